Source: an optimization exercise on an open RTL-to-GDS flow (aim: a short achievable clock period and few clock cycles). Production flows keep margins and buffers that such runs may drop.
Where RTL was checked, it was by simulation tests only, not by an equivalence proof against the original.
Order is by start time. A run may have started before the one above it ended, and the first run may already hold edits.
The series may have gaps, and a smaller design here may also do less where the tests do not look.
The RTL of run 2 was laid out without a check of its function.
Power is estimated from default activity; no workload was simulated.

==> flow/design.v <==
`timescale 1ns / 1ps
module ctrl(
    input [5:0] OpCode,
    input [5:0] Funct,
	 output [1:0] NPC_Sel,
	 output NPCOp,
    output [1:0] ExtOp,
	 output ALUSrc,
    output [2:0] ALUOp,
	 output MemWrite,
	 output [1:0] RegDst,
	 output [1:0] DataSrc,
    output RegWrite
    );
	assign nop = (OpCode == 6'b000000 && Funct == 6'b000000) ? 1 : 0;
	assign jr = (OpCode == 6'b000000 && Funct == 6'b001000) ? 1 : 0;
	assign jalr = (OpCode == 6'b000000 && Funct == 6'b001001) ? 1 : 0;
	assign addu = (OpCode == 6'b000000 && Funct == 6'b100001) ? 1 : 0;
	assign subu = (OpCode == 6'b000000 && Funct == 6'b100011) ? 1 : 0;
	assign slt = (OpCode == 6'b000000 && Funct == 6'b101010) ? 1 : 0;
	assign beq = (OpCode == 6'b000100) ? 1 : 0;
	assign addiu = (OpCode == 6'b001001) ? 1 : 0;
	assign ori = (OpCode == 6'b001101) ? 1 : 0;
	assign lui = (OpCode == 6'b001111) ? 1 : 0;
	assign lw = (OpCode == 6'b100011) ? 1 : 0;
	assign sw = (OpCode == 6'b101011) ? 1 : 0;
	assign j = (OpCode == 6'b000010) ? 1 : 0;
	assign jal = (OpCode == 6'b000011) ? 1 : 0;
	assign NPC_Sel = (nop + addu + subu + slt + addiu + ori + lui + lw + sw) ? 2'b00 :
	                 (j + jal) ? 2'b01 :
						  (beq) ? 2'b10 :
						  (jr + jalr) ? 2'b11 :
						  2'b00;
	assign NPCOp = (j + jal) ? 1'b1 :
	               (beq) ? 1'b0 :
						1'b0;
	assign ExtOp = (ori) ? 2'b00 :
	               (addiu + lw + sw) ? 2'b01 :
						(lui) ? 2'b10 :
						2'b00;
	assign ALUSrc = (jr + jalr + addu + subu + slt + beq) ? 1'b0 :
	                (addiu + ori + lui + lw + sw) ? 1'b1 :
						 1'b0;
	assign ALUOp = (addu + addiu + lw + sw) ? 3'b001 :
	               (subu + beq) ? 3'b010 :
						(jr + jalr + ori) ? 3'b100 :
						(slt) ? 3'b110 :
						(lui) ? 3'b111 :
						3'b000;
	assign MemWrite = (nop + jr + jalr + addu + subu + slt + beq + addiu + ori + lui + lw + j + jal) ? 1'b0 :
	                  (sw) ? 1'b1 :
							1'b0;
	assign RegDst = (addu + subu + slt) ? 2'b00 :
	                (addiu + ori + lui + lw) ? 2'b01 :
						 (jalr + jal) ? 2'b10 :
						 2'b00;
	assign DataSrc = (addu + subu + slt + addiu + ori + lui) ? 2'b00 :
	                 (lw) ? 2'b01 :
						  (jalr + jal) ? 2'b10 :
						  2'b00;
	assign RegWrite = (nop + jr + beq + sw + j) ? 1'b0 :
	                  (jalr + addu + subu + slt + addiu + ori + lui + lw + jal) ? 1'b1 :
							1'b0;
endmodule
`timescale 1ns / 1ps
module ATDecoder(
    input [31:0] Instr,
    output [4:0] A1,
    output [4:0] A2,
    output [4:0] A3,
    output [3:0] ic
    );
	wire [5:0] OpCode, Funct;
	assign OpCode = Instr[31:26];
	assign Funct = Instr[5:0];
	assign nop = (OpCode == 6'b000000 && Funct == 6'b000000) ? 1 : 0;
	assign jr = (OpCode == 6'b000000 && Funct == 6'b001000) ? 1 : 0;
	assign jalr = (OpCode == 6'b000000 && Funct == 6'b001001) ? 1 : 0;
	assign addu = (OpCode == 6'b000000 && Funct == 6'b100001) ? 1 : 0;
	assign subu = (OpCode == 6'b000000 && Funct == 6'b100011) ? 1 : 0;
	assign slt = (OpCode == 6'b000000 && Funct == 6'b101010) ? 1 : 0;
	assign beq = (OpCode == 6'b000100) ? 1 : 0;
	assign addiu = (OpCode == 6'b001001) ? 1 : 0;
	assign ori = (OpCode == 6'b001101) ? 1 : 0;
	assign lui = (OpCode == 6'b001111) ? 1 : 0;
	assign lw = (OpCode == 6'b100011) ? 1 : 0;
	assign sw = (OpCode == 6'b101011) ? 1 : 0;
	assign j = (OpCode == 6'b000010) ? 1 : 0;
	assign jal = (OpCode == 6'b000011) ? 1 : 0;
	assign ic = (addu + subu + slt) ? 4'b0001 : 
	            (addiu + ori + lui) ? 4'b0010 :
					(lw) ? 4'b0011 :
					(sw) ? 4'b0100 :
					(beq) ? 4'b0101 :
					(j) ? 4'b0110 :
					(jr) ? 4'b0111 :
					(jal) ? 4'b1000 :
					(jalr) ? 4'b1001 :
					4'b0000;
	assign A1 = (ic == 4'b0001 || ic == 4'b0010 || ic == 4'b0011 || 
						ic == 4'b0100 || ic == 4'b0101 || ic ==4'b0111 || ic == 4'b1001) ? Instr[25:21] :
					5'b0;
	assign A2 = (ic == 4'b0001 || ic == 4'b0101 || ic == 4'b0100) ? Instr[20:16] :
					5'b0;
	assign A3 = (ic == 4'b0001 || ic == 4'b1001) ? 
						((Instr[15:11] == 5'b0) ? 5'b0 : Instr[15:11]) :
					(ic == 4'b0010 || ic == 4'b0011) ? 
						((Instr[20:16] == 5'b0) ? 5'b0 : Instr[20:16]) :
					(ic == 4'b1000) ? 5'b11111 :
					5'b0;
endmodule
`timescale 1ns / 1ps
module hazard(
    input [31:0] Instr,
    input Clk,
    input Reset,
    output StallF,
    output StallD,
    output FlushE,
    output [2:0] Forward_RS_D_Sel,
    output [2:0] Forward_RT_D_Sel,
    output [2:0] Forward_RS_E_Sel,
    output [2:0] Forward_RT_E_Sel,
    output [2:0] Forward_RT_M_Sel
    );
	wire [4:0] A1D, A2D, A3D;
	wire [3:0] icD;
	reg [4:0] A1E, A2E, A3E, A1M, A2M, A3M, A1W, A2W, A3W;
	reg [3:0] icE, icM, icW;
	wire stall;
	wire stall_E, stall_M, stall_E_cal_r, stall_E_cal_i, stall_E_load, stall_M_load;
	assign StallF = stall;
	assign StallD = stall;
	assign FlushE = stall;
	assign stall = stall_E || stall_M;
		assign stall_E = (A3E != 5'b0 && (
							  (icE == 4'b0001 && stall_E_cal_r) || 
							  (icE == 4'b0010 && stall_E_cal_i) || 
							  (icE == 4'b0011 && stall_E_load)));
			assign stall_E_cal_r = ((icD == 4'b0101 && 
												((A1D != 5'b0 && A1D == A3E) || (A2D != 5'b0 && A2D == A3E))) || 
										  (icD == 4'b0111 && 
												A1D != 5'b0 && A1D == A3E) || 
										  (icD == 4'b1001 && 
												A1D != 5'b0 && A1D == A3E));
			assign stall_E_cal_i = ((icD == 4'b0101 && 
												((A1D != 5'b0 && A1D == A3E) || (A2D != 5'b0 && A2D == A3E))) || 
										  (icD == 4'b0111 && 
												A1D != 5'b0 && A1D == A3E) || 
										  (icD == 4'b1001 && 
												A1D != 5'b0 && A1D == A3E));
			assign stall_E_load = ((icD == 4'b0101 && 
												((A1D != 5'b0 && A1D == A3E) || (A2D != 5'b0 && A2D == A3E))) ||
										 (icD == 4'b0001 && 
												(A1D == A3E || A2D == A3E)) ||
										 (icD == 4'b0010 && 
												A1D != 5'b0 && A1D == A3E) ||
										 (icD == 4'b0011 && 
												A1D != 5'b0 && A1D == A3E) ||
										 (icD == 4'b0100 && 
												A1D != 5'b0 && A1D == A3E) ||
										 (icD == 4'b0111 && 
												A1D != 5'b0 && A1D == A3E) || 
										 (icD == 4'b1001 && 
												A1D != 5'b0 && A1D == A3E));
		assign stall_M = (A3M != 5'b0 && 
							  icM == 4'b0011 && stall_M_load);
			assign stall_M_load = ((icD == 4'b0101 && 
												(A1D != 5'b0 && A1D == A3M || A2D != 5'b0 && A2D == A3M)) || 
										 (icD == 4'b0111 && 
												A1D != 5'b0 && A1D == A3M) || 
										 (icD == 4'b1001 && 
												A1D != 5'b0 && A1D == A3M));
	assign Forward_RS_D_Sel = ((A1D != 5'b0 && A3E != 5'b0 && A1D == A3E && 
												(icE == 4'b1000 || icE == 4'b1001)) ? 3'b100 :
										(A1D != 5'b0 && A3M != 5'b0 && A1D == A3M && 
												(icM == 4'b0001 || icM == 4'b0010)) ? 3'b011 :
										(A1D != 5'b0 && A3M != 5'b0 && A1D == A3M && 
												(icM == 4'b1000 || icM == 4'b1001)) ? 3'b010 :
										(A1D != 5'b0 && A3W != 5'b0 && A1D == A3W && 
												(icW == 4'b0001 || icW == 4'b0010 || icW == 4'b0011 || icW == 4'b1000 || icW == 4'b1001)) ? 3'b001 :
										3'b000);
	assign Forward_RT_D_Sel = ((A2D != 5'b0 && A3E != 5'b0 && A2D == A3E && 
												(icE == 4'b1000 || icE == 4'b1001)) ? 3'b100 :
										(A2D != 5'b0 && A3M != 5'b0 && A2D == A3M && 
												(icM == 4'b0001 || icM == 4'b0010)) ? 3'b011 :
										(A2D != 5'b0 && A3M != 5'b0 && A2D == A3M && 
												(icM == 4'b1000 || icM == 4'b1001)) ? 3'b010 :
										(A2D != 5'b0 && A3W != 5'b0 && A2D == A3W && 
												(icW == 4'b0001 || icW == 4'b0010 || icW == 4'b0011 || icW == 4'b1000 || icW == 4'b1001)) ? 3'b001 :
										3'b000);
	assign Forward_RS_E_Sel = ((A1E != 5'b0 && A3M != 5'b0 && A1E == A3M && 
												(icM == 4'b0001 || icM == 4'b0010)) ? 3'b011 :
										(A1E != 5'b0 && A3M != 5'b0 && A1E == A3M && 
												(icM == 4'b1000 || icM == 4'b1001)) ? 3'b010 :
										(A1E != 5'b0 && A3W != 5'b0 && A1E == A3W && 
												(icW == 4'b0001 || icW == 4'b0010 || icW == 4'b0011 || icW == 4'b1000 || icW == 4'b1001)) ? 3'b001 :
										3'b000);
	assign Forward_RT_E_Sel = ((A2E != 5'b0 && A3M != 5'b0 && A2E == A3M && 
												(icM == 4'b0001 || icM == 4'b0010)) ? 3'b011 :
										(A2E != 5'b0 && A3M != 5'b0 && A2E == A3M && 
												(icM == 4'b1000 || icM == 4'b1001)) ? 3'b010 :
										(A2E != 5'b0 && A3W != 5'b0 && A2E == A3W && 
												(icW == 4'b0001 || icW == 4'b0010 || icW == 4'b0011 || icW == 4'b1000 || icW == 4'b1001)) ? 3'b001 :
										3'b000);
	assign Forward_RT_M_Sel = ((A2M != 5'b0 && A3W != 5'b0 && A2M == A3W && 
												(icW == 4'b0001 || icW == 4'b0010 || icW == 4'b0011 || icW == 4'b1000 || icW == 4'b1001)) ? 3'b001 :
										3'b000);
	always @(posedge Clk) begin
		if (Reset) begin
			A1E <= 5'b0; A2E <= 5'b0; A3E <= 5'b0; 
			A1M <= 5'b0; A2M <= 5'b0; A3M <= 5'b0; 
			A1W <= 5'b0; A2W <= 5'b0; A3W <= 5'b0; 
			icE <= 4'b0; icM <= 4'b0; icW <= 4'b0;
		end else if (stall) begin
			A1E <= 5'b0; A2E <= 5'b0; A3E <= 5'b0; 
			A1M <= A1E; A2M <= A2E; A3M <= A3E; 
			A1W <= A1M; A2W <= A2M; A3W <= A3M; 
			icE <= icD; icM <= icE; icW <= icM;
		end else begin
			A1E <= A1D; A2E <= A2D; A3E <= A3D; 
			A1M <= A1E; A2M <= A2E; A3M <= A3E; 
			A1W <= A1M; A2W <= A2M; A3W <= A3M; 
			icE <= icD; icM <= icE; icW <= icM;
		end
	end
	ATDecoder at (
    .Instr(Instr), 
    .A1(A1D), 
    .A2(A2D), 
    .A3(A3D), 
    .ic(icD)
    );
endmodule
`timescale 1ns / 1ps
module mf(
    input [31:0] PC4E,
    input [31:0] AO,
    input [31:0] PC4M,
    input [31:0] Wd,
    input [31:0] Rd,
    input [2:0] Forward_Sel,
    output [31:0] MF_OUT
    );
	assign MF_OUT = (Forward_Sel == 3'b100) ? (PC4E+4) : 
	                (Forward_Sel == 3'b011) ? AO : 
						 (Forward_Sel == 3'b010) ? (PC4M+4) : 
						 (Forward_Sel == 3'b001) ? Wd : 
						 (Forward_Sel == 3'b000) ? Rd : 
						 32'b0; 
endmodule
`timescale 1ns / 1ps
module MUX_RF_A3(
    input [4:0] A3,
    input [4:0] A2,
    input [1:0] RegDst,
    output reg [4:0] RegDstOut
    );
	always @(*) begin
		case(RegDst)
			2'b00: begin
				RegDstOut = A3;
			end
			2'b01: begin
				RegDstOut = A2;
			end
			2'b10: begin
				RegDstOut = 31;
			end
			default: begin
				RegDstOut = A3;
			end
		endcase
	end
endmodule
module MUX_ALU_B(
    input [31:0] Rd2,
	 input [31:0] Ext,
	 input ALUSrc,
	 output [31:0] ALUSrcOut
	 );
	assign ALUSrcOut = (ALUSrc == 1) ? Ext : Rd2;
endmodule
module MUX_RF_WD(
    input [31:0] C,
	 input [31:0] Dout,
	 input [31:0] PC,
	 input [1:0] DataSrc,
	 output reg [31:0] DataSrcOut
	 );
	always @(*) begin
		case (DataSrc)
			2'b00: begin
				DataSrcOut = C;
			end
			2'b01: begin
				DataSrcOut = Dout;
			end
			2'b10: begin
				DataSrcOut = PC;
			end
			default: begin
				DataSrcOut = C;
			end
		endcase
	end
endmodule
module MUX_PC(
	 input [31:0] add4,
	 input [31:0] NPC,
	 input [31:0] mf,
	 input [1:0] NPC_Sel,
	 input Branch,
	 output reg [31:0] MUX_PC_OUT
	 );
	always @(*) begin
		case (NPC_Sel)
			2'b00: begin
				MUX_PC_OUT = add4;
			end
			2'b01: begin
				MUX_PC_OUT = NPC;
			end
			2'b10: begin
				MUX_PC_OUT = (Branch == 1) ? NPC : add4;
			end
			2'b11: begin
				MUX_PC_OUT = mf;
			end
		endcase
	end
endmodule
`timescale 1ns / 1ps
module pc(
    input [31:0] NPC,
    input Clk,
    input Reset,
    input En,
    output reg [31:0] PC
    );
	always @(posedge Clk) begin
		if (Reset) begin
			PC <= 32'h0000_3000;
		end else begin
			if (En) begin
				PC <= NPC;
			end
		end
	end
endmodule
`timescale 1ns / 1ps
module F(
    input [31:0] NPC,
    input [1:0] NPC_Sel,
	 input Branch,
	 input [31:0] MF_RS_D_OUT,
    input Clk,
    input Reset,
    input StallF,
    input StallD,
    output reg [31:0] IRD,
    output reg [31:0] PC4D,
    output [31:0] i_addr,
    input [31:0] i_data
    );
	wire [31:0] PCF_OUT, Instr, PC4, MUX_PC_OUT;
	assign PC4 = PCF_OUT + 4;
	always @(posedge Clk) begin
		if (Reset) begin
			IRD <= 32'b0;
			PC4D <= 32'b0;
		end else if (~StallD) begin
			IRD <= Instr;
			PC4D <= PC4;
		end
	end
	pc PCF (
    .NPC(MUX_PC_OUT), 
    .Clk(Clk), 
    .Reset(Reset), 
    .En(~StallF), 
    .PC(PCF_OUT)
    );
	assign i_addr = PCF_OUT;
	assign Instr = i_data;
	MUX_PC mux_pc_F (
    .add4(PC4), 
    .NPC(NPC), 
    .mf(MF_RS_D_OUT), 
    .NPC_Sel(NPC_Sel), 
    .Branch(Branch), 
    .MUX_PC_OUT(MUX_PC_OUT)
    );
endmodule
`timescale 1ns / 1ps
module cmp(
    input [31:0] Rd1,
    input [31:0] Rd2,
    input [5:0] OpCode,
    output Branch
    );
	assign Branch = ((OpCode == 6'b000100 && Rd1 == Rd2) 
	                ) ? 1 : 0;
endmodule
`timescale 1ns / 1ps
module ext(
    input [1:0] ExtOp,
    input [15:0] Imm,
    output reg [31:0] Ext
    );
	always @(*) begin
		case (ExtOp)
			2'b00: begin
				Ext = {16'b0, Imm};
			end
			2'b01: begin
				Ext = {{16{Imm[15]}}, Imm};
			end
			2'b10: begin
				Ext = {Imm, 16'b0};
			end
			2'b11: begin
				Ext = 32'b0;
			end
		endcase
	end
endmodule
`timescale 1ns / 1ps
module grf(
    input [4:0] A1,
    input [4:0] A2,
    input [4:0] A3,
    input [31:0] Wd,
    input We,
    input Clk,
    input Reset,
    output [31:0] Rd1,
    output [31:0] Rd2
    );
	reg [31:0] generalRegister[31:0];
	integer i;
	assign Rd1 = generalRegister[A1];
	assign Rd2 = generalRegister[A2];
	always @(posedge Clk) begin
		if (Reset) begin
			for(i=0; i<32; i=i+1) begin
				generalRegister[i] <= 0;
			end
		end else begin
			if (We == 1 && A3 != 0) begin
				generalRegister[A3] <= Wd;
			end
		end
	end
endmodule
`timescale 1ns / 1ps
module npc(
    input [31:0] PC4,
    input [25:0] I26,
    input NPCOp,
    output [31:0] NPC
    );
	assign NPC = (NPCOp == 1'b1) ? {PC4[31:28], I26[25:0], 2'b00} :
											 PC4 + {{14{I26[15]}}, I26[15:0], 2'b00};
endmodule
`timescale 1ns / 1ps
module D(
    input [31:0] IRD,
    input [31:0] PC4D,
    input Clk,
    input Reset,
    input FlushE,
    input [2:0] Forward_RS_D_Sel,
    input [2:0] Forward_RT_D_Sel,
    input [31:0] PC4fromE,
    input [31:0] AO,
    input [31:0] PC4fromM,
    input [31:0] MUX_RF_WD_OUT,
    output Branch,
    output [1:0] NPC_Sel,
    output [31:0] NPC,
	 output [31:0] MF_RS_D_OUT,
    output reg [31:0] IRE,
    output reg [31:0] PC4E,
    output reg [31:0] RSE,
    output reg [31:0] RTE,
    output reg [31:0] EXTE,
    input [4:0] MUX_RF_A3_OUT,
    input We
    );
	wire [31:0] Rd1, Rd2, Ext, MF_RT_D_OUT;
	wire [1:0] ExtOp;
	wire NPCOp;
	always @(posedge Clk) begin
		if (Reset == 1'b1 || FlushE == 1) begin
			IRE <= 32'b0;
			PC4E <= 32'b0;
			RSE <= 32'b0;
			RTE <= 32'b0;
			EXTE <= 32'b0;
		end else begin
			IRE <= IRD;
			PC4E <= PC4D;
			RSE <= MF_RS_D_OUT;
			RTE <= MF_RT_D_OUT;
			EXTE <= Ext;
		end
	end
	ctrl controllerD (
    .OpCode(IRD[31:26]), 
    .Funct(IRD[5:0]), 
    .NPC_Sel(NPC_Sel), 
	 .NPCOp(NPCOp),
    .ExtOp(ExtOp)
    );
	grf GRFD (
    .A1(IRD[25:21]), 
    .A2(IRD[20:16]), 
    .A3(MUX_RF_A3_OUT), 
    .Wd(MUX_RF_WD_OUT), 
    .We(We), 
    .Clk(Clk), 
    .Reset(Reset), 
    .Rd1(Rd1), 
    .Rd2(Rd2)
    );
	cmp CMPD (
    .Rd1(MF_RS_D_OUT), 
    .Rd2(MF_RT_D_OUT), 
    .OpCode(IRD[31:26]), 
    .Branch(Branch)
    );
	npc NPCD (
    .PC4(PC4D), 
    .I26(IRD[25:0]), 
    .NPCOp(NPCOp), 
    .NPC(NPC)
    );
	ext EXTD (
    .ExtOp(ExtOp), 
    .Imm(IRD[15:0]), 
    .Ext(Ext)
    );
	mf MF_RS_D (
    .PC4E(PC4fromE), 
    .AO(AO), 
    .PC4M(PC4fromM), 
    .Wd(MUX_RF_WD_OUT), 
    .Rd(Rd1), 
    .Forward_Sel(Forward_RS_D_Sel), 
    .MF_OUT(MF_RS_D_OUT)
    );
	mf MF_RT_D (
    .PC4E(PC4fromE), 
    .AO(AO), 
    .PC4M(PC4fromM), 
    .Wd(MUX_RF_WD_OUT), 
    .Rd(Rd2), 
    .Forward_Sel(Forward_RT_D_Sel), 
    .MF_OUT(MF_RT_D_OUT)
    );
endmodule
`timescale 1ns / 1ps
module alu(
    input [31:0] A,
    input [31:0] B,
    input [2:0] ALUOp,
    output reg [31:0] C,
    output N,
    output Z,
    output reg V,
    output reg Carry
    );
	assign N = C[31];
	assign Z = ~(|C);
	reg CS;
	always @(*) begin
		C = 32'b0;
		CS = 1'b0;
		V = 1'b0;
		Carry = 1'b0;
		case (ALUOp)
			3'b000: begin
				C = 32'b0;
			end
			3'b001: begin
				{CS, C[30:0]} = A[30:0] + B[30:0];
				{Carry, C[31]} = A[31] + B[31] + CS;
				V = CS ^ Carry;
			end
			3'b010: begin
				{CS, C[30:0]} = A[30:0] - B[30:0];
				{Carry, C[31]} = A[31] - B[31] - CS;
				V = CS ^ Carry;
			end
			3'b011: begin
				C = A & B;
			end
			3'b100: begin
				C = A | B;
			end
			3'b101: begin
				C = A ^ B;
			end
			3'b110: begin
				C = (A<B) ? 32'b1 : 32'b0;
			end
			3'b111: begin
				C = B;
			end
		endcase
	end
endmodule
`timescale 1ns / 1ps
module E(
    input [31:0] IRE,
    input [31:0] PC4E,
    input [31:0] RSE,
    input [31:0] RTE,
    input [31:0] EXTE,
    input Clk,
    input Reset,
    output reg [31:0] IRM,
    output reg [31:0] PC4M,
    output reg [31:0] AOM,
    output reg [31:0] RTM,
    input [2:0] Forward_RS_E_Sel,
    input [2:0] Forward_RT_E_Sel,
    input [31:0] AO,
    input [31:0] PC4fromM,
    input [31:0] MUX_RF_WD_OUT
    );
	wire [31:0] ALUSrcOut, C, MF_RS_E_OUT, MF_RT_E_OUT;
	wire [2:0] ALUOp;
	wire ALUSrc, N, Z, V, Carry;
	always @(posedge Clk) begin
		if (Reset) begin
			IRM <= 32'b0;
			PC4M <= 32'b0;
			AOM <= 32'b0;
			RTM <= 32'b0;
		end else begin
			IRM <= IRE;
			PC4M <= PC4E;
			AOM <= C;
			RTM <= MF_RT_E_OUT;
		end
	end
	ctrl controllerE (
    .OpCode(IRE[31:26]), 
    .Funct(IRE[5:0]), 
    .ALUSrc(ALUSrc), 
    .ALUOp(ALUOp)
    );
	alu ALUE (
    .A(MF_RS_E_OUT), 
    .B(ALUSrcOut), 
    .ALUOp(ALUOp), 
    .C(C), 
    .N(N), 
    .Z(Z), 
    .V(V), 
    .Carry(Carry)
    );
	MUX_ALU_B mux_alu_b_E (
    .Rd2(MF_RT_E_OUT), 
    .Ext(EXTE), 
    .ALUSrc(ALUSrc), 
    .ALUSrcOut(ALUSrcOut)
    );
	mf MF_RS_E (
    .PC4E(32'b0), 
    .AO(AO), 
    .PC4M(PC4fromM), 
    .Wd(MUX_RF_WD_OUT), 
    .Rd(RSE), 
    .Forward_Sel(Forward_RS_E_Sel), 
    .MF_OUT(MF_RS_E_OUT)
    );
	mf MF_RT_E (
    .PC4E(32'b0), 
    .AO(AO), 
    .PC4M(PC4fromM), 
    .Wd(MUX_RF_WD_OUT), 
    .Rd(RTE), 
    .Forward_Sel(Forward_RT_E_Sel), 
    .MF_OUT(MF_RT_E_OUT)
    );
endmodule
`timescale 1ns / 1ps
module M(
    input [31:0] IRM,
    input [31:0] PC4M,
    input [31:0] AOM,
    input [31:0] RTM,
    input Clk,
    input Reset,
    output reg [31:0] IRW,
    output reg [31:0] PC4W,
    output reg [31:0] AOW,
    output reg [31:0] DRW,
    input [2:0] Forward_RT_M_Sel,
    input [31:0] MUX_RF_WD_OUT,
    output [31:0] d_addr,
    output [31:0] d_wdata,
    output d_we,
    input [31:0] d_rdata
    );
	wire [31:0] MF_RT_M_OUT, Dout;
	wire MemWrite;
	always @(posedge Clk) begin
		if (Reset) begin
			IRW <= 32'b0;
			PC4W <= 32'b0;
			AOW <= 32'b0;
			DRW <= 32'b0;
		end else begin
			IRW <= IRM;
			PC4W <= PC4M;
			AOW <= AOM;
			DRW <= Dout;
		end
	end
	ctrl controllerM (
    .OpCode(IRM[31:26]), 
    .Funct(IRM[5:0]), 
    .MemWrite(MemWrite)
    );
	assign d_addr = AOM;
	assign d_wdata = MF_RT_M_OUT;
	assign d_we = MemWrite;
	assign Dout = d_rdata;
	mf MF_RT_M (
    .PC4E(32'b0), 
    .AO(32'b0), 
    .PC4M(32'b0), 
    .Wd(MUX_RF_WD_OUT), 
    .Rd(RTM), 
    .Forward_Sel(Forward_RT_M_Sel), 
    .MF_OUT(MF_RT_M_OUT)
    );
endmodule
`timescale 1ns / 1ps
module W(
    input [31:0] IRW,
    input [31:0] PC4W,
    input [31:0] AOW,
    input [31:0] DRW,
    output [4:0] MUX_RF_A3_OUT,
    output [31:0] MUX_RF_WD_OUT,
	 output RegWrite
    );
	wire [1:0] RegDst, DataSrc;
	ctrl contorllerW (
    .OpCode(IRW[31:26]), 
    .Funct(IRW[5:0]), 
    .RegDst(RegDst), 
    .DataSrc(DataSrc), 
    .RegWrite(RegWrite)
    );
	MUX_RF_A3 mux_rf_a3_W (
    .A3(IRW[15:11]), 
    .A2(IRW[20:16]), 
    .RegDst(RegDst), 
    .RegDstOut(MUX_RF_A3_OUT)
    );
	MUX_RF_WD mux_rf_wd_W (
    .C(AOW), 
    .Dout(DRW), 
    .PC(PC4W+4), 
    .DataSrc(DataSrc), 
    .DataSrcOut(MUX_RF_WD_OUT)
    );
endmodule
`timescale 1ns / 1ps
module datapath(
    input StallF,
    input StallD,
    input FlushE,
    input [2:0] Forward_RS_D_Sel,
    input [2:0] Forward_RT_D_Sel,
    input [2:0] Forward_RS_E_Sel,
    input [2:0] Forward_RT_E_Sel,
    input [2:0] Forward_RT_M_Sel,
    input Clk,
    input Reset,
    output [31:0] IRD,
    output [31:0] i_addr,
    input [31:0] i_data,
    output [31:0] d_addr,
    output [31:0] d_wdata,
    output d_we,
    input [31:0] d_rdata,
    output rf_we,
    output [4:0] rf_waddr,
    output [31:0] rf_wdata
    );
	wire [31:0] PC4D;
	wire [31:0] IRE, PC4E, RSE, RTE, EXTE;
	wire [31:0] IRM, PC4M, AOM, RTM;
	wire [31:0] IRW, PC4W, AOW, DRW;
	wire [31:0] NPC, MF_RS_D_OUT, MUX_RF_WD_OUT;
	wire [4:0] MUX_RF_A3_OUT;
	wire [1:0] NPC_Sel;
	wire Branch, RegWrite;
	assign rf_we = RegWrite && MUX_RF_A3_OUT != 5'b0;
	assign rf_waddr = MUX_RF_A3_OUT;
	assign rf_wdata = MUX_RF_WD_OUT;
	F f (
    .NPC(NPC), 
    .NPC_Sel(NPC_Sel), 
    .Branch(Branch), 
	 .MF_RS_D_OUT(MF_RS_D_OUT),
    .Clk(Clk), 
    .Reset(Reset), 
    .StallF(StallF), 
    .StallD(StallD), 
    .IRD(IRD), 
    .PC4D(PC4D),
    .i_addr(i_addr),
    .i_data(i_data)
    );
	D d (
    .IRD(IRD), 
    .PC4D(PC4D), 
    .Clk(Clk), 
    .Reset(Reset), 
    .FlushE(FlushE), 
    .Forward_RS_D_Sel(Forward_RS_D_Sel), 
    .Forward_RT_D_Sel(Forward_RT_D_Sel), 
    .PC4fromE(PC4E), 
    .AO(AOM), 
    .PC4fromM(PC4M), 
    .MUX_RF_WD_OUT(MUX_RF_WD_OUT), 
    .Branch(Branch), 
    .NPC_Sel(NPC_Sel), 
    .NPC(NPC), 
	 .MF_RS_D_OUT(MF_RS_D_OUT),
    .IRE(IRE), 
    .PC4E(PC4E), 
    .RSE(RSE), 
    .RTE(RTE), 
    .EXTE(EXTE), 
    .MUX_RF_A3_OUT(MUX_RF_A3_OUT), 
    .We(RegWrite)
    );
	E e (
    .IRE(IRE), 
    .PC4E(PC4E), 
    .RSE(RSE), 
    .RTE(RTE), 
    .EXTE(EXTE), 
    .Clk(Clk), 
    .Reset(Reset), 
    .IRM(IRM), 
    .PC4M(PC4M), 
    .AOM(AOM), 
    .RTM(RTM), 
    .Forward_RS_E_Sel(Forward_RS_E_Sel), 
    .Forward_RT_E_Sel(Forward_RT_E_Sel), 
    .AO(AOM), 
    .PC4fromM(PC4M), 
    .MUX_RF_WD_OUT(MUX_RF_WD_OUT)
    );
	M m (
    .IRM(IRM), 
    .PC4M(PC4M), 
    .AOM(AOM), 
    .RTM(RTM), 
    .Clk(Clk), 
    .Reset(Reset), 
    .IRW(IRW), 
    .PC4W(PC4W), 
    .AOW(AOW), 
    .DRW(DRW), 
    .Forward_RT_M_Sel(Forward_RT_M_Sel), 
    .MUX_RF_WD_OUT(MUX_RF_WD_OUT),
    .d_addr(d_addr),
    .d_wdata(d_wdata),
    .d_we(d_we),
    .d_rdata(d_rdata)
    );
	W w (
    .IRW(IRW), 
    .PC4W(PC4W), 
    .AOW(AOW), 
    .DRW(DRW), 
    .MUX_RF_A3_OUT(MUX_RF_A3_OUT), 
    .MUX_RF_WD_OUT(MUX_RF_WD_OUT), 
    .RegWrite(RegWrite)
    );
endmodule
`timescale 1ns / 1ps
module mips(
    input clk,
    input reset,
    output [31:0] i_addr,
    input [31:0] i_data,
    output [31:0] d_addr,
    output [31:0] d_wdata,
    output d_we,
    input [31:0] d_rdata,
    output rf_we,
    output [4:0] rf_waddr,
    output [31:0] rf_wdata
    );
	wire StallF, StallD, FlushE;
	wire [2:0] Forward_RS_D_Sel, Forward_RT_D_Sel, Forward_RS_E_Sel, Forward_RT_E_Sel, Forward_RT_M_Sel;
	wire [31:0] Instr;
	datapath pipeline_dp (
    .StallF(StallF), 
    .StallD(StallD), 
    .FlushE(FlushE), 
    .Forward_RS_D_Sel(Forward_RS_D_Sel), 
    .Forward_RT_D_Sel(Forward_RT_D_Sel), 
    .Forward_RS_E_Sel(Forward_RS_E_Sel), 
    .Forward_RT_E_Sel(Forward_RT_E_Sel), 
    .Forward_RT_M_Sel(Forward_RT_M_Sel), 
    .Clk(clk), 
    .Reset(reset), 
    .IRD(Instr),
    .i_addr(i_addr),
    .i_data(i_data),
    .d_addr(d_addr),
    .d_wdata(d_wdata),
    .d_we(d_we),
    .d_rdata(d_rdata),
    .rf_we(rf_we),
    .rf_waddr(rf_waddr),
    .rf_wdata(rf_wdata)
    );
	hazard pipeline_hzd (
    .Instr(Instr), 
    .Clk(clk), 
    .Reset(reset), 
    .StallF(StallF), 
    .StallD(StallD), 
    .FlushE(FlushE), 
    .Forward_RS_D_Sel(Forward_RS_D_Sel), 
    .Forward_RT_D_Sel(Forward_RT_D_Sel), 
    .Forward_RS_E_Sel(Forward_RS_E_Sel), 
    .Forward_RT_E_Sel(Forward_RT_E_Sel), 
    .Forward_RT_M_Sel(Forward_RT_M_Sel)
    );
endmodule
==> flow/run.sh <==
#!/bin/bash
# synth_recipe.tcl (not shown) runs the flow's synth.tcl, then flattens the netlist and writes it again
# the make line also repeats each setting of config.mk as NAME=value (left out here)
make -C /OpenROAD-flow-scripts/flow DESIGN_CONFIG=/design/flow/config.mk WORK_HOME=/design/flow/orfs CLKGATE_MAP_FILE= SYNTH_SCRIPT=/design/flow/synth_recipe.tcl finish
==> flow/config.mk <==
export PLATFORM = sky130hd
export DESIGN_NAME = mips
export DESIGN_NICKNAME = mips
export VERILOG_FILES = /design/flow/design.v
export SDC_FILE = /design/flow/constraint.sdc
export NUM_CORES = 4
export LEC_CHECK = 0
export CAP_MARGIN = 20
export CORE_MARGIN = 2
export CORE_UTILIZATION = 40
export PLACE_DENSITY = 0.6
export SLEW_MARGIN = 20
==> flow/constraint.sdc <==
create_clock -name core_clock -period 8.0 [get_ports {clk}]
set_input_delay 1.6000 -clock core_clock [delete_from_list [all_inputs] [get_ports {clk}]]
set_output_delay 1.6000 -clock core_clock [all_outputs]
set_load 0.01 [all_outputs]
==> results of run 1 <==
==> state kept, by name, summed over array words and instances, names as in the netlist, 22 cells and up, named ones only <==
register,flops
pipeline_dp.d.GRFD.generalRegister,1024
pipeline_dp.d.IRE,22
pipeline_dp.f.PCF.PC,32
pipeline_dp.f.IRD,32
pipeline_dp.e.AOM,32
pipeline_dp.m.AOW,32
pipeline_dp.m.PC4W,32
pipeline_dp.e.RTM,32
pipeline_dp.m.IRW,22
pipeline_dp.e.PC4M,32
pipeline_dp.d.RSE,32
pipeline_dp.d.PC4E,32
pipeline_dp.m.DRW,32
pipeline_dp.f.PC4D,32
pipeline_dp.d.EXTE,32
pipeline_dp.d.RTE,32
pipeline_dp.e.IRM,22
==> layout make-up <==
| class | count | share of cell area |
|---|---|---|
| clock inverter | 101 | 0.01026 |
| sequential | 1558 | 0.4371 |
| clock buffer | 219 | 0.04952 |
| timing repair buffer | 439 | 0.04257 |
| tap | 2788 | 0.03677 |
| antenna | 3 | 0.00007912 |
| multi-input combinational | 4870 | 0.4160 |
| inverter | 194 | 0.007701 |
==> metal layers <==
| metal | routed length (µm) | share of wire | vias to the layer above | global-route usage |
|---|---|---|---|---|
| met4 | 24660 | 0.073 | 10 | 0.1954 |
| met5 | 57 | 0.00017 | - | 0 |
| met2 | 156200 | 0.46 | 4128 | 0.4992 |
| met3 | 33860 | 0.10 | 891 | 0.06392 |
| li1 | - | - | 26750 | - |
| met1 | 125400 | 0.37 | 32540 | 0.4013 |
==> kinds of logic after synthesis <==
logic type,Yosys count,synth area share
fa+ha+maj,133,0.02024
simple gates,2633,0.1413
mux,851,0.1992
compound gates,1024,0.08328
flops,1558,0.4972
other cells,1,0.00004499
xor+xnor,197,0.02070
buf+inv,822,0.03804
==> worst max-delay path by stage <==
stage,startpoint,to,slack (ps)
after floorplan,pipeline_hzd.A3W[3]$_SDFF_PP0_,pipeline_dp.e.AOM[30]$_SDFF_PP0_,1840
after global placement,pipeline_hzd.A3M[2]$_SDFF_PP0_,pipeline_dp.e.AOM[30]$_SDFF_PP0_,670
after detailed placement,pipeline_hzd.A3M[2]$_SDFF_PP0_,pipeline_dp.e.AOM[30]$_SDFF_PP0_,800
after CTS,pipeline_hzd.A3M[2]$_SDFF_PP0_,pipeline_dp.e.AOM[30]$_SDFF_PP0_,770
after global routing,pipeline_hzd.A3M[4]$_SDFF_PP0_,pipeline_dp.e.AOM[0]$_SDFF_PP0_,320
final,pipeline_hzd.A3M[2]$_SDFF_PP0_,pipeline_dp.e.AOM[30]$_SDFF_PP0_,640
==> synthesized netlist by cell type (all sizes together) (17+ instances only) <==
library cell  number
nor2            1535
edfxtp          1024
mux4             640
dfxtp            534
clkbuf           507
nand2            301
a21oi            275
nor2b            197
inv              193
o21ai            175
mux2i            150
ha               130
and3             129
nand3            122
buf              121
a211oi           105
xnor2            104
nor3             102
xor2              93
a221oi            61
mux2              61
o211ai            47
and2              46
nand4             42
nor4              42
a31oi             37
a21o              33
o21a              29
o31ai             29
o22ai             26
or3               23
o221ai            21
o21bai            18
a221o             17
nand2b            17
==> where the power goes <==
| group | internal [mW] | switching [mW] | leakage [nW] | total [mW] |
|---|---|---|---|---|
| sequential | 8.85 | 0.283 | 14.9 | 9.13 |
| clock | 4.46 | 3.58 | 2.75 | 8.04 |
| combinational | 1.07 | 1.60 | 15.3 | 2.67 |
| total | 14.4 | 5.46 | 33.0 | 19.8 |
==> stage by stage <==
| step | power [mW] | std cells | instance area, µm² | hold WS (ps) | setup slack [ps] |
|---|---|---|---|---|---|
| floorplan | 10.78 | 7250 | 83470 | 413.8 | 1842 |
| global placement | 11.87 | 9849 | 89190 | 420.5 | 667.9 |
| detailed placement | 11.89 | 9849 | 89190 | 423.1 | 797.9 |
| CTS | 19.83 | 10170 | 94860 | 415.9 | 768.2 |
| global route | 20.36 | 10170 | 94880 | 443.8 | 320.7 |
| finish | 19.85 | 10170 | 94880 | 422.3 | 642.2 |
==> worst register-to-register path, delay by kind of cell, from the launching register on <==
family          cells  cell delay [ps]
compound gates     16             3480
xor+xnor            1              180
fa+ha+maj           2              640
buf+inv             4              740
flops               1              590
mux                 1              220
simple gates        3             1400
==> run summary, run 1 <==
- Detailed placer's ending HPWL: 231.0 mm
- Port bufs: 200
- Worst Setup End Kind: flip-flop
- CTS tree: yes
- Worst-Margin Slew: 1251 ps
- Slew margin rel.: 0.1629
- RSZ-0062 raised after global routing: false
- Pwr dens: 209.2 nW/µm²
- Yosys warning count: 40
- Final count of hold timing violations: 0
- Gpl congestion: 1.020
- Clock Tree Root: clkbuf_16
- Initial antenna violation count: 15
- Die Wd: 460.5 µm
- Ports: 201
- Setup_tns: 0 ps
- Nets: 7435
- Delay-heaviest family, CP: compound AO/OA/AOI/OAI gates
- Area contributors post-synth: edfxtp_1 37%, mux4_2 17%, dfxtp_1 13%, nor2_1 6.9%, clkbuf_1 2.3%
- FF-to-FF End: pipeline_dp.e.AOM[30]$_SDFF_PP0_
- Starting density of the core: 0.4025
- Worst r2r src: pipeline_hzd.A3M[2]$_SDFF_PP0_
- Die Area: 212000 µm²
- WHS Endpoint: pipeline_dp.e.IRM[16]$_SDFF_PP0_
- Clock Sinks: 1558
- Share of cells above drive strength 1: 0.1830
- Total global-route track usage: 0.3168
- Worst hold start: pipeline_dp.d.IRE[16]$_SDFF_PP0_
- Clk Latency, worst-skew pair: 870 ps
- Routed vias/inst: 6.324
- Number of synthesized flops with an enable pin: 1024
- Min Tclk post-route: 7358 ps
- Area growth syn-to-layout: 13.83%
- Sequential-to-total area share from yosys stat: 0.4972
- GR Overflow Total: 0
- CTS hold repair buffers: 0
- # Post-CTS Setup Buffers: 0
- Post-route ant nets: 0
- Delay of the slowest critical-path stage: 860 ps
- Routed vias: 64330
- Ys async rst share: 0
- Worst path slowest cell: nor4_1
- Worst path bufs/invs: 4
- Clk_skew: 70.89 ps
- Setup-failing EPs final: 0
- Flop2flop setup slack: 640 ps
- Commonest non-fill, non-tap cell in the layout: nor2_1
- Fmax: 135.9 MHz
- Layout fillers: 18850
- Worst Setup Start Kind: flip-flop
- Cell Area, Synth: 83350 µm²
- Worst Path Max Fanout: 9
- Number of remaining DRC errors: 0
- Cell count along the critical path: 27
- Post-synth top flop: edfxtp_1
- Worst-case reg-to-reg path depth: 27
- H-tree depth: 4
- Part of the cycle the worst path needs: 0.9197
- Clk buf depth: 3
- Register Area: 41470 µm²
- Leading area contributor after synthesis: edfxtp_1
- Std cell rows: 167
- Max rail drop VDD: 206.8 µV
- Final core occ: 0.4582
- Highest-count cells in the layout ignoring fill and taps: 1531 x nor2_1, 1024 x edfxtp_1, 640 x mux4_2
- Worst Path Required: 8750 ps
- Mean area per synthesized cell: 11.55 µm²
- WS Path Type: reg -> reg
- Hold Path Class: reg -> reg
- Core Area: 207100 µm²
- Reg clk slew, reported paths: 60 ps
- Routed Wire Length: 340.2 mm
- DR WL/cell: 33.44 µm
- Largest net degree at the start of global routing: 164
- Total iterations of the first detailed-routing run: 7
- Hold path cells: 1
- Max-slew violation count: 0
- Status: finished clean
- First-pass GRT wire length: 477.8 mm
- Leakage: 32.98 nW
- Yosys reg bits: 1558
- TritonCTS buffer count: 173
- Cts repair resizes: 0
- Vias in the first global route: 62660
- Mapped Cells: 7219
- CP most frequent cell: a21oi_1
- Multi-input logic area: 39470 µm²
- Worst EP arrival: 8110 ps
- Maxcap violations: 0
- Initial DRC count: 8768
- Post-synth top area share: 0.3689
- Vert. Die Dim: 460.5 µm
- Yosys cell types: 97
Testbench counts, summed over its fixed seeds: cycles 48,407.
==> run 2: changes to the inputs <==
==> flow/design.v (replaced) <==
module mips(
    input clk,
    input reset,
    output [31:0] i_addr,
    input [31:0] i_data,
    output [31:0] d_addr,
    output [31:0] d_wdata,
    output d_we,
    input [31:0] d_rdata,
    output rf_we,
    output [4:0] rf_waddr,
    output [31:0] rf_wdata
    );
	reg [31:0] pc;
	reg [31:0] ir_d, pc4_d;
	reg [31:0] a_e, b_e, st_e, bt_e;
	reg byp_a_e, byp_b_e, byp_st_e, ld_st_e;
	reg add_e, sub_e, slt_e, or_e, beq_e, jr_e, ld_e, sw_e, we_e;
	reg [4:0] dst_e;
	reg [31:0] ao_m, st_m;
	reg ld_m, sw_m, we_m;
	reg [4:0] dst_m;
	reg rf_we_w;
	reg [4:0] rf_waddr_w;
	reg [31:0] rf_wdata_w;
	reg [31:0] rf [1:31];
	wire [31:0] pc4 = pc + 32'd4;
	assign i_addr = pc;
	wire [5:0] op = ir_d[31:26];
	wire [5:0] fn = ir_d[5:0];
	wire [4:0] rs = ir_d[25:21];
	wire [4:0] rt = ir_d[20:16];
	wire [4:0] rd = ir_d[15:11];
	wire [15:0] imm = ir_d[15:0];
	wire is_r = op == 6'h00;
	wire d_addu = is_r && fn == 6'h21;
	wire d_subu = is_r && fn == 6'h23;
	wire d_slt = is_r && fn == 6'h2a;
	wire d_jr = is_r && fn == 6'h08;
	wire d_beq = op == 6'h04;
	wire d_addiu = op == 6'h09;
	wire d_ori = op == 6'h0d;
	wire d_lui = op == 6'h0f;
	wire d_lw = op == 6'h23;
	wire d_sw = op == 6'h2b;
	wire d_j = op == 6'h02;
	wire d_jal = op == 6'h03;
	wire d_beq_st = d_beq && rs == rt;    
	wire d_beq_dy = d_beq && rs != rt;
	wire d_rrr = d_addu || d_subu || d_slt;
	wire use_a = d_rrr || d_jr || d_beq_dy || d_addiu || d_ori || d_lw || d_sw;
	wire use_b = d_rrr || d_beq_dy;
	wire [4:0] d_dst = d_rrr ? rd :
	                   (d_addiu || d_ori || d_lui || d_lw) ? rt :
	                   d_jal ? 5'd31 : 5'd0;
	wire dec_we = d_dst != 5'd0;
	wire stall = ld_e && ((use_a && rs == dst_e) || (use_b && rt == dst_e));
	wire [31:0] m_val = ld_m ? d_rdata : ao_m;
	wire [31:0] rf_a = (rs == 5'd0) ? 32'd0 : rf[rs];
	wire [31:0] rf_b = (rt == 5'd0) ? 32'd0 : rf[rt];
	wire [31:0] va = (we_m && dst_m == rs) ? m_val : rf_a;
	wire [31:0] vb = (we_m && dst_m == rt) ? m_val : rf_b;
	wire [31:0] sext = {{16{imm[15]}}, imm};
	wire [31:0] bt_d = pc4_d + {sext[29:0], 2'b00};
	wire [31:0] imm_v = d_ori ? {16'd0, imm} :
	                    d_lui ? {imm, 16'd0} :
	                    d_jal ? pc4_d + 32'd4 : sext;
	wire redir_d = d_j || d_jal || d_beq_st;
	wire [31:0] tgt_d = d_beq ? bt_d : {pc4_d[31:28], ir_d[25:0], 2'b00};
	wire [31:0] A = byp_a_e ? ao_m : a_e;
	wire [31:0] B = byp_b_e ? ao_m : b_e;
	wire [31:0] sum = A + B;
	wire [32:0] dif = {1'b0, A} - {1'b0, B};
	wire [31:0] res = ({32{add_e}} & sum) |
	                  ({32{sub_e}} & dif[31:0]) |
	                  {31'd0, slt_e & dif[32]} |
	                  ({32{or_e}} & (A | B));
	wire redir_e = (beq_e && A == B) || jr_e;
	wire [31:0] tgt_e = jr_e ? A : bt_e;
	wire [31:0] st_v = ld_st_e ? d_rdata : byp_st_e ? ao_m : st_e;
	integer i;
	always @(posedge clk) begin
		if (reset) begin
			pc <= 32'h0000_3000;
			ir_d <= 32'd0;
			pc4_d <= 32'd0;
		end else if (redir_e) begin
			pc <= tgt_e;
			ir_d <= 32'd0;
		end else if (!stall) begin
			pc <= redir_d ? tgt_d : pc4;
			ir_d <= i_data;
			pc4_d <= pc4;
		end
	end
	always @(posedge clk) begin
		if (reset || stall) begin
			byp_a_e <= 1'b0; byp_b_e <= 1'b0; byp_st_e <= 1'b0; ld_st_e <= 1'b0;
			add_e <= 1'b0; sub_e <= 1'b0; slt_e <= 1'b0; or_e <= 1'b0;
			beq_e <= 1'b0; jr_e <= 1'b0; ld_e <= 1'b0; sw_e <= 1'b0; we_e <= 1'b0;
			dst_e <= 5'd0;
		end else begin
			byp_a_e <= use_a && we_e && dst_e == rs;
			byp_b_e <= use_b && we_e && dst_e == rt;
			byp_st_e <= we_e && !ld_e && dst_e == rt;
			ld_st_e <= ld_e && dst_e == rt;
			add_e <= d_addu || d_addiu || d_lw || d_sw;
			sub_e <= d_subu;
			slt_e <= d_slt;
			or_e <= d_ori || d_lui || d_jal;
			beq_e <= d_beq_dy;
			jr_e <= d_jr;
			ld_e <= d_lw && dec_we;
			sw_e <= d_sw;
			we_e <= dec_we;
			dst_e <= d_dst;
		end
		if (reset) begin
			a_e <= 32'd0; b_e <= 32'd0; st_e <= 32'd0; bt_e <= 32'd0;
		end else begin
			a_e <= (d_lui || d_jal) ? 32'd0 : va;
			b_e <= use_b ? vb : imm_v;
			st_e <= vb;
			bt_e <= bt_d;
		end
	end
	always @(posedge clk) begin
		if (reset) begin
			ao_m <= 32'd0; st_m <= 32'd0;
			ld_m <= 1'b0; sw_m <= 1'b0; we_m <= 1'b0; dst_m <= 5'd0;
			rf_we_w <= 1'b0; rf_waddr_w <= 5'd0; rf_wdata_w <= 32'd0;
		end else begin
			ao_m <= res; st_m <= st_v;
			ld_m <= ld_e; sw_m <= sw_e; we_m <= we_e; dst_m <= dst_e;
			rf_we_w <= we_m; rf_waddr_w <= dst_m; rf_wdata_w <= m_val;
		end
	end
	always @(posedge clk) begin
		if (reset) begin
			for (i = 1; i < 32; i = i + 1) rf[i] <= 32'd0;
		end else if (we_m) begin
			rf[dst_m] <= m_val;
		end
	end
	assign d_addr = ao_m;
	assign d_wdata = st_m;
	assign d_we = sw_m;
	assign rf_we = rf_we_w;
	assign rf_waddr = rf_waddr_w;
	assign rf_wdata = rf_wdata_w;
endmodule
--- a/flow/config.mk
+++ b/flow/config.mk
@@ -9,4 +9,6 @@
 export CORE_MARGIN = 2
 export CORE_UTILIZATION = 40
 export PLACE_DENSITY = 0.6
+export SETUP_SLACK_MARGIN = 5
 export SLEW_MARGIN = 20
+export TNS_END_PERCENT = 100
==> run 2 against run 1 <==
Global-route usage is 1.9 points lower. Final area is 4.2% lower. Fmax is 100% higher. Flip-flop and latch count is 172 lower. Utilization is 4.5 points higher. Largest power group unchanged. Register-to-register slack better by 3700 ps.
==> run summary, run 2 <==
- Comb pwr share: 0.147
- Multi-input logic area: 36920 µm²
- Die Wd: 430.7 µm
- Worst-case reg-to-reg path depth: 14
- Routed length on met2: 132.0 mm
- Nets: 6353
- Clk Latency, worst-skew pair: 840 ps
- Vert. Die Dim: 430.7 µm
- Hold path cells: 2
- RSZ-0062 raised after global routing: true
- Die Area: 185500 µm²
- Worst Setup Start Kind: flip-flop
- Worst hold start: bt_e[31]$_SDFF_PP0_
- Std cell rows: 156
- Core Area: 180700 µm²
- Leakage: 31.72 nW
- Detailed placer's ending HPWL: 174.4 mm
- Sequential-to-total area share from yosys stat: 0.5217
- Worst r2r src: byp_b_e$_SDFF_PP0_
- Worst-Margin Slew: 1172 ps
- Share of cells above drive strength 1: 0.3339
- Fmax: 272.1 MHz
- Port bufs: 200
- Commonest non-fill, non-tap cell in the layout: nor2_1
- WS Path Type: reg -> reg
- Vias in the first global route: 53290
- Layout fillers: 15160
- Hold Path Class: reg -> reg
- H-tree depth: 4
- Clock Sinks: 1386
- Area contributors post-synth: edfxtp_1 42%, mux4_2 20%, dfxtp_1 10%, nor2_1 7.2%, mux2i_1 2.6%
- Met1 wire length: 99.71 mm
- Clock power share: 0.406
- Setup-failing EPs final: 0
- Most common cell in the netlist: nor2_1
- Yosys warning count: 1
- Max rail drop VDD: 233.0 µV
- Post-synth top area share: 0.4222
- Ys async rst share: 0
- Top reg by flops: rf
- Clk_skew: 56.16 ps
- Mapped Cells: 5857
- Starting density of the core: 0.4029
- Gpl congestion: 0.9620
- Routed Wire Length: 287.9 mm
- Status: finished clean
- Flop2flop setup slack: 4320 ps
- Switching Fraction: 0.2706
- Pwr dens: 200.2 nW/µm²
- Number of remaining DRC errors: 0
- Worst EP arrival: 4350 ps
- Leading area contributor after synthesis: edfxtp_1
- Slew margin rel.: 0.2178
- Total iterations of the first detailed-routing run: 6
- Synth top cells by count: 1390 x nor2_1, 1024 x edfxtp_1, 640 x mux4_2
- Number of synthesized flops with an enable pin: 1024
- Internal: 13.27 mW
- Register Area: 38310 µm²
- Largest net degree at the start of global routing: 83
- Clk buf depth: 3
- Worst Setup End Kind: flip-flop
- Maxcap violations: 0
- Setup_tns: 0 ps
- CTS tree: yes
- Max-slew violation count: 0
- Total global-route track usage: 0.2980
- Highest-count cells in the layout ignoring fill and taps: 1347 x nor2_1, 1024 x edfxtp_1, 640 x mux4_2
- P_sw: 4.923 mW
- Yosys cell types: 85
- Met3 WL post-DR: 33.45 mm
- WHS Endpoint: pc[31]$_SDFFE_PP0P_
- Power Total: 18.19 mW
- Routed vias: 55500
- Worst Path Required: 8670 ps
- Worst Path Max Fanout: 8
- Min Tclk post-route: 3676 ps
- DR WL/cell: 33.24 µm
- FF-to-FF End: pc[9]$_SDFFE_PP0P_
- GR Overflow Total: 0
- Post-route ant nets: 0
- Reg power frac: 0.447
- Highest routed layer: met5
- Post-synth top flop: edfxtp_1
- Ports: 201
- Initial DRC count: 8089
- Yosys reg bits: 1386
- First-pass GRT wire length: 394.7 mm
- Area growth syn-to-layout: 24.80%
- Mean area per synthesized cell: 12.43 µm²
- TritonCTS buffer count: 155
- Routed vias/inst: 6.408
- Initial antenna violation count: 7
- Cell Area, Synth: 72830 µm²
- Reg clk slew, reported paths: 60 ps
- Part of the cycle the worst path needs: 0.4595
- Final count of hold timing violations: 0
- CTS hold repair buffers: 0
- Clock Tree Root: clkbuf_16
- Number of flip-flops in the largest register: 1024
[run 2: layer usage]
| layer | GRT usage | up-vias |
|---|---|---|
| li1 | - | 22530 |
| met1 | 0.3742 | 28160 |
| met2 | 0.4636 | 3940 |
| met3 | 0.07435 | 865 |
| met4 | 0.1846 | 4 |
| met5 | 0 | - |
[run 2: worst max path at each step]
stage	endpoint	cells past startpoint	slack [ps]	from
5_1_grt	pc[9]$_SDFFE_PP0P_	14	4310	byp_b_e$_SDFF_PP0_
3_5_place_dp	rf[18][3]$_SDFFCE_PN0P_	6	2350	reset
3_3_place_gp	rf[18][11]$_SDFFCE_PN0P_	6	2390	reset
2_1_floorplan	ao_m[26]$_SDFF_PP0_	14	4700	byp_b_e$_SDFF_PP0_
4_1_cts	ao_m[30]$_SDFF_PP0_	16	4410	byp_b_e$_SDFF_PP0_
6_report	pc[9]$_SDFFE_PP0P_	14	4320	byp_b_e$_SDFF_PP0_
[run 2: kinds of logic after synthesis]
logic type,share of synthesized area
xor+xnor,0.01708
mux,0.2259
flops,0.5217
simple gates,0.1126
compound gates,0.06345
buf+inv,0.03670
fa+ha+maj,0.02247
[run 2: critical path, stage by stage (launching register included)]
cell and delay, ps:
dfxtp_4 360, buf_12 140, buf_12 150, mux2i_4 290, ha_4 250, or3_4 370, or4_4 480, nor2_4 120
nand4_1 120, buf_6 160, buf_12 150, a311oi_4 460, a21oi_4 130, a221oi_2 250, nor2_1 60
[run 2: repair_timing]
item / CTS / global route
gates resized for setup: 1213 / 234
pin swaps: 132 / 84
setup buffers: 231 / 58
setup endpoints to repair: 2403 / 683
gates cloned: 62 / 29
[run 2: layout make-up]
class / instances / area share
Timing Repair Buffer: 624 / 0.07564
Tap cell: 2370 / 0.03263
Inverter: 147 / 0.006347
Multi-Input combinational cell: 3843 / 0.4062
Timing Repair inverter: 1 / 0.00009637
Antenna cell: 4 / 0.0001101
Clock inverter: 79 / 0.009857
Clock buffer: 207 / 0.04762
Sequential cell: 1386 / 0.4215
[run 2: metrics by stage]
step                cells  utilization  setup WS [ps]  hold WS (ps)  cell area [µm²]
floorplan            5857            -           4700         413.8            73560
global placement     7987       0.4290           2388         443.2            77530
detailed placement   7989       0.4292           2348         446.5            77570
CTS                  8568       0.4918           4409         462.1            88890
global route         8657       0.5028           4311         487.2            90870
finish               8661       0.5028           4324         464.2            90880
[run 2: power groups by stage]
| stage | Sequential (mW) | Combinational, mW | Clock [mW] |
|---|---|---|---|
| after floorplan | 8.19 | 1.40 | 0 |
| after global placement | 8.30 | 2.08 | 0 |
| after detailed placement | 8.31 | 2.09 | 0 |
| after CTS | 8.12 | 2.47 | 7.42 |
| after global routing | 8.15 | 2.75 | 7.70 |
| final | 8.13 | 2.67 | 7.39 |
==> run 3: changes to the inputs <==
--- a/flow/design.v
+++ b/flow/design.v
@@ -12,10 +12,11 @@
     output [31:0] rf_wdata
     );
 	reg [31:0] pc;
-	reg [31:0] ir_d, pc4_d;
+	reg [31:0] ir_d, pc4_d, tgt_d;
+	reg redir_st_d;
 	reg [31:0] a_e, b_e, st_e, bt_e;
-	reg byp_a_e, byp_b_e, byp_st_e, ld_st_e;
-	reg add_e, sub_e, slt_e, or_e, beq_e, jr_e, ld_e, sw_e, we_e;
+	reg ld_st_e, byp_st_e;
+	reg add_e, sub_e, slt_e, or_e, inv_e, beq_e, jr_e, ld_e, sw_e, we_e;
 	reg [4:0] dst_e;
 	reg [31:0] ao_m, st_m;
 	reg ld_m, sw_m, we_m;
@@ -24,8 +25,16 @@
 	reg [4:0] rf_waddr_w;
 	reg [31:0] rf_wdata_w;
 	reg [31:0] rf [1:31];
-	wire [31:0] pc4 = pc + 32'd4;
+	wire [29:0] pc4_hi;
+	ks_add #(30) inc_f (.a(pc[31:2]), .b(30'd0), .cin(1'b1), .s(pc4_hi), .cout());
+	wire [31:0] pc4 = {pc4_hi, pc[1:0]};
 	assign i_addr = pc;
+	wire [5:0] f_op = i_data[31:26];
+	wire f_beq = f_op == 6'h04;
+	wire f_redir = f_op == 6'h02 || f_op == 6'h03 || (f_beq && i_data[25:21] == i_data[20:16]);
+	wire [29:0] f_bt;
+	ks_add #(30) bt_f (.a(pc[31:2]), .b({{14{i_data[15]}}, i_data[15:0]}), .cin(1'b1), .s(f_bt), .cout());
+	wire [31:0] f_tgt = f_beq ? {f_bt, pc[1:0]} : {pc4[31:28], i_data[25:0], 2'b00};
 	wire [5:0] op = ir_d[31:26];
 	wire [5:0] fn = ir_d[5:0];
 	wire [4:0] rs = ir_d[25:21];
@@ -45,8 +54,7 @@
 	wire d_sw = op == 6'h2b;
 	wire d_j = op == 6'h02;
 	wire d_jal = op == 6'h03;
-	wire d_beq_st = d_beq && rs == rt;    
-	wire d_beq_dy = d_beq && rs != rt;
+	wire d_beq_dy = d_beq && rs != rt;    
 	wire d_rrr = d_addu || d_subu || d_slt;
 	wire use_a = d_rrr || d_jr || d_beq_dy || d_addiu || d_ori || d_lw || d_sw;
 	wire use_b = d_rrr || d_beq_dy;
@@ -61,20 +69,33 @@
 	wire [31:0] va = (we_m && dst_m == rs) ? m_val : rf_a;
 	wire [31:0] vb = (we_m && dst_m == rt) ? m_val : rf_b;
 	wire [31:0] sext = {{16{imm[15]}}, imm};
-	wire [31:0] bt_d = pc4_d + {sext[29:0], 2'b00};
 	wire [31:0] imm_v = d_ori ? {16'd0, imm} :
 	                    d_lui ? {imm, 16'd0} :
 	                    d_jal ? pc4_d + 32'd4 : sext;
-	wire redir_d = d_j || d_jal || d_beq_st;
-	wire [31:0] tgt_d = d_beq ? bt_d : {pc4_d[31:28], ir_d[25:0], 2'b00};
-	wire [31:0] A = byp_a_e ? ao_m : a_e;
-	wire [31:0] B = byp_b_e ? ao_m : b_e;
-	wire [31:0] sum = A + B;
-	wire [32:0] dif = {1'b0, A} - {1'b0, B};
-	wire [31:0] res = ({32{add_e}} & sum) |
-	                  ({32{sub_e}} & dif[31:0]) |
-	                  {31'd0, slt_e & dif[32]} |
-	                  ({32{or_e}} & (A | B));
+	wire jr_late = d_jr && we_e && dst_e == rs;
+	wire byp_a = use_a && we_e && dst_e == rs;
+	wire byp_b = use_b && we_e && dst_e == rt;
+	wire jr_d = d_jr && !jr_late;
+	wire [31:0] A = a_e;
+	wire [31:0] B = b_e;
+	wire [31:0] sum;
+	wire cout;
+	ks_add #(32) alu_e (.a(A), .b(B ^ {32{inv_e}}), .cin(inv_e), .s(sum), .cout(cout));
+	wire lt = !cout;
+	wire [31:0] orv = A | B;
+	wire [31:0] res = ({32{add_e || sub_e}} & sum) |
+	                  {31'd0, slt_e & lt} |
+	                  ({32{or_e}} & orv);
+	wire [31:0] a_src = (d_lui || d_jal) ? 32'd0 : va;
+	wire [31:0] b_src = use_b ? vb : imm_v;
+	wire [31:0] a_nx = ({32{byp_a && (add_e || sub_e)}} & sum) |
+	                   {31'd0, byp_a && slt_e && lt} |
+	                   ({32{byp_a && or_e}} & orv) |
+	                   ({32{!byp_a}} & a_src);
+	wire [31:0] b_nx = ({32{byp_b && (add_e || sub_e)}} & sum) |
+	                   {31'd0, byp_b && slt_e && lt} |
+	                   ({32{byp_b && or_e}} & orv) |
+	                   ({32{!byp_b}} & b_src);
 	wire redir_e = (beq_e && A == B) || jr_e;
 	wire [31:0] tgt_e = jr_e ? A : bt_e;
 	wire [31:0] st_v = ld_st_e ? d_rdata : byp_st_e ? ao_m : st_e;
@@ -84,32 +105,36 @@
 			pc <= 32'h0000_3000;
 			ir_d <= 32'd0;
 			pc4_d <= 32'd0;
+			tgt_d <= 32'd0;
+			redir_st_d <= 1'b0;
 		end else if (redir_e) begin
 			pc <= tgt_e;
 			ir_d <= 32'd0;
+			redir_st_d <= 1'b0;
 		end else if (!stall) begin
-			pc <= redir_d ? tgt_d : pc4;
+			pc <= redir_st_d ? tgt_d : jr_d ? va : pc4;
 			ir_d <= i_data;
 			pc4_d <= pc4;
+			tgt_d <= f_tgt;
+			redir_st_d <= f_redir;
 		end
 	end
 	always @(posedge clk) begin
 		if (reset || stall) begin
-			byp_a_e <= 1'b0; byp_b_e <= 1'b0; byp_st_e <= 1'b0; ld_st_e <= 1'b0;
-			add_e <= 1'b0; sub_e <= 1'b0; slt_e <= 1'b0; or_e <= 1'b0;
+			ld_st_e <= 1'b0; byp_st_e <= 1'b0;
+			add_e <= 1'b0; sub_e <= 1'b0; slt_e <= 1'b0; or_e <= 1'b0; inv_e <= 1'b0;
 			beq_e <= 1'b0; jr_e <= 1'b0; ld_e <= 1'b0; sw_e <= 1'b0; we_e <= 1'b0;
 			dst_e <= 5'd0;
 		end else begin
-			byp_a_e <= use_a && we_e && dst_e == rs;
-			byp_b_e <= use_b && we_e && dst_e == rt;
+			ld_st_e <= ld_e && dst_e == rt;
 			byp_st_e <= we_e && !ld_e && dst_e == rt;
-			ld_st_e <= ld_e && dst_e == rt;
 			add_e <= d_addu || d_addiu || d_lw || d_sw;
 			sub_e <= d_subu;
 			slt_e <= d_slt;
 			or_e <= d_ori || d_lui || d_jal;
+			inv_e <= d_subu || d_slt;
 			beq_e <= d_beq_dy;
-			jr_e <= d_jr;
+			jr_e <= jr_late;
 			ld_e <= d_lw && dec_we;
 			sw_e <= d_sw;
 			we_e <= dec_we;
@@ -118,10 +143,10 @@
 		if (reset) begin
 			a_e <= 32'd0; b_e <= 32'd0; st_e <= 32'd0; bt_e <= 32'd0;
 		end else begin
-			a_e <= (d_lui || d_jal) ? 32'd0 : va;
-			b_e <= use_b ? vb : imm_v;
+			a_e <= a_nx;
+			b_e <= b_nx;
 			st_e <= vb;
-			bt_e <= bt_d;
+			bt_e <= tgt_d;
 		end
 	end
 	always @(posedge clk) begin
@@ -149,3 +174,33 @@
 	assign rf_waddr = rf_waddr_w;
 	assign rf_wdata = rf_wdata_w;
 endmodule
+module ks_add #(parameter W = 32) (
+    input [W-1:0] a,
+    input [W-1:0] b,
+    input cin,
+    output [W-1:0] s,
+    output cout
+    );
+	localparam L = (W > 16) ? 5 : (W > 8) ? 4 : (W > 4) ? 3 : (W > 2) ? 2 : 1;
+	wire [W-1:0] g [0:L];
+	wire [W-1:0] p [0:L];
+	wire [W-1:0] x = a ^ b;
+	assign g[0] = (a & b) | {{(W-1){1'b0}}, x[0] & cin};
+	assign p[0] = {x[W-1:1], 1'b0};
+	genvar k, i;
+	generate
+		for (k = 0; k < L; k = k + 1) begin : lvl
+			for (i = 0; i < W; i = i + 1) begin : bt
+				if (i >= (1 << k)) begin : cmb
+					assign g[k+1][i] = g[k][i] | (p[k][i] & g[k][i-(1<<k)]);
+					assign p[k+1][i] = p[k][i] & p[k][i-(1<<k)];
+				end else begin : pass
+					assign g[k+1][i] = g[k][i];
+					assign p[k+1][i] = p[k][i];
+				end
+			end
+		end
+	endgenerate
+	assign s = x ^ {g[L][W-2:0], cin};
+	assign cout = g[L][W-1];
+endmodule
--- a/flow/config.mk
+++ b/flow/config.mk
@@ -7,8 +7,8 @@
 export LEC_CHECK = 0
 export CAP_MARGIN = 20
 export CORE_MARGIN = 2
-export CORE_UTILIZATION = 40
-export PLACE_DENSITY = 0.6
+export CORE_UTILIZATION = 65
+export PLACE_DENSITY = 0.75
 export SETUP_SLACK_MARGIN = 5
 export SLEW_MARGIN = 20
 export TNS_END_PERCENT = 100
==> run 3 against run 2 <==
Via count increased by 8.1%. Combinational power is 6% lower. Register-to-register slack improved by 300 ps.
==> run summary, run 3 <==
- Mux cell area share after synthesis: 0.2131
- Mapped Cells: 5883
- Setup-failing EPs final: 0
- Clk Latency, worst-skew pair: 820 ps
- Routed vias/inst: 7.675
- Leading area contributor after synthesis: edfxtp_1
- Number of remaining DRC errors: 0
- Worst-case reg-to-reg path depth: 9
- WHS Endpoint: sw_m$_SDFF_PP0_
- Total global-route track usage: 0.4884
- Hold_ws: 443.5 ps
- Final count of hold timing violations: 0
- Leakage: 31.04 nW
- Initial antenna violation count: 8
- Starting density of the core: 0.6579
- Sequential-to-total area share from yosys stat: 0.5292
- Area growth syn-to-layout: 22.44%
- Post-route ant nets: 0
- Min Tclk post-route: 3377 ps
- Status: finished clean
- Nets: 6366
- Yosys cell types: 89
- Max-slew violation count: 0
- WS Path Type: reg -> reg
- Post-Synth Simple-Gate Area: 0.1140
- Post-synth top flop: edfxtp_1
- Synth Area in XOR/XNOR: 0.01931
- Highest-count cells in the layout ignoring fill and taps: 1283 x nor2_1, 1024 x edfxtp_1, 613 x mux4_2
- Maxcap violations: 0
- First-pass GRT wire length: 399.7 mm
- Largest net degree at the start of global routing: 89
- Worst hold start: sw_e$_SDFF_PP0_
- Clk buf depth: 3
- Worst Setup End Kind: flip-flop
- Ys async rst share: 0
- CTS tree: yes
- Area contributors post-synth: edfxtp_1 42%, mux4_2 19%, dfxtp_1 11%, nor2_1 6.8%, mux2i_1 2.4%
- Die Area: 115000 µm²
- Commonest non-fill, non-tap cell in the layout: nor2_1
- Yosys warning count: 3
- Post-synthesis adder-cell area fraction: 0.01666
- Routed vias: 59970
- Compound-Gate Fraction of Synth Area: 0.06901
- Flop2flop setup slack: 4620 ps
- H-tree depth: 4
- Worst Setup Start Kind: flip-flop
- Final WS setup: 4623 ps
- Max rail drop VDD: 279.8 µV
- Yosys reg bits: 1418
- Hold Path Class: reg -> reg
- Main combinational cell family by area after synthesis: multiplexers
- Vert. Die Dim: 339.2 µm
- Clock Sinks: 1418
- Share of cells above drive strength 1: 0.3193
- Worst Path Max Fanout: 10
- Part of the cycle the worst path needs: 0.4222
- Vias in the first global route: 56480
- Post-synth top area share: 0.4212
- Hold path cells: 1
- Worst-Margin Slew: 1310 ps
- Worst EP arrival: 4050 ps
- GR Overflow Total: 0
- Setup_tns: 0 ps
- FF-to-FF End: b_e[26]$_SDFF_PP0_
- Clk_skew: 36.57 ps
- Power Total: 17.96 mW
- Worst slack at placement: 3101 ps
- Synth top cells by count: 1318 x nor2_1, 1024 x edfxtp_1, 613 x mux4_2
- TritonCTS buffer count: 150
- Final core occ: 0.8056
- RSZ-0062 raised after global routing: true
- Cell Area, Synth: 73010 µm²
- Most common cell in the netlist: nor2_1
- Fmax: 296.1 MHz
- Number of synthesized flops with an enable pin: 1024
- Port bufs: 200
- Mean area per synthesized cell: 12.41 µm²
- Worst Path Required: 8670 ps
- DR WL/cell: 37.90 µm
- Total iterations of the first detailed-routing run: 6
- Detailed placer's ending HPWL: 166.2 mm
- Core Area: 111000 µm²
- Reg clk slew, reported paths: 70 ps
- Clock Tree Root: clkbuf_16
- Std cell rows: 122
- Initial DRC count: 11710
- Routed Wire Length: 296.1 mm
- Number of flip-flops in the largest register: 1024
- Top reg by flops: rf
- Die Wd: 339.2 µm
- Slew margin rel.: 0.1248
- Ports: 201
- Gpl congestion: 1.070
- Pwr dens: 200.9 nW/µm²
## run 3: cell count changes after synthesis, moves of 32 or more
| cell | delta |
|---|---|
| xor2_1 | +32 |
| clkbuf_1 | -33 |
| nor2b_1 | +33 |
| ha_1 | -32 |
| nand2_1 | +63 |
| nor2_1 | -72 |
| dfxtp_1 | +32 |
## run 3: how the worst max path moves through the flow
stage | cells past startpoint | from | end | slack, ps
after global routing | 10 | flip-flop | b_e[1]$_SDFF_PP0_ | 4660
after floorplan | 13 | i_data[0] | tgt_d[28]$_SDFFE_PP0P_ | 4440
after global placement | 7 | reset | rf[2][26]$_SDFFCE_PN0P_ | 3180
final | 9 | flip-flop | b_e[26]$_SDFF_PP0_ | 4620
after detailed placement | 7 | reset | rf[2][26]$_SDFFCE_PN0P_ | 3100
after CTS | 13 | inv_e$_SDFF_PP0_ | b_e[30]$_SDFF_PP0_ | 4780
## run 3: cell type report
cell class | instances | area [µm²]
well taps | 1488 | 1862
diodes | 5 | 12.51
flip-flops and latches | 1418 | 38960
inverters | 148 | 579.3
multi-input cells | 3801 | 35690
clock inverters | 59 | 486.7
repair buffers | 685 | 7485
fillers | 6069 | 21580
clock buffers | 209 | 4319
## run 3: cells by family after synthesis
family	after synthesis
AO/OA/AOI/OAI	756
AND/OR/NAND/NOR	1991
adder cells (fa/ha/maj)	96
multiplexers	788
XOR/XNOR	161
buffers and inverters	673
flip-flops	1418
## run 3: repair_timing
action,in CTS,in global routing
hold buffers,0,0
buffers inserted,180,147
setup endpoints to repair,2275,763
pin swaps,137,161
resized for setup,1015,298
gates cloned,32,18
## run 3: worst max-delay path: stages (launching register included)
cell      delay, ps
dfxtp_4         460
buf_12          170
buf_16          160
mux4_2          560
mux4_2          550
mux2i_4         250
o22a_1          240
nor3_1          120
a311oi_2        610
a21oi_1          90
## run 3: per-stage QoR
stage               instance area [µm²]  std cells
finish                            89400       7813
global route                      89390       7809
CTS                               86410       7643
detailed placement                76720       7163
global placement                  76720       7163
floorplan                         73730       5883
## run 3: power by group
part	leakage (nW)	internal [mW]	switching [mW]
registers	13.8	8.10	0.257
clock network	2.37	3.97	3.12
logic	14.8	1.10	1.42
total	31.0	13.2	4.79
## run 3: layer usage
| layer | track usage | up-vias | wire [µm] |
|---|---|---|---|
| met5 | 0 | - | 38 |
| met4 | 0.3719 | 6 | 31960 |
| met3 | 0.1520 | 1806 | 45360 |
| met2 | 0.7503 | 6812 | 131300 |
| met1 | 0.5805 | 28760 | 87380 |
| li1 | - | 22590 | - |
Testbench counts for the RTL of run 3, summed over its fixed seeds: cycles 46,510.
==> run 4: changes to the inputs <==
==> flow/design.v (replaced) <==
module mips(
    input clk,
    input reset,
    output [31:0] i_addr,
    input [31:0] i_data,
    output [31:0] d_addr,
    output [31:0] d_wdata,
    output d_we,
    input [31:0] d_rdata,
    output rf_we,
    output [4:0] rf_waddr,
    output [31:0] rf_wdata
    );
	reg [31:0] pc;
	reg [31:0] ir_d, pc4_d, tgt_d;
	reg [13:0] pch_d;           
	reg bc_d, bs_d, beq_f_d;    
	reg redir_st_d, valid_d, stall;
	reg fa_ld, fa_alu, fb_ld, fb_alu, byp_a, byp_b;
	reg [31:0] rs_oh_d, rt_oh_d;    
	reg [31:0] a_e, b_e, st_e, bt_e;
	reg ld_st_e, byp_st_e;
	reg add_e, sub_e, slt_e, or_e, inv_e, beq_e, jr_e, ld_e, sw_e, we_e;
	reg [4:0] dst_e;
	wire [31:0] dst_oh_e = 32'd1 << dst_e;
	reg [31:0] ao_m, st_m;
	reg ld_m, sw_m, we_m;
	reg [31:1] we_oh_m;    
	reg [4:0] dst_m;
	reg rf_we_w;
	reg [4:0] rf_waddr_w;
	reg [31:0] rf_wdata_w;
	reg [31:0] rf [1:31];
	wire [29:0] pc4_hi;
	assign pc4_hi = pc[31:2] + 30'd1;
	wire [31:0] pc4 = {pc4_hi, pc[1:0]};
	assign i_addr = pc;
	wire [5:0] f_op = i_data[31:26];
	wire f_beq = f_op == 6'h04;
	wire f_redir = f_op == 6'h02 || f_op == 6'h03 || (f_beq && i_data[25:21] == i_data[20:16]);
	wire [16:0] f_bt_lo;
	ling_add #(16, 1) bt_f (.a(pc[17:2]), .b(i_data[15:0]), .s(f_bt_lo[15:0]), .cout(f_bt_lo[16]));
	wire [31:0] f_tgt = f_beq ? {14'd0, f_bt_lo[15:0], pc[1:0]} : {pc4[31:28], i_data[25:0], 2'b00};
	wire [4:0] f_rs = i_data[25:21];
	wire [4:0] f_rt = i_data[20:16];
	wire [5:0] f_fn = i_data[5:0];
	wire f_rrr = f_op == 6'h00 && (f_fn == 6'h21 || f_fn == 6'h23 || f_fn == 6'h2a);
	wire f_bdy = f_beq && f_rs != f_rt;
	wire f_use_a = f_rrr || f_bdy || (f_op == 6'h00 && f_fn == 6'h08) ||
	               f_op == 6'h09 || f_op == 6'h0d || f_op == 6'h23 || f_op == 6'h2b;
	wire f_use_b = f_rrr || f_bdy;
	wire [5:0] op = ir_d[31:26];
	wire [5:0] fn = ir_d[5:0];
	wire [13:0] pch_p1 = pch_d + 14'd1;
	wire [13:0] pch_m1 = pch_d - 14'd1;
	wire [13:0] bt_hi = (bc_d == bs_d) ? pch_d : bc_d ? pch_p1 : pch_m1;
	wire [31:0] tgt_full = beq_f_d ? {bt_hi, tgt_d[17:0]} : tgt_d;
	wire [4:0] rs = ir_d[25:21];
	wire [4:0] rt = ir_d[20:16];
	wire [4:0] rd = ir_d[15:11];
	wire [15:0] imm = ir_d[15:0];
	wire is_r = valid_d && op == 6'h00;
	wire d_addu = is_r && fn == 6'h21;
	wire d_subu = is_r && fn == 6'h23;
	wire d_slt = is_r && fn == 6'h2a;
	wire d_jr = is_r && fn == 6'h08;
	wire d_beq = valid_d && op == 6'h04;
	wire d_addiu = valid_d && op == 6'h09;
	wire d_ori = valid_d && op == 6'h0d;
	wire d_lui = valid_d && op == 6'h0f;
	wire d_lw = valid_d && op == 6'h23;
	wire d_sw = valid_d && op == 6'h2b;
	wire d_j = valid_d && op == 6'h02;
	wire d_jal = valid_d && op == 6'h03;
	wire d_beq_dy = d_beq && rs != rt;    
	wire d_rrr = d_addu || d_subu || d_slt;
	wire use_a = d_rrr || d_jr || d_beq_dy || d_addiu || d_ori || d_lw || d_sw;
	wire use_b = d_rrr || d_beq_dy;
	wire [4:0] d_dst = d_rrr ? rd :
	                   (d_addiu || d_ori || d_lui || d_lw) ? rt :
	                   d_jal ? 5'd31 : 5'd0;
	wire dec_we = d_dst != 5'd0;
	wire stall_nx = !stall && !redir_e && d_lw && dec_we &&
	                ((f_use_a && f_rs == d_dst) || (f_use_b && f_rt == d_dst));
	wire [31:0] m_val = ld_m ? d_rdata : ao_m;
	reg [31:0] rf_a, rf_b;
	integer r;
	always @(*) begin
		rf_a = 32'd0;
		rf_b = 32'd0;
		for (r = 1; r < 32; r = r + 1) begin
			rf_a = rf_a | ({32{rs_oh_d[r]}} & rf[r]);
			rf_b = rf_b | ({32{rt_oh_d[r]}} & rf[r]);
		end
	end
	wire [31:0] va = ({32{fa_ld}} & d_rdata) | ({32{fa_alu}} & ao_m) |
	                 ({32{!fa_ld && !fa_alu}} & rf_a);
	wire [31:0] vb = ({32{fb_ld}} & d_rdata) | ({32{fb_alu}} & ao_m) |
	                 ({32{!fb_ld && !fb_alu}} & rf_b);
	wire fm_a_nx = we_e && (stall ? rs == dst_e : f_rs == dst_e);
	wire fm_b_nx = we_e && (stall ? rt == dst_e : f_rt == dst_e);
	wire byp_a_nx = !stall && f_use_a && dec_we && f_rs == d_dst;
	wire byp_b_nx = !stall && f_use_b && dec_we && f_rt == d_dst;
	wire [31:0] sext = {{16{imm[15]}}, imm};
	wire [31:0] imm_v = d_ori ? {16'd0, imm} :
	                    d_lui ? {imm, 16'd0} :
	                    d_jal ? pc4_d + 32'd4 : sext;
	wire fwd_m_a = fa_ld || fa_alu;
	wire jr_fast = d_jr && !byp_a && (fwd_m_a || rs == 5'd31);
	wire jr_late = d_jr && !jr_fast;
	wire [31:0] jr_tgt = fwd_m_a ? m_val : rf[31];
	wire jr_d = jr_fast;
	wire [31:0] A = a_e;
	wire [31:0] B = b_e;
	wire [31:0] sum, sumn;
	wire cout;
	ling_addc add_e_u (.a(A), .b(B), .cin(inv_e), .s(sum), .sn(sumn), .cout(cout));
	wire lt = !cout;
	wire [31:0] orv = A | B;
	wire [31:0] res;
	res_sel sel_m (.p(sum), .pn(sumn), .orv(orv), .src(32'd0), .lt(lt),
	               .s_p(add_e || sub_e), .s_pn(1'b0), .s_or(or_e), .s_orn(1'b0),
	               .s_lt(slt_e), .s_ltn(1'b0), .s_src(1'b0), .y(res));
	wire inv_nx = d_subu || d_slt;
	wire [31:0] a_src = (d_lui || d_jal) ? 32'd0 : va;
	wire [31:0] b_src = use_b ? (inv_nx ? ~vb : vb) : imm_v;
	wire byp_b_p = byp_b && !inv_nx;
	wire byp_b_n = byp_b && inv_nx;
	wire [31:0] a_nx, b_nx;
	res_sel sel_a (.p(sum), .pn(sumn), .orv(orv), .src(a_src), .lt(lt),
	               .s_p(byp_a && (add_e || sub_e)), .s_pn(1'b0), .s_or(byp_a && or_e), .s_orn(1'b0),
	               .s_lt(byp_a && slt_e), .s_ltn(1'b0), .s_src(!byp_a), .y(a_nx));
	res_sel sel_b (.p(sum), .pn(sumn), .orv(orv), .src(b_src), .lt(lt),
	               .s_p(byp_b_p && (add_e || sub_e)), .s_pn(byp_b_n && (add_e || sub_e)),
	               .s_or(byp_b_p && or_e), .s_orn(byp_b_n && or_e),
	               .s_lt(byp_b_p && slt_e), .s_ltn(byp_b_n && slt_e), .s_src(!byp_b), .y(b_nx));
	wire ab_eq;
	eq32 cmp_e (.a(A), .b(B), .eq(ab_eq));
	wire redir_e = (beq_e && ab_eq) || jr_e;
	wire [31:0] tgt_e = jr_e ? A : bt_e;
	wire [31:0] st_v = ld_st_e ? d_rdata : byp_st_e ? ao_m : st_e;
	integer i;
	always @(posedge clk) begin
		if (reset) begin
			pc <= 32'h0000_3000;
			ir_d <= 32'd0;
			pc4_d <= 32'd0;
			tgt_d <= 32'd0;
			redir_st_d <= 1'b0;
			valid_d <= 1'b0;
			stall <= 1'b0;
			fa_ld <= 1'b0; fa_alu <= 1'b0; fb_ld <= 1'b0; fb_alu <= 1'b0;
			byp_a <= 1'b0; byp_b <= 1'b0;
			rs_oh_d <= 32'd1;
			rt_oh_d <= 32'd1;
		end else begin
			stall <= stall_nx;
			fa_ld <= fm_a_nx && ld_e; fa_alu <= fm_a_nx && !ld_e;
			fb_ld <= fm_b_nx && ld_e; fb_alu <= fm_b_nx && !ld_e;
			byp_a <= byp_a_nx; byp_b <= byp_b_nx;
			if (redir_e)
				pc <= tgt_e;
			else if (!stall)
				pc <= (redir_st_d && valid_d) ? tgt_full : jr_d ? jr_tgt : pc4;
		end
		if (!reset && !stall) begin
			valid_d <= !redir_e;
			ir_d <= i_data;
			pc4_d <= pc4;
			tgt_d <= f_tgt;
			pch_d <= pc[31:18];
			bc_d <= f_bt_lo[16];
			bs_d <= i_data[15];
			beq_f_d <= f_beq;
			redir_st_d <= f_redir;
			rs_oh_d <= 32'd1 << i_data[25:21];
			rt_oh_d <= 32'd1 << i_data[20:16];
		end
	end
	always @(posedge clk) begin
		if (reset || stall) begin
			ld_st_e <= 1'b0; byp_st_e <= 1'b0;
			add_e <= 1'b0; sub_e <= 1'b0; slt_e <= 1'b0; or_e <= 1'b0; inv_e <= 1'b0;
			beq_e <= 1'b0; jr_e <= 1'b0; ld_e <= 1'b0; sw_e <= 1'b0; we_e <= 1'b0;
			dst_e <= 5'd0;
		end else begin
			ld_st_e <= ld_e && dst_e == rt;
			byp_st_e <= we_e && !ld_e && dst_e == rt;
			add_e <= d_addu || d_addiu || d_lw || d_sw;
			sub_e <= d_subu;
			slt_e <= d_slt;
			inv_e <= inv_nx;
			or_e <= d_ori || d_lui || d_jal;
			beq_e <= d_beq_dy;
			jr_e <= jr_late;
			ld_e <= d_lw && dec_we;
			sw_e <= d_sw;
			we_e <= dec_we;
			dst_e <= d_dst;
		end
		a_e <= a_nx;
		b_e <= b_nx;
		st_e <= vb;
		bt_e <= tgt_full;
	end
	always @(posedge clk)
		ao_m <= res;
	always @(posedge clk) begin
		if (reset) begin
			st_m <= 32'd0;
			ld_m <= 1'b0; sw_m <= 1'b0; we_m <= 1'b0; dst_m <= 5'd0; we_oh_m <= 31'd0;
			rf_we_w <= 1'b0; rf_waddr_w <= 5'd0; rf_wdata_w <= 32'd0;
		end else begin
			st_m <= st_v;
			ld_m <= ld_e; sw_m <= sw_e; we_m <= we_e; dst_m <= dst_e;
			we_oh_m <= we_e ? dst_oh_e[31:1] : 31'd0;
			rf_we_w <= we_m; rf_waddr_w <= dst_m; rf_wdata_w <= m_val;
		end
	end
	always @(posedge clk) begin
		if (reset) begin
			for (i = 1; i < 32; i = i + 1) rf[i] <= 32'd0;
		end else begin
			for (i = 1; i < 32; i = i + 1)
				if (we_oh_m[i]) rf[i] <= m_val;
		end
	end
	assign d_addr = ao_m;
	assign d_wdata = st_m;
	assign d_we = sw_m;
	assign rf_we = rf_we_w;
	assign rf_waddr = rf_waddr_w;
	assign rf_wdata = rf_wdata_w;
endmodule
module ling_add #(parameter W = 32, parameter CIN = 0) (
    input [W-1:0] a,
    input [W-1:0] b,
    output [W-1:0] s,
    output cout
    );
	localparam L = (W > 16) ? 5 : (W > 8) ? 4 : (W > 4) ? 3 : (W > 2) ? 2 : 1;
	wire [W-1:0] x = a ^ b;
	wire [W-1:0] t = a | b;
	wire [W-1:0] g = a & b;
	wire [W-1:0] h [0:L];
	wire [W-1:0] q [0:L];
	assign h[0] = {g[W-1:1], (CIN != 0) ? t[0] : g[0]};
	assign q[0] = {t[W-2:0], 1'b0};
	genvar k, i;
	generate
		for (k = 0; k < L; k = k + 1) begin : lvl
			for (i = 0; i < W; i = i + 1) begin : bt
				if (i >= (1 << k)) begin : cmb
					assign h[k+1][i] = h[k][i] | (q[k][i] & h[k][i-(1<<k)]);
					assign q[k+1][i] = q[k][i] & q[k][i-(1<<k)];
				end else begin : pass
					assign h[k+1][i] = h[k][i];
					assign q[k+1][i] = q[k][i];
				end
			end
		end
		for (i = 1; i < W; i = i + 1) begin : sm
			assign s[i] = h[L][i-1] ? (x[i] ^ t[i-1]) : x[i];
		end
	endgenerate
	assign s[0] = (CIN != 0) ? !x[0] : x[0];
	assign cout = t[W-1] & h[L][W-1];
endmodule
module res_sel (
    input [31:0] p,
    input [31:0] pn,
    input [31:0] orv,
    input [31:0] src,
    input lt,
    input s_p,
    input s_pn,
    input s_or,
    input s_orn,
    input s_lt,
    input s_ltn,
    input s_src,
    output [31:0] y
    );
	assign y = ({32{s_p}} & p) | ({32{s_pn}} & pn) | ({32{s_or}} & orv) | ({32{s_orn}} & ~orv) |
	           ({32{s_src}} & src) | {{31{s_ltn}}, (s_lt & lt) | (s_ltn & !lt)};
endmodule
module ling_addc (
    input [31:0] a,
    input [31:0] b,
    input cin,
    output [31:0] s,
    output [31:0] sn,
    output cout
    );
	wire [31:0] x = a ^ b;
	wire [31:0] t = a | b;
	wire [31:0] g = a & b;
	wire [31:0] h [0:5];
	wire [31:0] q [0:5];
	assign h[0] = {g[31:1], cin ? t[0] : g[0]};
	assign q[0] = {t[30:0], 1'b0};
	genvar k, i;
	generate
		for (k = 0; k < 5; k = k + 1) begin : lvl
			for (i = 0; i < 32; i = i + 1) begin : bt
				if (i >= (1 << k)) begin : cmb
					assign h[k+1][i] = h[k][i] | (q[k][i] & h[k][i-(1<<k)]);
					assign q[k+1][i] = q[k][i] & q[k][i-(1<<k)];
				end else begin : pass
					assign h[k+1][i] = h[k][i];
					assign q[k+1][i] = q[k][i];
				end
			end
		end
		for (i = 1; i < 32; i = i + 1) begin : sm
			assign s[i] = h[5][i-1] ? (x[i] ^ t[i-1]) : x[i];
			assign sn[i] = h[5][i-1] ? !(x[i] ^ t[i-1]) : !x[i];
		end
	endgenerate
	assign s[0] = x[0] ^ cin;
	assign sn[0] = !(x[0] ^ cin);
	assign cout = t[31] & h[5][31];
endmodule
module eq32 (
    input [31:0] a,
    input [31:0] b,
    output eq
    );
	wire [31:0] d = a ^ b;
	wire [7:0] z4;
	genvar i;
	generate
		for (i = 0; i < 8; i = i + 1) begin : g4
			assign z4[i] = !(d[4*i] | d[4*i+1] | d[4*i+2] | d[4*i+3]);
		end
	endgenerate
	assign eq = &z4;
endmodule
--- a/flow/config.mk
+++ b/flow/config.mk
@@ -7,8 +7,10 @@
 export LEC_CHECK = 0
 export CAP_MARGIN = 20
 export CORE_MARGIN = 2
-export CORE_UTILIZATION = 65
-export PLACE_DENSITY = 0.75
+export CORE_UTILIZATION = 40
+export PLACE_DENSITY = 0.6
 export SETUP_SLACK_MARGIN = 5
 export SLEW_MARGIN = 20
+export SYNTH_HIERARCHICAL = 1
+export SYNTH_MINIMUM_KEEP_SIZE = 0
 export TNS_END_PERCENT = 100
==> run 4 against run 3 <==
Global-route usage decreased by 8.2 points. First-iteration DRC count up 32%. Highest routed layer unchanged. Worst setup slack better by 190 ps. Critical path depth up 3. Non-clock buffer count down 56. Area after synthesis decreased by 1.7%. Still clean. Clock power increased by 15%. Final area is 4.3% lower.
==> run summary, run 4 <==
- Area growth syn-to-layout: 19.24%
- GR Overflow Total: 0
- Internal: 13.26 mW
- Reg power frac: 0.419
- Total iterations of the first detailed-routing run: 10
- H-tree depth: 4
- Mean area per synthesized cell: 8.945 µm²
- Slew margin rel.: 0.1399
- Critical-path cell list: buf_6 -> buf_12 -> a22o_1 -> a221oi_2 -> nand4_1 -> nor3_4 -> o21ai_0 -> xor2_1 -> nor2_1 -> a21oi_1 -> a22oi_1 -> nand3_1
- DR WL/cell: 36.90 µm
- Fmax: 314.1 MHz
- Clock Sinks: 1494
- Routed vias: 75220
- Max-slew violation count: 0
- Number of remaining DRC errors: 0
- Maxcap violations: 0
- Reg clk slew, reported paths: 60 ps
- Worst path bufs/invs: 2
- Clk buf depth: 3
- Synth top cells by count: 1424 x nor2_1, 1317 x dfxtp_1, 1014 x a211oi_1
- Most common cell in the netlist: nor2_1
- Clk_skew: 43.73 ps
- Core Area: 178400 µm²
- Status: finished clean
- Yosys cell types: 89
- Largest net degree at the start of global routing: 198
- Worst-Margin Slew: 1290 ps
- Worst EP arrival: 3920 ps
- Initial antenna violation count: 24
- Leakage: 29.95 nW
- Post-route ant nets: 0
- Sequential-to-total area share from yosys stat: 0.4414
- First-pass GRT wire length: 528.7 mm
- Post-synth top area share: 0.3673
- CTS tree: yes
- Top reg by flops: rf
- Pwr dens: 221.8 nW/µm²
- Worst Path Max Fanout: 18
- Leading area contributor after synthesis: dfxtp_1
- Vert. Die Dim: 427.6 µm
- Worst Setup Start Kind: flip-flop
- Worst Path Required: 8730 ps
- Nets: 8282
- Total global-route track usage: 0.4059
- Cell Area, Synth: 71770 µm²
- Final WS setup: 4816 ps
- Clk Latency, worst-skew pair: 860 ps
- Gpl congestion: 1.029
- RSZ-0062 raised after global routing: true
- Clock Tree Root: clkbuf_16
- Die Wd: 427.6 µm
- Final count of hold timing violations: 0
- Starting density of the core: 0.4023
- Clock power share: 0.430
- Hold Path Class: reg -> reg
- Share of cells above drive strength 1: 0.1615
- Die Area: 182800 µm²
- Delay-heaviest family, CP: compound AO/OA/AOI/OAI gates
- Routed vias/inst: 7.107
- Min Tclk post-route: 3184 ps
- P_sw: 5.721 mW
- Worst slack at placement: 3378 ps
- Worst Setup End Kind: flip-flop
- Port bufs: 200
- Yosys reg bits: 1494
- Post-synth top flop: dfxtp_1
- Number of synthesized flops with an enable pin: 177
- Delay of the slowest critical-path stage: 410 ps
- Setup-failing EPs final: 0
- Ports: 201
- Number of flip-flops in the largest register: 992
- Commonest non-fill, non-tap cell in the layout: nor2_1
- Highest-count cells in the layout ignoring fill and taps: 1413 x nor2_1, 1174 x dfxtp_1, 1008 x a211oi_1
- Part of the cycle the worst path needs: 0.3980
- Mapped Cells: 8024
- TritonCTS buffer count: 167
- Initial DRC count: 15460
- Detailed placer's ending HPWL: 223.5 mm
- Vias in the first global route: 67920
- Yosys warning count: 10
- Setup_tns: 0 ps
- Worst path slowest cell: nor3_4
- Comb pwr share: 0.151
- Ys async rst share: 0
- Max rail drop VDD: 158.8 µV
- Std cell rows: 155
- Switching Fraction: 0.3014
- Flop2flop setup slack: 4820 ps
- Routed Wire Length: 390.5 mm
- Area contributors post-synth: dfxtp_1 37%, a211oi_1 11%, nor2_1 7.4%, edfxtp_1 7.4%, a221oi_1 4.6%
- WS Path Type: reg -> reg
==> run 4: cell types whose count changed after synthesis, sizes merged, moves of 67 or more <==
| cell | change |
|---|---|
| a22o | +345 |
| nand2 | -164 |
| a222oi | +67 |
| a22oi | +321 |
| edfxtp | -847 |
| a221oi | +374 |
| dfxtp | +923 |
| nand3 | +109 |
| clkbuf | +332 |
| mux4 | -613 |
| nand4 | +115 |
| a211oi | +949 |
| nor2 | +107 |
==> run 4: final timing paths <==
| path | cells after the start | endpoint | from |
|---|---|---|---|
| setup reg to reg | 12 | b_e[15]$_DFF_P_ | rt_oh_d[16]$_SDFFCE_PP0P_ |
| hold / removal | 0 | bt_e[4]$_DFF_P_ | tgt_d[4]$_SDFFCE_PN0P_ |
| setup / recovery | 12 | b_e[15]$_DFF_P_ | rt_oh_d[16]$_SDFFCE_PP0P_ |
| hold reg to reg | 0 | bt_e[4]$_DFF_P_ | tgt_d[4]$_SDFFCE_PN0P_ |
==> run 4: area by class of cell <==
class	instances	area, µm²
antenna	14	35.03
clock buffer	222	4697
clock inverter	83	1013
fill	16770	92840
inverter	144	560.5
multi-input combinational	5643	38610
sequential	1494	32130
tap	2355	2947
timing repair buffer	629	5590
==> run 4: power groups by stage <==
stage	clock, mW	combinational (mW)	sequential, mW
2_1_floorplan	0	1.44	8.04
3_3_place_gp	0	2.36	8.15
3_5_place_dp	0	2.37	8.15
4_1_cts	8.12	2.56	7.95
5_1_grt	8.43	2.96	7.96
6_report	8.16	2.87	7.95
==> run 4: per-stage QoR <==
stage                       util  instance area, µm²  hold slack, ps  cells  total power, mW
after floorplan                -               72140           342.8   8090            9.484
after global placement    0.4267               76130           359.9  10040            10.51
after detailed placement  0.4269               76170           360.4  10040            10.52
after CTS                 0.4699               83840           375.8  10500            18.63
after global routing      0.4795               85560           391.0  10570            19.35
final                     0.4797               85580           381.3  10580            18.98
==> run 4: routing by layer <==
metal	vias to the layer above	share of wire	GRT usage
li1	30420	-	-
met1	35640	0.36	0.5227
met2	7159	0.38	0.5380
met3	1969	0.17	0.1779
met4	29	0.089	0.2796
met5	-	0.00067	0.001302
==> run 4: what timing repair did <==
item | CTS | global route
buffers inserted | 142 | 56
pin swaps | 39 | 108
hold buffers | 0 | 0
gates cloned | 12 | 10
setup endpoints to repair | 480 | 502
resized for setup | 943 | 330
==> run 4: cell families (layout without fill, tap and decap cells) <==
| kind of cell | count (synthesis) | in the layout | share of synthesized area |
|---|---|---|---|
| fa+ha+maj | 137 | 137 | 0.02399 |
| flops | 1494 | 1494 | 0.4414 |
| buf+inv | 963 | 1078 | 0.05191 |
| mux | 180 | 186 | 0.02517 |
| xor+xnor | 217 | 217 | 0.02648 |
| simple gates | 2269 | 2273 | 0.1391 |
| other cells | 1 | 81 | 0.00005225 |
| compound gates | 2763 | 2763 | 0.2919 |
==> run 4: Yosys stat by module (local to each module, per instance), a selection <==
module	area, µm²	flops+latches
eq32	346.6	0
ling_addc	2875	0
mips	64380	1494
res_sel	979.7	0
Testbench counts for the RTL of run 4, summed over its fixed seeds: cycles 46,510.

afterwards: timing with drivers on the ports:
Ports are ideal in the flow. The routed layouts listed here were re-timed in OpenROAD. Step 1 assumes that a clkbuf_16 drives the clock port and a buf_2 every other input. Step 2 moves the port delays by t, midway between the first and last clock arrival at a register: inputs arrive t later, outputs are due t later. That takes back most of the time a late clock gives input paths. Three values: ideal, step 1, step 2; two values: the first two.
run	shift t [ns]	slack for setup (ns)	latest minus earliest clock arrival (ns)
run 1	0.932	0.642 / 0.642 / 0.642	0.075 / 0.075
run 2	0.896	4.324 / 4.324 / 4.007	0.062 / 0.062
run 3	0.885	4.623 / 4.623 / 3.846	0.040 / 0.041
run 4	0.931	4.816 / 4.816 / 4.052	0.046 / 0.047
After both steps setup and hold are still met in every run listed. For run 3, which loses most, drivers alone change the setup slack by 0.000 ns; drivers and shift together by -0.777 ns.
